This design comes from an exercise in tuning for small area on the open sky130 flow, not from production work. At most, simulation tests tie the RTL to the original design; equivalence was not proved. The runs stand in the order in which they began. Some may have run side by side, so a run need not build on the results above it, and the first need not be the original design. Not every run is shown, and edits may drop behaviour that the tests do not exercise. Only the layout flow was run in run 1; the RTL was not checked for function there. Power and IR drop assume default switching activity.

## design/flow/design.v

```verilog
`timescale 1ns / 1ps
module rand_gen(
    input wire clk,
    input wire reset,
    input wire en,
    output reg [31:0] rnd
    );
    always @ (posedge clk) begin
        if (reset)
            rnd <= 1;
        else if (en)
            rnd <= (rnd * 32'h41C6_4E6D + 32'h0000_3039) & 32'hffff_ffff;
    end
endmodule
`timescale 1ns / 1ps
module mario(
    input wire clk,
    input wire reset,
    input wire en,
    input wire rst,
    input wire start,
    input wire over,
    input wire [4:0] keydown,
    output reg [9:0] x,
    output reg [8:0] y,
    output reg [2:0] state,
    output reg [3:0] animation_state
    );
    localparam MARIO_INITIAL  = 3'b000,
               MARIO_FLYING   = 3'b001,
               MARIO_JUMPING  = 3'b010,
               MARIO_WALKING  = 3'b011,
               MARIO_STANDING = 3'b100,
               MARIO_DYING    = 3'b101,
               MARIO_CLAMPING = 3'b110;
    localparam MARIO_STAND       = 4'b0000,
               MARIO_WALK_LEFT1  = 4'b0001,
               MARIO_WALK_LEFT2  = 4'b0010,
               MARIO_WALK_LEFT3  = 4'b0011,
               MARIO_WALK_RIGHT1 = 4'b0100,
               MARIO_WALK_RIGHT2 = 4'b0101,
               MARIO_WALK_RIGHT3 = 4'b1110,
               MARIO_FLY_LEFT    = 4'b0110,
               MARIO_FLY_RIGHT   = 4'b0111,
               MARIO_CLAMP1      = 4'b1000,
               MARIO_CLAMP2      = 4'b1001,
               MARIO_DIE1        = 4'b1010,
               MARIO_DIE2        = 4'b1011,
               MARIO_DIE3        = 4'b1100,
               MARIO_DIE4        = 4'b1101;
    localparam TOP_BOARD = 9'd5,
               BOTTOM_BOARD = 9'd461,
               LEFT_BOARD = 10'd5,
               RIGHT_BOARD = 10'd640;
    localparam land0lx = 10'd250,
               land0ly =  9'd53,
               land0rx = 10'd388,
               land0ry =  9'd70,
               land1lx = 10'd0,
               land1ly =  9'd115,
               land1rx = 10'd591,
               land1ry =  9'd131,
               land2lx = 10'd49,
               land2ly =  9'd197,
               land2rx = 10'd640,
               land2ry =  9'd213,
               land3lx = 10'd0,
               land3ly =  9'd286,
               land3rx = 10'd591,
               land3ry =  9'd302,
               land4lx = 10'd49,
               land4ly =  9'd376,
               land4rx = 10'd640,
               land4ry =  9'd393,
               land5lx = 10'd0,
               land5ly =  9'd461,
               land5rx = 10'd640,
               land5ry =  9'd479;
    localparam ladder0lx = 10'd339,
               ladder0ly =  9'd15,
               ladder0rx = 10'd353,
               ladder0ry =  9'd81,
               ladder1lx = 10'd541,
               ladder1ly =  9'd77,
               ladder1rx = 10'd555,
               ladder1ry =  9'd163,
               ladder2lx = 10'd48,
               ladder2ly =  9'd159,
               ladder2rx = 10'd62,
               ladder2ry =  9'd252,
               ladder3lx = 10'd546,
               ladder3ly =  9'd248,
               ladder3rx = 10'd560,
               ladder3ry =  9'd342,
               ladder4lx = 10'd53,
               ladder4ly =  9'd338,
               ladder4rx = 10'd67,
               ladder4ry =  9'd427;
    localparam MARIO_INITIAL_X = 10'd450,
               MARIO_INITIAL_Y = 9'd425;
    localparam MARIO_HEIGHT = 9'd36,
	           MARIO_WIDTH  = 10'd34;
    localparam MOVSPEED_X = 3'd4,
               MOVSPEED_Y = 6'd50,
               CLAMPSPEED = 3'd3,
               ACCELERATION_Y = 3'd3;
    wire COLLATION_LEFT, COLLATION_RIGHT, COLLATION_DOWN, COLLATION_UP;
    wire KEYUP, KEYDOWN, KEYLEFT, KEYRIGHT, KEYJUMP;
    wire EN_CLAMP_DOWN, EN_CLAMP_UP;
    assign COLLATION_RIGHT = (x + MARIO_WIDTH  >= RIGHT_BOARD) |
                             (y < land0ry & y + MARIO_HEIGHT > land0ly) & (x + MARIO_WIDTH >= land0lx & x + MARIO_WIDTH <= land0rx) |
                             (y < land1ry & y + MARIO_HEIGHT > land1ly) & (x + MARIO_WIDTH >= land1lx & x + MARIO_WIDTH <= land1rx) |
                             (y < land2ry & y + MARIO_HEIGHT > land2ly) & (x + MARIO_WIDTH >= land2lx & x + MARIO_WIDTH <= land2rx) |
                             (y < land3ry & y + MARIO_HEIGHT > land3ly) & (x + MARIO_WIDTH >= land3lx & x + MARIO_WIDTH <= land3rx) |
                             (y < land4ry & y + MARIO_HEIGHT > land4ly) & (x + MARIO_WIDTH >= land4lx & x + MARIO_WIDTH <= land4rx) |
                             (y < land5ry & y + MARIO_HEIGHT > land5ly) & (x + MARIO_WIDTH >= land5lx & x + MARIO_WIDTH <= land5rx);
    assign COLLATION_LEFT  = (x <= LEFT_BOARD) |
                             ((y < land0ry & y + MARIO_HEIGHT > land0ly) & (x >= land0lx & x <= land0rx)) |
                             ((y < land1ry & y + MARIO_HEIGHT > land1ly) & (x >= land1lx & x <= land1rx)) |
                             ((y < land2ry & y + MARIO_HEIGHT > land2ly) & (x >= land2lx & x <= land2rx)) |
                             ((y < land3ry & y + MARIO_HEIGHT > land3ly) & (x >= land3lx & x <= land3rx)) |
                             ((y < land4ry & y + MARIO_HEIGHT > land4ly) & (x >= land4lx & x <= land4rx)) |
                             ((y < land5ry & y + MARIO_HEIGHT > land5ly) & (x >= land5lx & x <= land5rx));
    assign COLLATION_DOWN  = (y + MARIO_HEIGHT >= BOTTOM_BOARD) | 
                             ((x < land0rx & x + MARIO_WIDTH > land0lx) & (y + MARIO_HEIGHT >= land0ly & y + MARIO_HEIGHT <= land0ry)) |
                             ((x < land1rx & x + MARIO_WIDTH > land1lx) & (y + MARIO_HEIGHT >= land1ly & y + MARIO_HEIGHT <= land1ry)) |
                             ((x < land2rx & x + MARIO_WIDTH > land2lx) & (y + MARIO_HEIGHT >= land2ly & y + MARIO_HEIGHT <= land2ry)) |
                             ((x < land3rx & x + MARIO_WIDTH > land3lx) & (y + MARIO_HEIGHT >= land3ly & y + MARIO_HEIGHT <= land3ry)) |
                             ((x < land4rx & x + MARIO_WIDTH > land4lx) & (y + MARIO_HEIGHT >= land4ly & y + MARIO_HEIGHT <= land4ry)) |
                             ((x < land5rx & x + MARIO_WIDTH > land5lx) & (y + MARIO_HEIGHT >= land5ly & y + MARIO_HEIGHT <= land5ry));
    assign COLLATION_UP    = (y <= TOP_BOARD) |
                             ((x < land0rx & x + MARIO_WIDTH > land0lx) & (y >= land0ly & y <= land0ry)) |
                             ((x < land1rx & x + MARIO_WIDTH > land1lx) & (y >= land1ly & y <= land1ry)) |
                             ((x < land2rx & x + MARIO_WIDTH > land2lx) & (y >= land2ly & y <= land2ry)) |
                             ((x < land3rx & x + MARIO_WIDTH > land3lx) & (y >= land3ly & y <= land3ry)) |
                             ((x < land4rx & x + MARIO_WIDTH > land4lx) & (y >= land4ly & y <= land4ry)) |
                             ((x < land5rx & x + MARIO_WIDTH > land5lx) & (y >= land5ly & y <= land5ry));
    assign KEYUP    = keydown[0];
    assign KEYLEFT  = keydown[1];
    assign KEYRIGHT = keydown[2];
    assign KEYDOWN  = keydown[3];
    assign KEYJUMP  = keydown[4];
    assign EN_CLAMP_UP   = (x > 300 && x < 400) | 
                           (x >= ladder0lx & x <= ladder0rx & y > ladder0ly & y < ladder0ry) |
                           (x >= ladder1lx & x <= ladder1rx & y > ladder1ly & y < ladder1ry) |
                           (x >= ladder2lx & x <= ladder2rx & y > ladder2ly & y < ladder2ry) |
                           (x >= ladder3lx & x <= ladder3rx & y > ladder3ly & y < ladder3ry) |
                           (x >= ladder4lx & x <= ladder4rx & y > ladder4ly & y < ladder4ry);
    assign EN_CLAMP_DOWN = (x > 300 && x < 400) |
                           (x >= ladder0lx & x <= ladder0rx & y > ladder0ly & y < ladder0ry) |
                           (x >= ladder1lx & x <= ladder1rx & y > ladder1ly & y < ladder1ry) |
                           (x >= ladder2lx & x <= ladder2rx & y > ladder2ly & y < ladder2ry) |
                           (x >= ladder3lx & x <= ladder3rx & y > ladder3ly & y < ladder3ry) |
                           (x >= ladder4lx & x <= ladder4rx & y > ladder4ly & y < ladder4ry);
    reg signed [9:0] SPEED_X;
    wire signed [12:0] SPEED_Y;
    reg signed [12:0] SPEED_Y10x;
    assign SPEED_Y = SPEED_Y10x / 10;
    reg [2:0] next_state;
    reg [4:0] animation_counter;
    reg last_direction;
    reg [3:0] animation_hold;
    always@ (posedge clk) begin
        if (reset) animation_hold <= MARIO_STAND;
        else animation_hold <= animation_state;
    end
    always@ (posedge clk) begin
      if (reset) begin
        x <= MARIO_INITIAL_X;
        y <= MARIO_INITIAL_Y;
        SPEED_X <= 0;
        SPEED_Y10x <= 0;
        state <= MARIO_INITIAL;
        animation_counter <= 0;
        last_direction <= 1'b1;
      end
      else if (en) begin
        state <= next_state;
        case (state)
            MARIO_INITIAL: begin
                x <= MARIO_INITIAL_X;
                y <= MARIO_INITIAL_Y;
            end
            MARIO_JUMPING: begin
                SPEED_Y10x <= -MOVSPEED_Y;
            end
            MARIO_FLYING: begin
                animation_counter <= animation_counter + 1'b1;
                if(y + SPEED_Y < TOP_BOARD) begin
                    y <= TOP_BOARD;
                    SPEED_Y10x <= 0;
                end
                else if((y + SPEED_Y > land0ly & y + SPEED_Y < land0ry) & (x + SPEED_X < land0rx & x + SPEED_X + MARIO_WIDTH > land0lx)) begin
                    y <= land0ry;
                    SPEED_Y10x <= 0;
                end
                else if((y + SPEED_Y > land1ly & y + SPEED_Y < land1ry) & (x + SPEED_X < land1rx & x + SPEED_X + MARIO_WIDTH > land1lx)) begin
                    y <= land1ry;
                    SPEED_Y10x <= 0;
                end
                else if((y + SPEED_Y > land2ly & y + SPEED_Y < land2ry) & (x + SPEED_X < land2rx & x + SPEED_X + MARIO_WIDTH > land2lx)) begin
                    y <= land2ry;
                    SPEED_Y10x <= 0;
                end
                else if((y + SPEED_Y > land3ly & y + SPEED_Y < land3ry) & (x + SPEED_X < land3rx & x + SPEED_X + MARIO_WIDTH > land3lx)) begin
                    y <= land3ry;
                    SPEED_Y10x <= 0;
                end
                else if((y + SPEED_Y > land4ly & y + SPEED_Y < land4ry) & (x + SPEED_X < land4rx & x + SPEED_X + MARIO_WIDTH > land4lx)) begin
                    y <= land4ry;
                    SPEED_Y10x <= 0;
                end
                else if((y + SPEED_Y > land5ly & y + SPEED_Y < land5ry) & (x + SPEED_X < land5rx & x + SPEED_X + MARIO_WIDTH > land5lx)) begin
                    y <= land5ry;
                    SPEED_Y10x <= 0;
                end
                else if(y + MARIO_HEIGHT + SPEED_Y > BOTTOM_BOARD) begin
                    y <= BOTTOM_BOARD - MARIO_HEIGHT;
                    SPEED_Y10x <= 0;
                end
                else if((y + MARIO_HEIGHT + SPEED_Y > land0ly & y + MARIO_HEIGHT + SPEED_Y < land0ry) & (x + SPEED_X < land0rx & x + SPEED_X + MARIO_WIDTH > land0lx)) begin
                    y <= land0ly - MARIO_HEIGHT;
                    SPEED_Y10x <= 0;
                end
                else if((y + MARIO_HEIGHT + SPEED_Y > land1ly & y + MARIO_HEIGHT + SPEED_Y < land1ry) & (x + SPEED_X < land1rx & x + SPEED_X + MARIO_WIDTH > land1lx)) begin
                    y <= land1ly - MARIO_HEIGHT;
                    SPEED_Y10x <= 0;
                end
                else if((y + MARIO_HEIGHT + SPEED_Y > land2ly & y + MARIO_HEIGHT + SPEED_Y < land2ry) & (x + SPEED_X < land2rx & x + SPEED_X + MARIO_WIDTH > land2lx)) begin
                    y <= land2ly - MARIO_HEIGHT;
                    SPEED_Y10x <= 0;
                end
                else if((y + MARIO_HEIGHT + SPEED_Y > land3ly & y + MARIO_HEIGHT + SPEED_Y < land3ry) & (x + SPEED_X < land3rx & x + SPEED_X + MARIO_WIDTH > land3lx)) begin
                    y <= land3ly - MARIO_HEIGHT;
                    SPEED_Y10x <= 0;
                end
                else if((y + MARIO_HEIGHT + SPEED_Y > land4ly & y + MARIO_HEIGHT + SPEED_Y < land4ry) & (x + SPEED_X < land4rx & x + SPEED_X + MARIO_WIDTH > land4lx)) begin
                    y <= land4ly - MARIO_HEIGHT;
                    SPEED_Y10x <= 0;
                end
                else if((y + MARIO_HEIGHT + SPEED_Y > land5ly & y + MARIO_HEIGHT + SPEED_Y < land5ry) & (x + SPEED_X < land5rx & x + SPEED_X + MARIO_WIDTH > land5lx)) begin
                    y <= land5ly - MARIO_HEIGHT;
                    SPEED_Y10x <= 0;
                end
                else y <= y + SPEED_Y;
                if(x + SPEED_X < LEFT_BOARD) begin
                    x <= LEFT_BOARD;
                    SPEED_X <= 0;
                end
                else if(x + MARIO_WIDTH + SPEED_X > RIGHT_BOARD) begin
                    x <= RIGHT_BOARD - MARIO_WIDTH;
                    SPEED_X <= 0;
                end
                else x <= x + SPEED_X;
                SPEED_Y10x <= SPEED_Y10x + ACCELERATION_Y;
            end
            MARIO_WALKING: begin
                animation_counter <= animation_counter + 1'b1;
                SPEED_Y10x <= 0;
                if(KEYLEFT) begin
                    SPEED_X <= -MOVSPEED_X;
                    last_direction <= 1;
                end
                else if(KEYRIGHT) begin
                    SPEED_X <= MOVSPEED_X;
                    last_direction <= 0;
                end
                else begin
                    SPEED_X <= MOVSPEED_X;
                end
                if(x + SPEED_X < LEFT_BOARD)
                    x <= LEFT_BOARD;
                else if(x + MARIO_WIDTH + SPEED_X > RIGHT_BOARD)
                    x <= RIGHT_BOARD - MARIO_WIDTH;
                else x <= x + SPEED_X;
            end
            MARIO_STANDING: begin
                SPEED_X <= 0;
                SPEED_Y10x <= 0;
            end
            MARIO_DYING: begin
                SPEED_X <= 0;
                SPEED_Y10x <= 0;
            end
            MARIO_CLAMPING: begin
                SPEED_X <= 0;
                SPEED_Y10x <= 0;
                if(KEYUP | KEYDOWN) begin
                    animation_counter <= animation_counter + 1'b1;
                    if(KEYUP) begin
                        if(y - CLAMPSPEED < TOP_BOARD)
                            y <= TOP_BOARD;
                        else y <= y - CLAMPSPEED;
                    end
                    else begin
                        if(y + MARIO_HEIGHT + CLAMPSPEED > BOTTOM_BOARD)
                            y <= BOTTOM_BOARD - MARIO_HEIGHT;
                        else y <= y + CLAMPSPEED;
                    end
                end
            end
        endcase
      end
    end
    always@ (*) begin
        case(state)
            MARIO_FLYING: begin
                if(last_direction) animation_state = MARIO_FLY_LEFT;
                else animation_state = MARIO_FLY_RIGHT;
            end
            MARIO_WALKING: begin
                if(SPEED_X > 0) begin
                    case (animation_counter[3:2])
                        2'b00: animation_state = MARIO_WALK_RIGHT1;
                        2'b01: animation_state = MARIO_WALK_RIGHT3;
                        2'b10: animation_state = MARIO_WALK_RIGHT2;
                        2'b11: animation_state = MARIO_WALK_RIGHT3;
                    endcase
                end
                else begin
                    case (animation_counter[3:2])
                        2'b00: animation_state = MARIO_WALK_LEFT1;
                        2'b01: animation_state = MARIO_WALK_LEFT3;
                        2'b10: animation_state = MARIO_WALK_LEFT2;
                        2'b11: animation_state = MARIO_WALK_LEFT3;
                    endcase
                end
            end
            MARIO_DYING: begin
                case (animation_counter[4:3])
                    2'b00: animation_state = MARIO_DIE1;
                    2'b01: animation_state = MARIO_DIE2;
                    2'b10: animation_state = MARIO_DIE3;
                    2'b11: animation_state = MARIO_DIE4;
                endcase
            end
            MARIO_CLAMPING: begin
                if(KEYDOWN | KEYUP) begin
                    case (animation_counter[2:1])
                        2'b00: animation_state = MARIO_CLAMP1;
                        2'b01: animation_state = MARIO_CLAMP1;
                        2'b10: animation_state = MARIO_CLAMP2;
                        2'b11: animation_state = MARIO_CLAMP2;
                    endcase
                end
                else animation_state = animation_hold;
            end
            default: animation_state = last_direction ? MARIO_WALK_LEFT3 : MARIO_WALK_RIGHT3;
        endcase
    end
    always@ (*) begin
        next_state = state;
        case(state)
            MARIO_INITIAL: begin
                if(start & (~rst)) next_state = MARIO_STANDING;
                else next_state = MARIO_INITIAL;
            end
            MARIO_JUMPING: begin
                if(rst) next_state = MARIO_INITIAL;
                else if(over) next_state = MARIO_DYING;
                else next_state = MARIO_FLYING;
            end
            MARIO_FLYING: begin
                if(rst) next_state = MARIO_INITIAL;
                else if(over) next_state = MARIO_DYING;
                else if(COLLATION_DOWN & (SPEED_Y10x >= 0)) next_state = MARIO_STANDING;
                else next_state = MARIO_FLYING;
            end
            MARIO_WALKING: begin
                if(rst) next_state = MARIO_INITIAL;
                else if(over) next_state = MARIO_DYING;
                else if(~COLLATION_DOWN) next_state = MARIO_FLYING;
                else if(KEYJUMP) next_state = MARIO_JUMPING;
                else if(KEYUP & EN_CLAMP_UP) next_state = MARIO_CLAMPING;
                else if(KEYDOWN & EN_CLAMP_DOWN) next_state = MARIO_CLAMPING;
                else if((~KEYLEFT) & (~KEYRIGHT)) next_state = MARIO_STANDING;
                else next_state = MARIO_WALKING;
            end
            MARIO_STANDING: begin
                if(rst) begin
                    next_state = MARIO_INITIAL;
                end
                else if(over) begin
                    next_state = MARIO_DYING;
                end
                else if(~COLLATION_DOWN) begin
                    next_state = MARIO_FLYING;
                end
                else if(KEYJUMP) begin
                    next_state = MARIO_JUMPING;
                end
                else if(KEYUP & EN_CLAMP_UP) begin
                    next_state = MARIO_CLAMPING;
                end
                else if(KEYDOWN & EN_CLAMP_DOWN) begin
                    next_state = MARIO_CLAMPING;
                end
                else if(KEYLEFT | KEYRIGHT) begin
                    next_state = MARIO_WALKING;
                end
                else next_state = MARIO_STANDING;
            end
            MARIO_DYING: begin
                if(rst) begin
                    next_state = MARIO_INITIAL;
                end
                else next_state = MARIO_DYING;
            end
            MARIO_CLAMPING: begin
                if(rst) begin
                    next_state = MARIO_INITIAL;
                end
                else if(over) begin
                    next_state = MARIO_DYING;
                end
                else if(COLLATION_DOWN & KEYJUMP) begin
                    next_state = MARIO_JUMPING;
                end
                else if(KEYLEFT & (~COLLATION_LEFT)) begin
                    next_state = MARIO_WALKING;
                end
                else if(KEYRIGHT & (~COLLATION_RIGHT)) begin
                    next_state = MARIO_WALKING;
                end
                else if(EN_CLAMP_UP | EN_CLAMP_DOWN) begin
                    next_state = MARIO_CLAMPING;
                end
                else begin
                    next_state = MARIO_STANDING;
                end
            end
        endcase
    end
endmodule
`timescale 1ns / 1ps
module barrel(
    input wire clk,
    input wire reset,
    input wire en,
    input wire rst,
    input wire start,
    input wire over,
    output reg [9:0] x,
    output reg [8:0] y,
    output reg [1:0] state,
    output reg [2:0] animation_state
    );
    localparam BARREL_INITIAL = 2'b00,
               BARREL_ROLLING = 2'b01,
               BARREL_FALLING = 2'b10;
    localparam BARREL_ROLL1 = 3'b000,
               BARREL_ROLL2 = 3'b001,
               BARREL_ROLL3 = 3'b010,
               BARREL_ROLL4 = 3'b011,
               BARREL_FALL1 = 3'b100,
               BARREL_FALL2 = 3'b101;
    localparam TOP_BOARD = 9'd5,
               BOTTOM_BOARD = 9'd461,
               LEFT_BOARD = 10'd5,
               RIGHT_BOARD = 10'd640;
    localparam land0lx = 10'd250,
               land0ly =  9'd53,
               land0rx = 10'd388,
               land0ry =  9'd70,
               land1lx = 10'd0,
               land1ly =  9'd115,
               land1rx = 10'd591,
               land1ry =  9'd131,
               land2lx = 10'd49,
               land2ly =  9'd197,
               land2rx = 10'd640,
               land2ry =  9'd213,
               land3lx = 10'd0,
               land3ly =  9'd286,
               land3rx = 10'd591,
               land3ry =  9'd302,
               land4lx = 10'd49,
               land4ly =  9'd376,
               land4rx = 10'd640,
               land4ry =  9'd393,
               land5lx = 10'd0,
               land5ly =  9'd461,
               land5rx = 10'd640,
               land5ry =  9'd479;
    localparam ladder0lx = 10'd137,
               ladder0ly =  9'd27,
               ladder0rx = 10'd147,
               ladder0ry =  9'd48,
               ladder1lx = 10'd539,
               ladder1ly =  9'd89,
               ladder1rx = 10'd549,
               ladder1ry =  9'd109,
               ladder2lx = 10'd46,
               ladder2ly =  9'd171,
               ladder2rx = 10'd56,
               ladder2ry =  9'd191,
               ladder3lx = 10'd544,
               ladder3ly =  9'd260,
               ladder3rx = 10'd554,
               ladder3ry =  9'd280,
               ladder4lx = 10'd51,
               ladder4ly =  9'd350,
               ladder4rx = 10'd61,
               ladder4ry =  9'd371;
    localparam BARREL_INITIAL_X = 10'd203,
               BARREL_INITIAL_Y =  9'd90;
    localparam BARREL_FALL_WIDTH  = 10'd42,
               BARREL_FALL_HEIGHT = 9'd24,
               BARREL_ROLL_WIDTH  = 10'd32,
               BARREL_ROLL_HEIGHT = 9'd24;
    localparam MOVESPEED_X = 3'd1,
               MOVESPEED_Y = 3'd1,
               accumulate_Y = 1'b0;
    wire COLLATION_DOWN;
    wire EN_FALL;
    wire [31:0] randnumber;
    wire RAND_MATCH;
    assign COLLATION_DOWN = (y + BARREL_FALL_HEIGHT >= BOTTOM_BOARD) | 
                            ((x < land0rx & x + BARREL_FALL_WIDTH > land0lx) & (y + BARREL_FALL_HEIGHT >= land0ly & y + BARREL_FALL_HEIGHT <= land0ry)) |
                            ((x < land1rx & x + BARREL_FALL_WIDTH > land1lx) & (y + BARREL_FALL_HEIGHT >= land1ly & y + BARREL_FALL_HEIGHT <= land1ry)) |
                            ((x < land2rx & x + BARREL_FALL_WIDTH > land2lx) & (y + BARREL_FALL_HEIGHT >= land2ly & y + BARREL_FALL_HEIGHT <= land2ry)) |
                            ((x < land3rx & x + BARREL_FALL_WIDTH > land3lx) & (y + BARREL_FALL_HEIGHT >= land3ly & y + BARREL_FALL_HEIGHT <= land3ry)) |
                            ((x < land4rx & x + BARREL_FALL_WIDTH > land4lx) & (y + BARREL_FALL_HEIGHT >= land4ly & y + BARREL_FALL_HEIGHT <= land4ry)) |
                            ((x < land5rx & x + BARREL_FALL_WIDTH > land5lx) & (y + BARREL_FALL_HEIGHT >= land5ly & y + BARREL_FALL_HEIGHT <= land5ry));
    assign EN_FALL = (x >= ladder0lx & x <= ladder0rx & y >= ladder0ly & y <= ladder0ry) |
                     (x >= ladder1lx & x <= ladder1rx & y >= ladder1ly & y <= ladder1ry) |
                     (x >= ladder2lx & x <= ladder2rx & y >= ladder2ly & y <= ladder2ry) |
                     (x >= ladder3lx & x <= ladder3rx & y >= ladder3ly & y <= ladder3ry) |
                     (x >= ladder4lx & x <= ladder4rx & y >= ladder4ly & y <= ladder4ry);
    rand_gen m20(.clk(clk), .reset(reset), .en(en), .rnd(randnumber));
    assign RAND_MATCH = randnumber[3:2] == 2'b10;
   reg signed [10:0] SPEED_X;
	reg signed [9:0] SPEED_Y;
    reg [1:0] next_state;
    reg [4:0] animation_counter;
    always@ (posedge clk) begin
      if (reset) begin
        x <= BARREL_INITIAL_X;
        y <= BARREL_INITIAL_Y;
        SPEED_X <= MOVESPEED_X;
        SPEED_Y <= 0;
        state <= BARREL_INITIAL;
        animation_counter <= 0;
      end
      else if (en) begin
        state <= next_state;
        if (state == BARREL_ROLLING || state == BARREL_FALLING)
            animation_counter <= animation_counter + 1'b1;
        case (state)
            BARREL_INITIAL: begin
                x <= BARREL_INITIAL_X;
                y <= BARREL_INITIAL_Y;
                SPEED_X <= MOVESPEED_X;
                SPEED_Y <= 0;
            end
            BARREL_ROLLING: begin
                if(x + BARREL_ROLL_WIDTH + SPEED_X > RIGHT_BOARD) begin
                    x <= RIGHT_BOARD - BARREL_ROLL_WIDTH;
                    SPEED_X <= -MOVESPEED_X;
                end
                else if(x + SPEED_X < LEFT_BOARD) begin
                    x <= LEFT_BOARD;
                    SPEED_X <= MOVESPEED_X;
                end
                else begin
                    x <= x + SPEED_X;
                end
                SPEED_Y <= 0;
            end
            BARREL_FALLING: begin
                if(y + BARREL_FALL_HEIGHT + SPEED_Y > BOTTOM_BOARD) begin
                    y <= BOTTOM_BOARD - BARREL_FALL_HEIGHT;
                    SPEED_Y <= 0;
                end
                else if((y + BARREL_FALL_HEIGHT + SPEED_Y > land0ly & y + BARREL_FALL_HEIGHT + SPEED_Y < land0ry) & (x + SPEED_X < land0rx & x + SPEED_X + BARREL_ROLL_WIDTH > land0lx) & (~EN_FALL)) begin
                    y <= land0ly - BARREL_FALL_HEIGHT;
                    SPEED_Y <= 0;
                end
                else if((y + BARREL_FALL_HEIGHT + SPEED_Y > land1ly & y + BARREL_FALL_HEIGHT + SPEED_Y < land1ry) & (x + SPEED_X < land1rx & x + SPEED_X + BARREL_ROLL_WIDTH > land1lx) & (~EN_FALL)) begin
                    y <= land1ly - BARREL_FALL_HEIGHT;
                    SPEED_Y <= 0;
                end
                else if((y + BARREL_FALL_HEIGHT + SPEED_Y > land2ly & y + BARREL_FALL_HEIGHT + SPEED_Y < land2ry) & (x + SPEED_X < land2rx & x + SPEED_X + BARREL_ROLL_WIDTH > land2lx) & (~EN_FALL)) begin
                    y <= land2ly - BARREL_FALL_HEIGHT;
                    SPEED_Y <= 0;
                end
                else if((y + BARREL_FALL_HEIGHT + SPEED_Y > land3ly & y + BARREL_FALL_HEIGHT + SPEED_Y < land3ry) & (x + SPEED_X < land3rx & x + SPEED_X + BARREL_ROLL_WIDTH > land3lx) & (~EN_FALL)) begin
                    y <= land3ly - BARREL_FALL_HEIGHT;
                    SPEED_Y <= 0;
                end
                else if((y + BARREL_FALL_HEIGHT + SPEED_Y > land4ly & y + BARREL_FALL_HEIGHT + SPEED_Y < land4ry) & (x + SPEED_X < land4rx & x + SPEED_X + BARREL_ROLL_WIDTH > land4lx) & (~EN_FALL)) begin
                    y <= land4ly - BARREL_FALL_HEIGHT;
                    SPEED_Y <= 0;
                end
                else if((y + BARREL_FALL_HEIGHT + SPEED_Y > land5ly & y + BARREL_FALL_HEIGHT + SPEED_Y < land5ry) & (x + SPEED_X < land5rx & x + SPEED_X + BARREL_ROLL_WIDTH > land5lx) & (~EN_FALL)) begin
                    y <= land5ly - BARREL_FALL_HEIGHT;
                    SPEED_Y <= 0;
                end
                else begin
                    y <= y + SPEED_Y;
                end
                SPEED_Y <= MOVESPEED_Y;
            end
        endcase
      end
    end
    always@ (*) begin
        case(state)
            BARREL_FALLING: begin
                case (animation_counter[4])
                    1'b1: animation_state = BARREL_FALL1;
                    1'b0: animation_state = BARREL_FALL2;
                endcase
            end
            BARREL_ROLLING: begin
                case (animation_counter[4:3])
                    2'b00: animation_state = BARREL_ROLL1;
                    2'b01: animation_state = BARREL_ROLL2;
                    2'b10: animation_state = BARREL_ROLL3;
                    2'b11: animation_state = BARREL_ROLL4;
                endcase
            end
            default: begin
                animation_state = BARREL_ROLL1;
            end
        endcase
    end
    always@ (*) begin
        case(state)
            BARREL_INITIAL: begin
                if(start & (~rst)) next_state <= BARREL_ROLLING;
                else next_state <= BARREL_INITIAL;
            end
            BARREL_ROLLING: begin
                if(rst) next_state <= BARREL_INITIAL;
                else if(over) next_state <= BARREL_INITIAL;
                else if(~COLLATION_DOWN) next_state <= BARREL_FALLING;
                else if(EN_FALL & RAND_MATCH) next_state <= BARREL_FALLING;
                else next_state <= BARREL_ROLLING;
            end
            BARREL_FALLING: begin
                if(rst) next_state <= BARREL_INITIAL;
                else if(over) next_state <= BARREL_INITIAL;
                else if(EN_FALL) next_state <= BARREL_FALLING;
                else if(COLLATION_DOWN) next_state <= BARREL_ROLLING;
                else next_state <= BARREL_FALLING;
            end
            default: begin
                next_state <= BARREL_INITIAL;
            end
        endcase
    end
endmodule
`timescale 1ns / 1ps
module kong(
    input wire clk,
    input wire reset,
    input wire en,
    input wire rst,
    input wire start,
    input wire over,
    output reg is_drop,
    output wire [9:0] x,
    output wire [8:0] y,
    output reg state,
    output reg [1:0] animation_state
    );
    localparam KONG_INITIAL = 1'b0,
               KONG_PLAYING = 1'b1;
    localparam KONG_NORMAL = 2'b00,
               KONG_GET    = 2'b01,
               KONG_HOLD   = 2'b10,
               KONG_DROP   = 2'b11;
    localparam KONG_INITIAL_X = 127,
               KONG_INITIAL_Y = 79;
    reg next_state;
    reg [7:0] animation_counter;
    assign x = KONG_INITIAL_X;
    assign y = KONG_INITIAL_Y;
    always@ (posedge clk) begin
        if (reset) state <= KONG_INITIAL;
        else if (en) state <= next_state;
    end
    always@ (posedge clk) begin
      if (reset) begin
        is_drop <= 0;
        animation_state <= KONG_NORMAL;
        animation_counter <= 0;
      end
      else if (en) begin
        case(state)
            KONG_INITIAL: begin
                animation_state <= KONG_NORMAL;
            end
            KONG_PLAYING: begin
                case (animation_counter[7:5])
                    3'b101: begin
                        is_drop <= 0;
                        animation_state <= KONG_GET;
                    end
                    3'b110: begin
                        is_drop <= 0;
                        animation_state <= KONG_HOLD;
                    end
                    3'b111: begin
                        is_drop <= 1;
                        animation_state <= KONG_DROP;
                    end
                    default: begin
                        is_drop <= 0;
                        animation_state <= KONG_NORMAL;
                    end
                endcase
                animation_counter <= animation_counter + 1'b1;
            end
        endcase
      end
    end
    always@ (*) begin
        next_state = state;
        case(state)
            KONG_INITIAL: begin
                if(start & (~rst)) next_state = KONG_PLAYING;
                else next_state = KONG_INITIAL;
            end
            KONG_PLAYING: begin
                if(rst | over) next_state = KONG_INITIAL;
                else next_state = KONG_PLAYING;
            end
        endcase
    end
endmodule
`timescale 1ns / 1ps
module queue(
    input wire clk,
    input wire reset,
    input wire en,
    input wire rst,
    input wire start,
    input wire over,
    output wire [9:0] x,
    output wire [8:0] y,
    output reg state,
    output reg animation_state
    );
    localparam QUEUE_INITIAL = 1'b0,
               QUEUE_PLAYING = 1'b1;
    localparam QUEUE_LEFT  = 1'b0,
               QUEUE_RIGHT = 1'b1;
    localparam QUEUE_INITIAL_X = 280,
               QUEUE_INITIAL_Y = 27;
    reg next_state;
    reg [4:0] animation_counter;
    assign x = QUEUE_INITIAL_X;
    assign y = QUEUE_INITIAL_Y;
    always@ (posedge clk) begin
        if (reset) state <= QUEUE_INITIAL;
        else if (en) state <= next_state;
    end
    always@ (posedge clk) begin
      if (reset) begin
        animation_state <= QUEUE_RIGHT;
        animation_counter <= 0;
      end
      else if (en) begin
        case(state)
            QUEUE_INITIAL: begin
                animation_state <= QUEUE_RIGHT;
            end
            QUEUE_PLAYING: begin
                case (animation_counter[4])
                    1'b0: animation_state <= QUEUE_RIGHT;
                    1'b1: animation_state <= QUEUE_LEFT;
                endcase
                animation_counter <= animation_counter + 1'b1;
            end
        endcase
      end
    end
    always@ (*) begin
        next_state = state;
        case(state)
            QUEUE_INITIAL: begin
                if(start & (~rst)) next_state = QUEUE_PLAYING;
                else next_state = QUEUE_INITIAL;
            end
            QUEUE_PLAYING: begin
                if(rst | over) next_state = QUEUE_INITIAL;
                else next_state = QUEUE_PLAYING;
            end
        endcase
    end
endmodule
module score(
    input wire clk,
    input wire reset,
    input wire rst,
    input wire[9:0] mario_posx, barrel_posx,
    input wire[8:0] mario_posy, barrel_posy,
    input wire barrel_fall,
    input wire mario_jumping,
    output reg[10:0] count
);
    localparam[2:0] same_floor_no_intersection = 3'b001, start = 3'b000,
        different_floor = 3'b010, same_floor_with_intersection = 3'b011, goal = 3'b100;
    localparam[9:0] mario_width = 34, barrel_fall_width = 42, barrel_roll_width = 32;
    localparam[8:0] mario_height = 36, barrel_height = 24, jump_height = 60;
    wire same_floor;
    wire intersection;
    wire[9:0] barrel_posx1,barrel_posx2,mario_posx1,mario_posx2;
    wire[8:0] barrel_bottom, mario_bottom;
    reg[10:0] count_next;
    reg[2:0] state, state_next;
    assign barrel_posx1 = barrel_posx;
    assign barrel_posx2 = barrel_posx + (barrel_fall ? barrel_fall_width : barrel_roll_width);
    assign mario_posx1 = mario_posx;
    assign mario_posx2 = mario_posx + mario_width;
    assign barrel_bottom = barrel_posy + barrel_height;
    assign mario_bottom = mario_posy + mario_height;
    assign same_floor = mario_bottom <= barrel_bottom + 4 & mario_bottom >= barrel_bottom - jump_height;
    assign intersection = (mario_posx2 > barrel_posx1 & barrel_posx2 > mario_posx1)
    | (mario_posx2 < barrel_posx1 & barrel_posx2 < mario_posx1);
    always @(posedge clk)
    begin
        if(reset | rst)
        begin
            count <= 0;
            state <= start;
        end
        else begin
            count <= count_next;
            state <= state_next;
        end
    end
    always @(*) begin
        case (state)
          start:
          begin
            count_next = 0;
            if(same_floor)
                state_next = intersection ? same_floor_with_intersection : same_floor_no_intersection;
            else
                state_next = different_floor;
          end
          different_floor:
          begin
            count_next = count;
            if(same_floor)
                state_next = intersection ? same_floor_with_intersection : same_floor_no_intersection;
            else
                state_next = different_floor;
          end
          same_floor_no_intersection:
          begin
            count_next = count;
            if(same_floor)
                state_next = intersection ? same_floor_with_intersection : same_floor_no_intersection;
            else
                state_next = different_floor;
          end
          same_floor_with_intersection:
          begin
            count_next = count;
            if(same_floor)
                state_next =  intersection ? same_floor_with_intersection :
                 (mario_jumping ? goal : same_floor_no_intersection);
            else
                state_next = different_floor;
          end
          goal:
            begin
                count_next = count + 1;
                state_next = same_floor_no_intersection;
            end
          default:
            begin
                count_next = count;
                state_next = start;
            end
        endcase
    end
endmodule
`timescale 1ns / 1ps
module state_fsm(
    input wire clk,
    input wire reset,
    input wire start,
    input wire restart,
    input wire over,
    input wire success,
    output reg [1:0] state
    );
    localparam GAME_INITIAL = 2'b00,
               GAME_RUNNING = 2'b01,
               GAME_OVER    = 2'b10,
               GAME_SUCCESS = 2'b11;
    reg [1:0] next_state;
    always @ (posedge clk) begin
        if (reset) state <= GAME_INITIAL;
        else state <= next_state;
    end
    always@ (*) begin
        next_state = state;
        case (state)
            GAME_INITIAL: begin
                if (start & ~restart)
                    next_state = GAME_RUNNING;
            end
            GAME_RUNNING: begin
                if (over) begin
                    next_state = GAME_OVER;
                end
                else if (restart) begin
                    next_state = GAME_INITIAL;
                end
                else if (success) begin
                    next_state = GAME_SUCCESS;
                end
            end
            GAME_OVER: begin
                if (restart) begin
                    next_state = GAME_INITIAL;
                end
            end
            GAME_SUCCESS: begin
                if(restart) begin
                    next_state = GAME_INITIAL;
                end
            end
        endcase
    end
endmodule
`timescale 1ns / 1ps
module game_core(
    input  wire         clk,
    input  wire         reset,
    input  wire         tick_slow,
    input  wire         tick_fast,
    input  wire [4:0]   keys,
    input  wire         start,
    input  wire         restart,
    input  wire         cheat,
    output wire [1:0]   game_state,
    output wire [9:0]   mario_x,
    output wire [8:0]   mario_y,
    output wire [2:0]   mario_state,
    output wire [3:0]   mario_anim,
    output wire [1:0]   kong_anim,
    output wire         queue_anim,
    output wire [159:0] barrel_x_flat,
    output wire [143:0] barrel_y_flat,
    output wire [31:0]  barrel_state_flat,
    output wire [47:0]  barrel_anim_flat,
    output wire [23:0]  score_bcd
    );
	localparam GAME_INITIAL = 2'b00,
               GAME_RUNNING = 2'b01,
               GAME_OVER    = 2'b10,
               GAME_SUCCESS = 2'b11;
	wire over, success;
	wire [1:0] cur_state;
	wire [31:0] total_count;
	assign success = cheat||(mario_y < 30 && (mario_x > 250 && mario_x < 350) && mario_state == 3'b100);
	state_fsm StateControl(.clk(clk), .reset(reset), .start(start), .restart(restart), .over(over), .success(success), .state(cur_state));
	assign game_state = cur_state;
	localparam queue_width  	  = 44,
           	   queue_height 	  = 50,
               kong_height  	  = 72,
	           kong_width   	  = 112,
               mario_height 	  = 36,
	           mario_width        = 34,
			      BARREL_FALL_WIDTH  = 42,
               BARREL_FALL_HEIGHT = 24,
               BARREL_ROLL_WIDTH  = 32,
               BARREL_ROLL_HEIGHT = 24;
	wire [3:0] mario_animation;
	mario myMario(.clk(clk), .reset(reset), .en(tick_slow),
				  .rst(cur_state == GAME_INITIAL),
				  .start(cur_state == GAME_RUNNING),
				  .over(cur_state == GAME_OVER),
				  .keydown(keys),
				  .x(mario_x), .y(mario_y),
				  .state(mario_state),
				  .animation_state(mario_animation));
	assign mario_anim = mario_animation;
	wire [9:0] kong_x;
	wire [8:0] kong_y;
	wire kong_state;
	wire [1:0] kong_animation;
	reg [3:0] drop_count;
	reg is_drop_d;
	wire is_drop;
	kong myKong(.clk(clk), .reset(reset), .en(tick_slow),
				.rst(cur_state == GAME_INITIAL),
				.start(cur_state == GAME_RUNNING),
				.over(cur_state == GAME_OVER),
				.is_drop(is_drop),
				.x(kong_x), .y(kong_y),
				.state(kong_state),
				.animation_state(kong_animation));
	assign kong_anim = kong_animation;
	always @(posedge clk) begin
		if (reset) begin
			is_drop_d <= 1'b0;
			drop_count <= 4'd0;
		end
		else begin
			is_drop_d <= is_drop;
			if (is_drop & ~is_drop_d)
				drop_count <= drop_count + 1'b1;
		end
	end
	wire [9:0] queue_x;
	wire [8:0] queue_y;
	wire queue_state;
	wire queue_animation;
	queue myQueue(.clk(clk), .reset(reset), .en(tick_slow),
				  .rst(cur_state == GAME_INITIAL),
				  .start(cur_state == GAME_RUNNING),
				  .over(cur_state == GAME_OVER),
				  .x(queue_x), .y(queue_y),
				  .state(queue_state),
				  .animation_state(queue_animation));
	assign queue_anim = queue_animation;
	localparam BARREL_NUM_MAX = 16;
	localparam BARREL_INITIAL = 2'b00,
               BARREL_ROLLING = 2'b01,
               BARREL_FALLING = 2'b10;
	wire [9:0] barrel_x [0:BARREL_NUM_MAX - 1];
	wire [8:0] barrel_y [0:BARREL_NUM_MAX - 1];
	wire [1:0] barrel_state [0:BARREL_NUM_MAX - 1];
	wire [2:0] barrel_animation [0:BARREL_NUM_MAX - 1];
	wire [9:0] barrel_curwidth [0:BARREL_NUM_MAX - 1];
	wire [8:0] barrel_curheight [0:BARREL_NUM_MAX - 1];
	wire [10:0] barrel_count [0:BARREL_NUM_MAX - 1];
	generate
		genvar target_index;
		for(target_index = 0; target_index < BARREL_NUM_MAX; target_index = target_index + 1) begin: barrel_generator
			barrel myBarrel(.clk(clk), .reset(reset), .en(tick_fast),
							.rst(cur_state == GAME_INITIAL),
							.start((cur_state == GAME_RUNNING) & (target_index == drop_count)),
							.over((cur_state == GAME_OVER) | (barrel_x[target_index] > 560 & barrel_y[target_index] > 410)),
							.x(barrel_x[target_index]), .y(barrel_y[target_index]),
							.state(barrel_state[target_index]),
							.animation_state(barrel_animation[target_index]));
			assign barrel_curwidth[target_index] = barrel_state[target_index] == BARREL_FALLING ? BARREL_FALL_WIDTH : (barrel_state[target_index] == BARREL_ROLLING ? BARREL_ROLL_WIDTH : 0);
			assign barrel_curheight[target_index] = barrel_state[target_index] == BARREL_FALLING ? BARREL_FALL_HEIGHT : (barrel_state[target_index] == BARREL_ROLLING ? BARREL_ROLL_HEIGHT : 0);
			score myScore(.clk(clk), .reset(reset),
						  .rst(cur_state == GAME_INITIAL),
						  .mario_posx(mario_x), .mario_posy(mario_y),
						  .barrel_posx(barrel_x[target_index]), .barrel_posy(barrel_y[target_index]),
						  .barrel_fall(barrel_animation[target_index][2] == 1'b1),
						  .mario_jumping(mario_state == 3'b001),
						  .count(barrel_count[target_index]));
			assign barrel_x_flat[target_index*10 +: 10] = barrel_x[target_index];
			assign barrel_y_flat[target_index*9 +: 9] = barrel_y[target_index];
			assign barrel_state_flat[target_index*2 +: 2] = barrel_state[target_index];
			assign barrel_anim_flat[target_index*3 +: 3] = barrel_animation[target_index];
		end
	endgenerate
	assign total_count = (barrel_count[0] + barrel_count[1] + barrel_count[2] + barrel_count[3] + barrel_count[4] + barrel_count[5] + barrel_count[6] + barrel_count[7] + barrel_count[8] + barrel_count[9] + barrel_count[10] + barrel_count[11] + barrel_count[12] + barrel_count[13] + barrel_count[14] + barrel_count[15]);
	assign
        score_bcd[ 3: 0] = total_count % 10,
        score_bcd[ 7: 4] = total_count/     10 % 10,
        score_bcd[11: 8] = total_count/    100 % 10,
        score_bcd[15:12] = total_count/   1000 % 10,
        score_bcd[19:16] = total_count/  10000 % 10,
        score_bcd[23:20] = total_count/ 100000 % 10;
	reg [BARREL_NUM_MAX - 1 : 0] mario_collision;
	wire collision;
	generate
		genvar coltarget_index;
		for(coltarget_index = 0; coltarget_index < BARREL_NUM_MAX; coltarget_index = coltarget_index + 1) begin: barrel_collision_check
			always@ (*) begin
				mario_collision[coltarget_index] = ((barrel_state[coltarget_index] == BARREL_ROLLING) ||
				(barrel_state[coltarget_index] == BARREL_FALLING)) &&
				((barrel_x[coltarget_index] > mario_x &&
				barrel_x[coltarget_index] < mario_x + mario_width-2 &&
				barrel_y[coltarget_index] > mario_y+2 &&
				barrel_y[coltarget_index] < mario_y + mario_height) ||
				(barrel_x[coltarget_index] + barrel_curwidth[coltarget_index] > mario_x &&
				barrel_x[coltarget_index] + barrel_curwidth[coltarget_index] < mario_x + mario_width-2 &&
				barrel_y[coltarget_index] > mario_y+2 &&
				barrel_y[coltarget_index] < mario_y + mario_height) ||
				(barrel_x[coltarget_index] > mario_x &&
				barrel_x[coltarget_index] < mario_x + mario_width-2 &&
				barrel_y[coltarget_index] + barrel_curheight[coltarget_index] > mario_y+2 &&
				barrel_y[coltarget_index] + barrel_curheight[coltarget_index] < mario_y + mario_height) ||
				(barrel_x[coltarget_index] + barrel_curwidth[coltarget_index] > mario_x &&
				barrel_x[coltarget_index] + barrel_curwidth[coltarget_index] < mario_x-2 + mario_width &&
				barrel_y[coltarget_index] + barrel_curheight[coltarget_index] > mario_y+2 &&
				barrel_y[coltarget_index] + barrel_curheight[coltarget_index] < mario_y + mario_height));
			end
		end
	endgenerate
	reg [127:0] collision_sampler;
	assign collision = |mario_collision;
	assign over = (~cheat) & ((&collision_sampler) | (mario_x < 183 && mario_y < 114));
	always @(posedge clk) begin
		if (reset)
			collision_sampler <= 128'b0;
		else if (tick_slow)
			collision_sampler <= {collision_sampler[126:0], collision};
	end
endmodule
```

## design/flow/run.sh

```bash
#!/bin/bash
# synth_recipe.tcl (not shown) runs the flow's synth.tcl, then flattens the netlist and writes it again
# the make line also repeats each setting of config.mk as NAME=value (left out here)
make -C /OpenROAD-flow-scripts/flow DESIGN_CONFIG=/design/flow/config.mk WORK_HOME=/design/flow/orfs CLKGATE_MAP_FILE= SYNTH_SCRIPT=/design/flow/synth_recipe.tcl finish
```

## design/flow/config.mk

```make
export PLATFORM = sky130hd
export DESIGN_NAME = game_core
export DESIGN_NICKNAME = game_core
export VERILOG_FILES = /design/flow/design.v
export SDC_FILE = /design/flow/constraint.sdc
export NUM_CORES = 4
export LEC_CHECK = 0
export CAP_MARGIN = 20
export CORE_MARGIN = 2
export CORE_UTILIZATION = 40
export SLEW_MARGIN = 20
```

## design/flow/constraint.sdc

```tcl
create_clock -name core_clock -period 30.0 [get_ports {clk}]
set_input_delay 6.0000 -clock core_clock [delete_from_list [all_inputs] [get_ports {clk}]]
set_output_delay 6.0000 -clock core_clock [all_outputs]
set_load 0.01 [all_outputs]
```

==> flow_summary.toml, run 1 <==
[drt]
wl_per_cell_um = 23.1
drt_iter0_drc = 14000
routed_via_density = 6.04
drc_errors = 0
antenna_left = 0
vias = 148000
routed_wl_um = 567000
drtPass1Iterations = 8

[critical_path]
critPathLaunchType = "flop"
end_kind = "output pin"
cp_max_fo = 13
reg2reg_slack_ps = 19160
timing.rr.end = "myMario.y[6]"
rr_startpoint = "myMario.SPEED_Y10x[4]"
critPathKind = "reg -> out"
cp.arrival_ps = 15640
required_ps = 24000
slowest_stage = "o32ai_2"
cp_top_family = "compound AO/OA/AOI/OAI gates"
crit_path_max_incr_delay_ps = 810
crit_top_cell = "fa_1"
critPathBufInv = 3
rr_worst_depth = 45

[pwr]
p_leak_nw = 69.0
power.density_mw_per_mm2 = 25.2
vdd_ir_drop_max_uv = 69.6

[final_layout]
drive_gt1_frac = 0.0464
final_common_cell = "ha_1"
area_growth_pct = 10.3
layout.nets = 22500
instances_no_fill = 24600
layout_common_cells = "ha_1, nor2_1, a21oi_1"

[cts]
cts_tree = "built"
cts_num_sinks = 937
cts_root_buffer = "clkbuf_16"
h-tree-depth = 3
clockBufferDepth = 3
clk_latency_ps = 850
numCtsBuffers = 114
post_cts_buffers = 0
cts-resized-gates = 0
clkTransAtPathRegs_ps = 60
ctsHoldBuffers = 0

[global_routing]
grt.overflow.total = 0
grt_pass1_wl_um = 854000
grt_max_degree = 93
antenna_found_initial = 29
grt_pass1_vias = 138000
grt_usage = 0.292

[placed_design]
dp_hpwl_um = 421000
placedCellCount = 24300
io_buffers = 445
gp_congestion = 0.969

[floorplan]
dieWidth_um = 609
initial_core_util = 0.401
die_h_um = 609
io_pins = 451
dieArea_mm2 = 0.371
core_area_mm2 = 0.365
rows = 222

[timing]
fin_skew_ps = 73.6
fin_setup_tns_ps = 0
fmax_ghz = 0.0462
maxSlewViolCount = 0
final.period_utilization = 0.721
finalHoldViolCount = 0
finalSetupViolCount = 0
rsz0062_at_grt = "false"
finalCriticalPeriod_ps = 21640
worst_pin_slew_ps = 1260
slew_headroom = 0.158

[synthesis]
async_flop_share = 0
ys_dominant_reg_cell = "dfxtp_1"
yosysSeqAreaShare = 0.128
yosysWarningCount = 8
synth_area_mm2 = 0.147
postSynthCellCount = 19500
synth_cell_type_count = 134
synth_edf_count = 0
synth_seq_cells = 937
synth_area_per_cell_um2 = 7.53

[min_path]
holdPathStages = 2
hold_path_startpoint = "myKong.animation_state[0]"
hold_end = "myKong.animation_state[0]"
hold_path_class = "reg -> reg"

[run_status]
outcome = "complete, no violations"

[flow_run]
max_cap_violations = 0
[area by class of cell]
class	count	area [µm²]
repair buffers	843	7450
diodes	17	42.5
fillers	37100	203000
flip-flops and latches	937	18800
clock buffers	156	3320
inverters	1013	3840
clock inverters	53	738
multi-input cells	16700	121000
well taps	4816	6030
[kinds of logic (layout without fill, tap and decap cells)]
| kind of cell | after synthesis | after routing | share of synthesized area |
|---|---|---|---|
| AND/OR/NAND/NOR | 6778 | 6778 | 0.226 |
| AO/OA/AOI/OAI | 5328 | 5328 | 0.230 |
| other | 1 | 22 | 0.0000256 |
| buffers and inverters | 1802 | 2065 | 0.0475 |
| XOR/XNOR | 1437 | 1437 | 0.0862 |
| flip-flops | 937 | 937 | 0.128 |
| multiplexers | 265 | 265 | 0.0183 |
| adder cells (fa/ha/maj) | 2907 | 2907 | 0.264 |
[per-stage QoR]
stage	hold WS [ps]	cell area, µm²	power, mW	utilization	setup WS, ps
6_report	474	162000	4.07	0.443	8360
2_1_floorplan	450	147000	2.18	-	12380
5_1_grt	489	162000	4.28	0.443	7410
3_3_place_gp	463	157000	2.52	0.431	9370
4_1_cts	478	161000	4.08	0.442	8280
3_5_place_dp	465	157000	2.53	0.431	9240
[power by group]
group          switching (mW)  leakage, nW  internal, mW  total, mW
Clock                   0.656         1.98         0.889       1.54
Combinational           0.764         59.5         0.453       1.22
Sequential             0.0404         7.59          1.27       1.31
[worst max-delay path by stage]
stage | startpoint | to | slack [ps] | cells after the start
floorplan | barrel_generator[6].myScore.count[6] | score_bcd[11] | 12380 | 44
global placement | barrel_generator[1].myScore.count[2] | score_bcd[7] | 9370 | 43
detailed placement | barrel_generator[1].myScore.count[2] | score_bcd[7] | 9240 | 43
CTS | barrel_generator[1].myScore.count[2] | score_bcd[7] | 8280 | 43
global route | barrel_generator[3].myScore.count[1] | score_bcd[7] | 7410 | 49
finish | barrel_generator[1].myScore.count[2] | score_bcd[7] | 8360 | 45
[flip-flops by register name, indices dropped and copies added (netlist names), 16 cells and up]
signal / cells
barrel_generator.myBarrel.SPEED_X: 16
barrel_generator.myBarrel.SPEED_Y: 16
barrel_generator.myBarrel.animation_counter: 80
barrel_generator.myBarrel.m20.rnd: 64
barrel_generator.myBarrel.state: 32
barrel_generator.myBarrel.x: 160
barrel_generator.myBarrel.y: 144
barrel_generator.myScore.count: 176
barrel_generator.myScore.state: 48
collision_sampler: 128
[worst register-to-register path, delay by kind of cell (launching register included)]
kind / cells / cell delay [ps]
AO/OA/AOI/OAI: 24 / 4960
AND/OR/NAND/NOR: 13 / 2880
XOR/XNOR: 3 / 1150
multiplexers: 2 / 690
adder cells (fa/ha/maj): 2 / 610
flip-flops: 1 / 390
buffers and inverters: 1 / 50
[cell usage after synthesis, drive strengths merged (434+ instances only)]
library cell / instances / area [µm²]
o21ai: 1221 / 6120
nand3: 599 / 3000
inv: 956 / 3590
nor2: 1861 / 6990
xor2: 514 / 4500
xnor2: 922 / 8100
nor3: 438 / 2200
nand4: 485 / 3030
dfxtp: 937 / 18800
nand2: 1585 / 5960
nand2b: 434 / 2720
ha: 2577 / 32200
nor2b: 475 / 2970
clkbuf: 616 / 2310
a21oi: 1718 / 8620
[metal layers]
| metal | wire length [µm] | vias up | GRT usage |
|---|---|---|---|
| li1 | - | 70900 | - |
| met1 | 241000 | 70200 | 0.381 |
| met2 | 244000 | 5975 | 0.455 |
| met3 | 48600 | 1176 | 0.0561 |
| met4 | 33300 | 4 | 0.152 |
| met5 | 31 | - | 0 |
==> run 2, diff against run 1 <==
--- a/design/flow/design.v
+++ b/design/flow/design.v
@@ -3,13 +3,13 @@
     input wire clk,
     input wire reset,
     input wire en,
-    output reg [31:0] rnd
+    output reg [3:0] rnd
     );
     always @ (posedge clk) begin
         if (reset)
-            rnd <= 1;
+            rnd <= 4'd1;
         else if (en)
-            rnd <= (rnd * 32'h41C6_4E6D + 32'h0000_3039) & 32'hffff_ffff;
+            rnd <= {rnd[1:0], 2'b00} + {rnd[2:0], 3'b000} + rnd + 4'd9;
     end
 endmodule
 `timescale 1ns / 1ps
@@ -439,217 +439,128 @@
     input wire en,
     input wire rst,
     input wire start,
-    input wire over,
+    input wire over_game,
+    input wire rnd_match,
+    input wire [6:0] nax,        
+    input wire [3:0] hx0,        
+    input wire [3:0] hx1,        
+    input wire [6:0] nay,        
+    input wire [3:0] hy0,
+    input wire [3:0] hy1,
+    input wire mario_jumping,
     output reg [9:0] x,
     output reg [8:0] y,
-    output reg [1:0] state,
-    output reg [2:0] animation_state
+    output wire [1:0] state,
+    output wire [2:0] animation_state,
+    output wire collision,
+    output reg goal,
+    output wire wrap
     );
-    localparam BARREL_INITIAL = 2'b00,
-               BARREL_ROLLING = 2'b01,
-               BARREL_FALLING = 2'b10;
-    localparam BARREL_ROLL1 = 3'b000,
-               BARREL_ROLL2 = 3'b001,
-               BARREL_ROLL3 = 3'b010,
-               BARREL_ROLL4 = 3'b011,
-               BARREL_FALL1 = 3'b100,
-               BARREL_FALL2 = 3'b101;
-    localparam TOP_BOARD = 9'd5,
-               BOTTOM_BOARD = 9'd461,
-               LEFT_BOARD = 10'd5,
-               RIGHT_BOARD = 10'd640;
-    localparam land0lx = 10'd250,
-               land0ly =  9'd53,
-               land0rx = 10'd388,
-               land0ry =  9'd70,
-               land1lx = 10'd0,
-               land1ly =  9'd115,
-               land1rx = 10'd591,
-               land1ry =  9'd131,
-               land2lx = 10'd49,
-               land2ly =  9'd197,
-               land2rx = 10'd640,
-               land2ry =  9'd213,
-               land3lx = 10'd0,
-               land3ly =  9'd286,
-               land3rx = 10'd591,
-               land3ry =  9'd302,
-               land4lx = 10'd49,
-               land4ly =  9'd376,
-               land4rx = 10'd640,
-               land4ry =  9'd393,
-               land5lx = 10'd0,
-               land5ly =  9'd461,
-               land5rx = 10'd640,
-               land5ry =  9'd479;
-    localparam ladder0lx = 10'd137,
-               ladder0ly =  9'd27,
-               ladder0rx = 10'd147,
-               ladder0ry =  9'd48,
-               ladder1lx = 10'd539,
-               ladder1ly =  9'd89,
-               ladder1rx = 10'd549,
-               ladder1ry =  9'd109,
-               ladder2lx = 10'd46,
-               ladder2ly =  9'd171,
-               ladder2rx = 10'd56,
-               ladder2ry =  9'd191,
-               ladder3lx = 10'd544,
-               ladder3ly =  9'd260,
-               ladder3rx = 10'd554,
-               ladder3ry =  9'd280,
-               ladder4lx = 10'd51,
-               ladder4ly =  9'd350,
-               ladder4rx = 10'd61,
-               ladder4ry =  9'd371;
-    localparam BARREL_INITIAL_X = 10'd203,
-               BARREL_INITIAL_Y =  9'd90;
-    localparam BARREL_FALL_WIDTH  = 10'd42,
-               BARREL_FALL_HEIGHT = 9'd24,
-               BARREL_ROLL_WIDTH  = 10'd32,
-               BARREL_ROLL_HEIGHT = 9'd24;
-    localparam MOVESPEED_X = 3'd1,
-               MOVESPEED_Y = 3'd1,
-               accumulate_Y = 1'b0;
-    wire COLLATION_DOWN;
-    wire EN_FALL;
-    wire [31:0] randnumber;
-    wire RAND_MATCH;
-    assign COLLATION_DOWN = (y + BARREL_FALL_HEIGHT >= BOTTOM_BOARD) | 
-                            ((x < land0rx & x + BARREL_FALL_WIDTH > land0lx) & (y + BARREL_FALL_HEIGHT >= land0ly & y + BARREL_FALL_HEIGHT <= land0ry)) |
-                            ((x < land1rx & x + BARREL_FALL_WIDTH > land1lx) & (y + BARREL_FALL_HEIGHT >= land1ly & y + BARREL_FALL_HEIGHT <= land1ry)) |
-                            ((x < land2rx & x + BARREL_FALL_WIDTH > land2lx) & (y + BARREL_FALL_HEIGHT >= land2ly & y + BARREL_FALL_HEIGHT <= land2ry)) |
-                            ((x < land3rx & x + BARREL_FALL_WIDTH > land3lx) & (y + BARREL_FALL_HEIGHT >= land3ly & y + BARREL_FALL_HEIGHT <= land3ry)) |
-                            ((x < land4rx & x + BARREL_FALL_WIDTH > land4lx) & (y + BARREL_FALL_HEIGHT >= land4ly & y + BARREL_FALL_HEIGHT <= land4ry)) |
-                            ((x < land5rx & x + BARREL_FALL_WIDTH > land5lx) & (y + BARREL_FALL_HEIGHT >= land5ly & y + BARREL_FALL_HEIGHT <= land5ry));
-    assign EN_FALL = (x >= ladder0lx & x <= ladder0rx & y >= ladder0ly & y <= ladder0ry) |
-                     (x >= ladder1lx & x <= ladder1rx & y >= ladder1ly & y <= ladder1ry) |
-                     (x >= ladder2lx & x <= ladder2rx & y >= ladder2ly & y <= ladder2ry) |
-                     (x >= ladder3lx & x <= ladder3rx & y >= ladder3ly & y <= ladder3ry) |
-                     (x >= ladder4lx & x <= ladder4rx & y >= ladder4ly & y <= ladder4ry);
-    rand_gen m20(.clk(clk), .reset(reset), .en(en), .rnd(randnumber));
-    assign RAND_MATCH = randnumber[3:2] == 2'b10;
-   reg signed [10:0] SPEED_X;
-	reg signed [9:0] SPEED_Y;
-    reg [1:0] next_state;
+    reg [1:0] st;
+    reg sx;
     reg [4:0] animation_counter;
-    always@ (posedge clk) begin
-      if (reset) begin
-        x <= BARREL_INITIAL_X;
-        y <= BARREL_INITIAL_Y;
-        SPEED_X <= MOVESPEED_X;
-        SPEED_Y <= 0;
-        state <= BARREL_INITIAL;
-        animation_counter <= 0;
-      end
-      else if (en) begin
-        state <= next_state;
-        if (state == BARREL_ROLLING || state == BARREL_FALLING)
-            animation_counter <= animation_counter + 1'b1;
-        case (state)
-            BARREL_INITIAL: begin
-                x <= BARREL_INITIAL_X;
-                y <= BARREL_INITIAL_Y;
-                SPEED_X <= MOVESPEED_X;
-                SPEED_Y <= 0;
-            end
-            BARREL_ROLLING: begin
-                if(x + BARREL_ROLL_WIDTH + SPEED_X > RIGHT_BOARD) begin
-                    x <= RIGHT_BOARD - BARREL_ROLL_WIDTH;
-                    SPEED_X <= -MOVESPEED_X;
-                end
-                else if(x + SPEED_X < LEFT_BOARD) begin
-                    x <= LEFT_BOARD;
-                    SPEED_X <= MOVESPEED_X;
-                end
-                else begin
-                    x <= x + SPEED_X;
-                end
-                SPEED_Y <= 0;
-            end
-            BARREL_FALLING: begin
-                if(y + BARREL_FALL_HEIGHT + SPEED_Y > BOTTOM_BOARD) begin
-                    y <= BOTTOM_BOARD - BARREL_FALL_HEIGHT;
-                    SPEED_Y <= 0;
-                end
-                else if((y + BARREL_FALL_HEIGHT + SPEED_Y > land0ly & y + BARREL_FALL_HEIGHT + SPEED_Y < land0ry) & (x + SPEED_X < land0rx & x + SPEED_X + BARREL_ROLL_WIDTH > land0lx) & (~EN_FALL)) begin
-                    y <= land0ly - BARREL_FALL_HEIGHT;
-                    SPEED_Y <= 0;
-                end
-                else if((y + BARREL_FALL_HEIGHT + SPEED_Y > land1ly & y + BARREL_FALL_HEIGHT + SPEED_Y < land1ry) & (x + SPEED_X < land1rx & x + SPEED_X + BARREL_ROLL_WIDTH > land1lx) & (~EN_FALL)) begin
-                    y <= land1ly - BARREL_FALL_HEIGHT;
-                    SPEED_Y <= 0;
-                end
-                else if((y + BARREL_FALL_HEIGHT + SPEED_Y > land2ly & y + BARREL_FALL_HEIGHT + SPEED_Y < land2ry) & (x + SPEED_X < land2rx & x + SPEED_X + BARREL_ROLL_WIDTH > land2lx) & (~EN_FALL)) begin
-                    y <= land2ly - BARREL_FALL_HEIGHT;
-                    SPEED_Y <= 0;
-                end
-                else if((y + BARREL_FALL_HEIGHT + SPEED_Y > land3ly & y + BARREL_FALL_HEIGHT + SPEED_Y < land3ry) & (x + SPEED_X < land3rx & x + SPEED_X + BARREL_ROLL_WIDTH > land3lx) & (~EN_FALL)) begin
-                    y <= land3ly - BARREL_FALL_HEIGHT;
-                    SPEED_Y <= 0;
-                end
-                else if((y + BARREL_FALL_HEIGHT + SPEED_Y > land4ly & y + BARREL_FALL_HEIGHT + SPEED_Y < land4ry) & (x + SPEED_X < land4rx & x + SPEED_X + BARREL_ROLL_WIDTH > land4lx) & (~EN_FALL)) begin
-                    y <= land4ly - BARREL_FALL_HEIGHT;
-                    SPEED_Y <= 0;
-                end
-                else if((y + BARREL_FALL_HEIGHT + SPEED_Y > land5ly & y + BARREL_FALL_HEIGHT + SPEED_Y < land5ry) & (x + SPEED_X < land5rx & x + SPEED_X + BARREL_ROLL_WIDTH > land5lx) & (~EN_FALL)) begin
-                    y <= land5ly - BARREL_FALL_HEIGHT;
-                    SPEED_Y <= 0;
-                end
-                else begin
-                    y <= y + SPEED_Y;
+    wire idle    = (st == 2'd0);
+    wire rolling = (st == 2'd1);
+    wire falling = st[1];
+    wire sy = st[1] & st[0];
+    assign state = {st[1], st[0] & ~st[1]};
+    assign animation_state = falling ? {2'b10, ~animation_counter[4]} :
+                             rolling ? {1'b0, animation_counter[4:3]} : 3'b000;
+    wire collation_down = (y >= 9'd437) |
+                          (x <= 10'd590 && y >= 9'd91  && y <= 9'd107) |
+                          (x >= 10'd8   && y >= 9'd173 && y <= 9'd189) |
+                          (x <= 10'd590 && y >= 9'd262 && y <= 9'd278) |
+                          (x >= 10'd8   && y >= 9'd352 && y <= 9'd369);
+    wire en_fall = (x >= 10'd539 && x <= 10'd549 && y <= 9'd109) |
+                   (x >= 10'd46  && x <= 10'd56  && y >= 9'd171 && y <= 9'd191) |
+                   (x >= 10'd544 && x <= 10'd554 && y >= 9'd260 && y <= 9'd280) |
+                   (x >= 10'd51  && x <= 10'd61  && y >= 9'd350 && y <= 9'd371);
+    wire over = over_game | (x > 10'd560 && y > 9'd410);
+    wire hit_right = sx & (x >= 10'd608);
+    wire hit_left  = ~sx & (x <= 10'd5);
+    wire ov1 = sx ? (x <= 10'd589) : (x <= 10'd591);
+    wire ov2 = sx ? (x >= 10'd17) : (x >= 10'd19);
+    wire [8:0] yp = y + sy;
+    wire land_bot = yp >= 9'd438;
+    wire land1 = yp >= 9'd92  && yp <= 9'd106 && ov1 && !en_fall;
+    wire land2 = yp >= 9'd174 && yp <= 9'd188 && ov2 && !en_fall;
+    wire land3 = yp >= 9'd263 && yp <= 9'd277 && ov1 && !en_fall;
+    wire land4 = yp >= 9'd353 && yp <= 9'd368 && ov2 && !en_fall;
+    always @(posedge clk) begin
+        if (reset) begin
+            x <= 10'd203;
+            y <= 9'd90;
+            sx <= 1'b1;
+            st <= 2'd0;
+            animation_counter <= 5'd0;
+        end
+        else if (en) begin
+            if (!idle)
+                animation_counter <= animation_counter + 1'b1;
+            case (st)
+                2'd0: begin
+                    x <= 10'd203;
+                    y <= 9'd90;
+                    sx <= 1'b1;
+                    if (start) st <= 2'd1;
+                end
+                2'd1: begin
+                    if (hit_right) begin
+                        x <= 10'd608;
+                        sx <= 1'b0;
+                    end
+                    else if (hit_left) begin
+                        x <= 10'd5;
+                        sx <= 1'b1;
+                    end
+                    else if (sx)
+                        x <= x + 1'b1;
+                    else
+                        x <= x - 1'b1;
+                    if (rst | over) st <= 2'd0;
+                    else if (~collation_down | (en_fall & rnd_match)) st <= 2'd2;
+                end
+                default: begin
+                    if (land_bot)   y <= 9'd437;
+                    else if (land1) y <= 9'd91;
+                    else if (land2) y <= 9'd173;
+                    else if (land3) y <= 9'd262;
+                    else if (land4) y <= 9'd352;
+                    else y <= yp;
+                    if (rst | over) st <= 2'd0;
+                    else if (~en_fall & collation_down) st <= 2'd1;
+                    else st <= 2'd3;
                 end
-                SPEED_Y <= MOVESPEED_Y;
-            end
-        endcase
-      end
-    end
-    always@ (*) begin
-        case(state)
-            BARREL_FALLING: begin
-                case (animation_counter[4])
-                    1'b1: animation_state = BARREL_FALL1;
-                    1'b0: animation_state = BARREL_FALL2;
-                endcase
-            end
-            BARREL_ROLLING: begin
-                case (animation_counter[4:3])
-                    2'b00: animation_state = BARREL_ROLL1;
-                    2'b01: animation_state = BARREL_ROLL2;
-                    2'b10: animation_state = BARREL_ROLL3;
-                    2'b11: animation_state = BARREL_ROLL4;
-                endcase
-            end
-            default: begin
-                animation_state = BARREL_ROLL1;
-            end
-        endcase
+            endcase
+        end
     end
-    always@ (*) begin
-        case(state)
-            BARREL_INITIAL: begin
-                if(start & (~rst)) next_state <= BARREL_ROLLING;
-                else next_state <= BARREL_INITIAL;
-            end
-            BARREL_ROLLING: begin
-                if(rst) next_state <= BARREL_INITIAL;
-                else if(over) next_state <= BARREL_INITIAL;
-                else if(~COLLATION_DOWN) next_state <= BARREL_FALLING;
-                else if(EN_FALL & RAND_MATCH) next_state <= BARREL_FALLING;
-                else next_state <= BARREL_ROLLING;
-            end
-            BARREL_FALLING: begin
-                if(rst) next_state <= BARREL_INITIAL;
-                else if(over) next_state <= BARREL_INITIAL;
-                else if(EN_FALL) next_state <= BARREL_FALLING;
-                else if(COLLATION_DOWN) next_state <= BARREL_ROLLING;
-                else next_state <= BARREL_FALLING;
-            end
-            default: begin
-                next_state <= BARREL_INITIAL;
-            end
-        endcase
+    wire [7:0] ux = {1'b0, x[6:0]} + {1'b0, nax};
+    wire okx = ux[7] ? ({1'b0, x[9:7]} == hx1) : ({1'b0, x[9:7]} == hx0);
+    wire [6:0] u = ux[6:0];
+    wire [7:0] uy = {1'b0, y[6:0]} + {1'b0, nay};
+    wire oky = uy[7] ? ({2'b0, y[8:7]} == hy1) : ({2'b0, y[8:7]} == hy0);
+    wire [6:0] v = uy[6:0];
+    wire near_y = oky && v >= 7'd11 && v <= 7'd67;         
+    wire same_floor = oky && v >= 7'd40 && v <= 7'd104;    
+    wire hit_x = okx && (falling ? ((u >= 7'd65 && u <= 7'd95) || (u >= 7'd23 && u <= 7'd53))
+                                 : (u >= 7'd33 && u <= 7'd95 && u != 7'd64));
+    assign collision = !idle && near_y && hit_x;
+    wire intersection = okx && u <= 7'd97 && (falling ? u >= 7'd23 : u >= 7'd33);
+    reg sfwi;
+    reg [10:0] count;
+    always @(posedge clk) begin
+        if (reset | rst) begin
+            sfwi <= 1'b0;
+            goal <= 1'b0;
+            count <= 11'd0;
+        end
+        else begin
+            sfwi <= ~goal & same_floor & intersection;
+            goal <= sfwi & same_floor & ~intersection & mario_jumping;
+            count <= count + goal;
+        end
     end
+    assign wrap = goal & (&count);
 endmodule
 `timescale 1ns / 1ps
 module kong(
@@ -791,94 +702,40 @@
         endcase
     end
 endmodule
+`timescale 1ns / 1ps
 module score(
     input wire clk,
     input wire reset,
     input wire rst,
-    input wire[9:0] mario_posx, barrel_posx,
-    input wire[8:0] mario_posy, barrel_posy,
-    input wire barrel_fall,
-    input wire mario_jumping,
-    output reg[10:0] count
-);
-    localparam[2:0] same_floor_no_intersection = 3'b001, start = 3'b000,
-        different_floor = 3'b010, same_floor_with_intersection = 3'b011, goal = 3'b100;
-    localparam[9:0] mario_width = 34, barrel_fall_width = 42, barrel_roll_width = 32;
-    localparam[8:0] mario_height = 36, barrel_height = 24, jump_height = 60;
-    wire same_floor;
-    wire intersection;
-    wire[9:0] barrel_posx1,barrel_posx2,mario_posx1,mario_posx2;
-    wire[8:0] barrel_bottom, mario_bottom;
-    reg[10:0] count_next;
-    reg[2:0] state, state_next;
-    assign barrel_posx1 = barrel_posx;
-    assign barrel_posx2 = barrel_posx + (barrel_fall ? barrel_fall_width : barrel_roll_width);
-    assign mario_posx1 = mario_posx;
-    assign mario_posx2 = mario_posx + mario_width;
-    assign barrel_bottom = barrel_posy + barrel_height;
-    assign mario_bottom = mario_posy + mario_height;
-    assign same_floor = mario_bottom <= barrel_bottom + 4 & mario_bottom >= barrel_bottom - jump_height;
-    assign intersection = (mario_posx2 > barrel_posx1 & barrel_posx2 > mario_posx1)
-    | (mario_posx2 < barrel_posx1 & barrel_posx2 < mario_posx1);
-    always @(posedge clk)
-    begin
-        if(reset | rst)
-        begin
-            count <= 0;
-            state <= start;
-        end
-        else begin
-            count <= count_next;
-            state <= state_next;
-        end
+    input wire [15:0] goal,
+    input wire [15:0] wrap,
+    output wire [23:0] bcd
+    );
+    reg [14:0] total;
+    wire [4:0] n_goal = goal[0] + goal[1] + goal[2] + goal[3] + goal[4] + goal[5] + goal[6] + goal[7] +
+                        goal[8] + goal[9] + goal[10] + goal[11] + goal[12] + goal[13] + goal[14] + goal[15];
+    wire [4:0] n_wrap = wrap[0] + wrap[1] + wrap[2] + wrap[3] + wrap[4] + wrap[5] + wrap[6] + wrap[7] +
+                        wrap[8] + wrap[9] + wrap[10] + wrap[11] + wrap[12] + wrap[13] + wrap[14] + wrap[15];
+    always @(posedge clk) begin
+        if (reset | rst)
+            total <= 15'd0;
+        else
+            total <= total + n_goal - {n_wrap[3:0], 11'd0};
     end
+    integer i;
+    reg [34:0] sh;
     always @(*) begin
-        case (state)
-          start:
-          begin
-            count_next = 0;
-            if(same_floor)
-                state_next = intersection ? same_floor_with_intersection : same_floor_no_intersection;
-            else
-                state_next = different_floor;
-          end
-          different_floor:
-          begin
-            count_next = count;
-            if(same_floor)
-                state_next = intersection ? same_floor_with_intersection : same_floor_no_intersection;
-            else
-                state_next = different_floor;
-          end
-          same_floor_no_intersection:
-          begin
-            count_next = count;
-            if(same_floor)
-                state_next = intersection ? same_floor_with_intersection : same_floor_no_intersection;
-            else
-                state_next = different_floor;
-          end
-          same_floor_with_intersection:
-          begin
-            count_next = count;
-            if(same_floor)
-                state_next =  intersection ? same_floor_with_intersection :
-                 (mario_jumping ? goal : same_floor_no_intersection);
-            else
-                state_next = different_floor;
-          end
-          goal:
-            begin
-                count_next = count + 1;
-                state_next = same_floor_no_intersection;
-            end
-          default:
-            begin
-                count_next = count;
-                state_next = start;
-            end
-        endcase
+        sh = {20'd0, total};
+        for (i = 0; i < 15; i = i + 1) begin
+            if (sh[18:15] >= 5) sh[18:15] = sh[18:15] + 3;
+            if (sh[22:19] >= 5) sh[22:19] = sh[22:19] + 3;
+            if (sh[26:23] >= 5) sh[26:23] = sh[26:23] + 3;
+            if (sh[30:27] >= 5) sh[30:27] = sh[30:27] + 3;
+            if (sh[34:31] >= 5) sh[34:31] = sh[34:31] + 3;
+            sh = sh << 1;
+        end
     end
+    assign bcd = {4'd0, sh[34:15]};
 endmodule
 `timescale 1ns / 1ps
 module state_fsm(
@@ -959,46 +816,30 @@
                GAME_SUCCESS = 2'b11;
 	wire over, success;
 	wire [1:0] cur_state;
-	wire [31:0] total_count;
 	assign success = cheat||(mario_y < 30 && (mario_x > 250 && mario_x < 350) && mario_state == 3'b100);
 	state_fsm StateControl(.clk(clk), .reset(reset), .start(start), .restart(restart), .over(over), .success(success), .state(cur_state));
 	assign game_state = cur_state;
-	localparam queue_width  	  = 44,
-           	   queue_height 	  = 50,
-               kong_height  	  = 72,
-	           kong_width   	  = 112,
-               mario_height 	  = 36,
-	           mario_width        = 34,
-			      BARREL_FALL_WIDTH  = 42,
-               BARREL_FALL_HEIGHT = 24,
-               BARREL_ROLL_WIDTH  = 32,
-               BARREL_ROLL_HEIGHT = 24;
-	wire [3:0] mario_animation;
+	wire g_init = (cur_state == GAME_INITIAL);
+	wire g_run  = (cur_state == GAME_RUNNING);
+	wire g_over = (cur_state == GAME_OVER);
 	mario myMario(.clk(clk), .reset(reset), .en(tick_slow),
-				  .rst(cur_state == GAME_INITIAL),
-				  .start(cur_state == GAME_RUNNING),
-				  .over(cur_state == GAME_OVER),
+				  .rst(g_init), .start(g_run), .over(g_over),
 				  .keydown(keys),
 				  .x(mario_x), .y(mario_y),
 				  .state(mario_state),
-				  .animation_state(mario_animation));
-	assign mario_anim = mario_animation;
+				  .animation_state(mario_anim));
 	wire [9:0] kong_x;
 	wire [8:0] kong_y;
 	wire kong_state;
-	wire [1:0] kong_animation;
 	reg [3:0] drop_count;
 	reg is_drop_d;
 	wire is_drop;
 	kong myKong(.clk(clk), .reset(reset), .en(tick_slow),
-				.rst(cur_state == GAME_INITIAL),
-				.start(cur_state == GAME_RUNNING),
-				.over(cur_state == GAME_OVER),
+				.rst(g_init), .start(g_run), .over(g_over),
 				.is_drop(is_drop),
 				.x(kong_x), .y(kong_y),
 				.state(kong_state),
-				.animation_state(kong_animation));
-	assign kong_anim = kong_animation;
+				.animation_state(kong_anim));
 	always @(posedge clk) begin
 		if (reset) begin
 			is_drop_d <= 1'b0;
@@ -1013,93 +854,51 @@
 	wire [9:0] queue_x;
 	wire [8:0] queue_y;
 	wire queue_state;
-	wire queue_animation;
 	queue myQueue(.clk(clk), .reset(reset), .en(tick_slow),
-				  .rst(cur_state == GAME_INITIAL),
-				  .start(cur_state == GAME_RUNNING),
-				  .over(cur_state == GAME_OVER),
+				  .rst(g_init), .start(g_run), .over(g_over),
 				  .x(queue_x), .y(queue_y),
 				  .state(queue_state),
-				  .animation_state(queue_animation));
-	assign queue_anim = queue_animation;
-	localparam BARREL_NUM_MAX = 16;
-	localparam BARREL_INITIAL = 2'b00,
-               BARREL_ROLLING = 2'b01,
-               BARREL_FALLING = 2'b10;
-	wire [9:0] barrel_x [0:BARREL_NUM_MAX - 1];
-	wire [8:0] barrel_y [0:BARREL_NUM_MAX - 1];
-	wire [1:0] barrel_state [0:BARREL_NUM_MAX - 1];
-	wire [2:0] barrel_animation [0:BARREL_NUM_MAX - 1];
-	wire [9:0] barrel_curwidth [0:BARREL_NUM_MAX - 1];
-	wire [8:0] barrel_curheight [0:BARREL_NUM_MAX - 1];
-	wire [10:0] barrel_count [0:BARREL_NUM_MAX - 1];
+				  .animation_state(queue_anim));
+	wire [3:0] rnd;
+	rand_gen rng(.clk(clk), .reset(reset), .en(tick_fast), .rnd(rnd));
+	wire rnd_match = (rnd[3:2] == 2'b10);
+	wire mario_jumping = (mario_state == 3'b001);
+	wire [10:0] nax = 11'd64 - {1'b0, mario_x};
+	wire [10:0] nay = 11'd32 - {2'b0, mario_y};
+	wire [3:0] hx0 = 4'd0 - nax[10:7];
+	wire [3:0] hx1 = ~nax[10:7];
+	wire [3:0] hy0 = 4'd0 - nay[10:7];
+	wire [3:0] hy1 = ~nay[10:7];
+	wire [15:0] collide, goal, wrap;
+	genvar i;
 	generate
-		genvar target_index;
-		for(target_index = 0; target_index < BARREL_NUM_MAX; target_index = target_index + 1) begin: barrel_generator
+		for (i = 0; i < 16; i = i + 1) begin: barrel_generator
 			barrel myBarrel(.clk(clk), .reset(reset), .en(tick_fast),
-							.rst(cur_state == GAME_INITIAL),
-							.start((cur_state == GAME_RUNNING) & (target_index == drop_count)),
-							.over((cur_state == GAME_OVER) | (barrel_x[target_index] > 560 & barrel_y[target_index] > 410)),
-							.x(barrel_x[target_index]), .y(barrel_y[target_index]),
-							.state(barrel_state[target_index]),
-							.animation_state(barrel_animation[target_index]));
-			assign barrel_curwidth[target_index] = barrel_state[target_index] == BARREL_FALLING ? BARREL_FALL_WIDTH : (barrel_state[target_index] == BARREL_ROLLING ? BARREL_ROLL_WIDTH : 0);
-			assign barrel_curheight[target_index] = barrel_state[target_index] == BARREL_FALLING ? BARREL_FALL_HEIGHT : (barrel_state[target_index] == BARREL_ROLLING ? BARREL_ROLL_HEIGHT : 0);
-			score myScore(.clk(clk), .reset(reset),
-						  .rst(cur_state == GAME_INITIAL),
-						  .mario_posx(mario_x), .mario_posy(mario_y),
-						  .barrel_posx(barrel_x[target_index]), .barrel_posy(barrel_y[target_index]),
-						  .barrel_fall(barrel_animation[target_index][2] == 1'b1),
-						  .mario_jumping(mario_state == 3'b001),
-						  .count(barrel_count[target_index]));
-			assign barrel_x_flat[target_index*10 +: 10] = barrel_x[target_index];
-			assign barrel_y_flat[target_index*9 +: 9] = barrel_y[target_index];
-			assign barrel_state_flat[target_index*2 +: 2] = barrel_state[target_index];
-			assign barrel_anim_flat[target_index*3 +: 3] = barrel_animation[target_index];
+							.rst(g_init),
+							.start(g_run & (drop_count == i)),
+							.over_game(g_over),
+							.rnd_match(rnd_match),
+							.nax(nax[6:0]), .hx0(hx0), .hx1(hx1),
+							.nay(nay[6:0]), .hy0(hy0), .hy1(hy1),
+							.mario_jumping(mario_jumping),
+							.x(barrel_x_flat[i*10 +: 10]), .y(barrel_y_flat[i*9 +: 9]),
+							.state(barrel_state_flat[i*2 +: 2]),
+							.animation_state(barrel_anim_flat[i*3 +: 3]),
+							.collision(collide[i]), .goal(goal[i]), .wrap(wrap[i]));
 		end
 	endgenerate
-	assign total_count = (barrel_count[0] + barrel_count[1] + barrel_count[2] + barrel_count[3] + barrel_count[4] + barrel_count[5] + barrel_count[6] + barrel_count[7] + barrel_count[8] + barrel_count[9] + barrel_count[10] + barrel_count[11] + barrel_count[12] + barrel_count[13] + barrel_count[14] + barrel_count[15]);
-	assign
-        score_bcd[ 3: 0] = total_count % 10,
-        score_bcd[ 7: 4] = total_count/     10 % 10,
-        score_bcd[11: 8] = total_count/    100 % 10,
-        score_bcd[15:12] = total_count/   1000 % 10,
-        score_bcd[19:16] = total_count/  10000 % 10,
-        score_bcd[23:20] = total_count/ 100000 % 10;
-	reg [BARREL_NUM_MAX - 1 : 0] mario_collision;
-	wire collision;
-	generate
-		genvar coltarget_index;
-		for(coltarget_index = 0; coltarget_index < BARREL_NUM_MAX; coltarget_index = coltarget_index + 1) begin: barrel_collision_check
-			always@ (*) begin
-				mario_collision[coltarget_index] = ((barrel_state[coltarget_index] == BARREL_ROLLING) ||
-				(barrel_state[coltarget_index] == BARREL_FALLING)) &&
-				((barrel_x[coltarget_index] > mario_x &&
-				barrel_x[coltarget_index] < mario_x + mario_width-2 &&
-				barrel_y[coltarget_index] > mario_y+2 &&
-				barrel_y[coltarget_index] < mario_y + mario_height) ||
-				(barrel_x[coltarget_index] + barrel_curwidth[coltarget_index] > mario_x &&
-				barrel_x[coltarget_index] + barrel_curwidth[coltarget_index] < mario_x + mario_width-2 &&
-				barrel_y[coltarget_index] > mario_y+2 &&
-				barrel_y[coltarget_index] < mario_y + mario_height) ||
-				(barrel_x[coltarget_index] > mario_x &&
-				barrel_x[coltarget_index] < mario_x + mario_width-2 &&
-				barrel_y[coltarget_index] + barrel_curheight[coltarget_index] > mario_y+2 &&
-				barrel_y[coltarget_index] + barrel_curheight[coltarget_index] < mario_y + mario_height) ||
-				(barrel_x[coltarget_index] + barrel_curwidth[coltarget_index] > mario_x &&
-				barrel_x[coltarget_index] + barrel_curwidth[coltarget_index] < mario_x-2 + mario_width &&
-				barrel_y[coltarget_index] + barrel_curheight[coltarget_index] > mario_y+2 &&
-				barrel_y[coltarget_index] + barrel_curheight[coltarget_index] < mario_y + mario_height));
-			end
-		end
-	endgenerate
-	reg [127:0] collision_sampler;
-	assign collision = |mario_collision;
-	assign over = (~cheat) & ((&collision_sampler) | (mario_x < 183 && mario_y < 114));
+	score myScore(.clk(clk), .reset(reset), .rst(g_init), .goal(goal), .wrap(wrap), .bcd(score_bcd));
+	reg [7:0] collision_run;
+	wire collision = |collide;
+	assign over = (~cheat) & (collision_run[7] | (mario_x < 183 && mario_y < 114));
 	always @(posedge clk) begin
 		if (reset)
-			collision_sampler <= 128'b0;
-		else if (tick_slow)
-			collision_sampler <= {collision_sampler[126:0], collision};
+			collision_run <= 8'd0;
+		else if (tick_slow) begin
+			if (!collision)
+				collision_run <= 8'd0;
+			else if (!collision_run[7])
+				collision_run <= collision_run + 1'b1;
+		end
 	end
 endmodule
==> flow_summary.toml, run 2 <==
[pwr]
vdd_ir_drop_max_uv = 46.9
power.density_mw_per_mm2 = 35.4
p_leak_nw = 32.9

[global_routing]
antenna_found_initial = 9
grt_usage = 0.276
grt_max_degree = 96
grt_pass1_vias = 72600
grt_pass1_wl_um = 422000
grt.overflow.total = 0

[synthesis]
synth_area_leaders = "dfxtp_1, ha_1, a21oi_1"
yosysWarningCount = 8
synth_top_family_by_area = "compound AO/OA/AOI/OAI gates"
ys_dominant_reg_cell = "dfxtp_1"
synthTopCellsByCount = "nor2_1, a21oi_1, nand2_1"
yosysMostFrequentCell = "nor2_1"
yosysSeqAreaShare = 0.199
synth_top_area_share = 0.199
synth_xor_xnor_area_share = 0.105
synth_area_mm2 = 0.0746
synthAdderAreaFrac = 0.119
synth_edf_count = 0
synth_compound_area_frac = 0.259
synth_cell_type_count = 119
synth_mux_area_frac = 0.0175
async_flop_share = 0
postSynthCellCount = 10300
synth-simple-area-share = 0.243
synth_seq_cells = 740
synth_area_per_cell_um2 = 7.27
yosysTopAreaCell = "dfxtp_1"

[critical_path]
critPathBufInv = 12
cp_max_fo = 6
crit_top_cell = "ha_1"
slowest_stage = "clkdlybuf4s50_1"
crit_path_max_incr_delay_ps = 620
cp_top_family = "compound AO/OA/AOI/OAI gates"
cp.arrival_ps = 16540
end_kind = "output pin"
required_ps = 24000
rr_worst_depth = 35
critPathLaunchType = "flop"
critPathKind = "reg -> out"
critical_path_depth = 74

[timing]
finalSetupViolCount = 0
fin_skew_ps = 28.1
final.period_utilization = 0.751
fmax_ghz = 0.0444
worst_pin_slew_ps = 1210
finalCriticalPeriod_ps = 22540
setup_ws_ps = 7460
slew_headroom = 0.187
rsz0062_at_grt = "false"
maxSlewViolCount = 0
fin_setup_tns_ps = 0
finalHoldViolCount = 0

[final_layout]
final_common_cell = "nor2_1"
drive_gt1_frac = 0.0403
layout.nets = 11000
layout_common_cells = "nor2_1, a21oi_1, nand2_1"
largest_register = "barrel_generator.myBarrel.count"
largest_reg_flops = 176
area_growth_pct = 13.0
final_area_mm2 = 0.0843
top_regs = "barrel_generator.myBarrel.count (176), barrel_generator.myBarrel.x (160), barrel_generator.myBarrel.y (144)"

[cts]
cts-resized-gates = 0
numCtsBuffers = 94
cts_num_sinks = 740
clockBufferDepth = 3
ctsHoldBuffers = 0
cts_tree = "built"
h-tree-depth = 3
post_cts_buffers = 0
clk_latency_ps = 750
cts_root_buffer = "clkbuf_16"
clkTransAtPathRegs_ps = 60

[min_path]
hold_path_class = "reg -> reg"
holdPathStages = 2

[drt]
drtPass1Iterations = 6
met1_length_um = 115000
vias = 77200
antenna_left = 0
routed_wl_um = 275000
wl_per_cell_um = 21.3
wl_met3_um = 18800
drt_iter0_drc = 6519
drc_errors = 0
wl_met2_um = 124000
routed_via_density = 5.98
routed.top_layer = "met5"

[placed_design]
gp_congestion = 0.932
io_buffers = 445
dp_hpwl_um = 197000
dp_slack_ps = 8310
placed_area_mm2 = 0.0809

[flow_run]
max_cap_violations = 0

[run_status]
outcome = "complete, no violations"

[floorplan]
dieArea_mm2 = 0.190
core_area_mm2 = 0.185
die_h_um = 436
dieWidth_um = 436
initial_core_util = 0.402
io_pins = 451
rows = 158
## run 2: path summary, 6_finish.rpt
check | slack, ps | to | from
hold / removal | 420 | barrel_generator[13].myBarrel.goal | barrel_generator[13].myBarrel.sfwi
setup reg to reg | 19900 | myMario.y[0] | myMario.SPEED_Y10x[2]
setup / recovery | 7460 | score_bcd[10] | myScore.total[12]
hold reg to reg | 420 | barrel_generator[13].myBarrel.goal | barrel_generator[13].myBarrel.sfwi
## run 2: where the power goes
part / switching (mW) / internal, mW
clock network: 0.515 / 0.758
registers: 0.0311 / 0.992
logic: 0.440 / 0.250
total: 0.987 / 2.00
## run 2: layer usage
layer  vias to the layer above  GRT usage
li1                      37100          -
met1                     36800      0.346
met2                      2710      0.450
met3                       586     0.0432
met4                         4      0.158
met5                         -          0
## run 2: final cells by class
class                           instances  area, µm²
Antenna cell                            3       7.51
Fill cell                           18800     101000
Multi-Input combinational cell       8442      55800
Tap cell                             2480       3100
Timing Repair Buffer                  546       5220
Clock inverter                         40        676
Sequential cell                       740      14800
Inverter                              529       1990
Clock buffer                          133       2760
## run 2: tightest hold or removal path, cell delays in order (launching register included)
cell and delay (ps):
dfxtp_1 290, nand2_1 50, nor3_1 40
## run 2: per-stage QoR
stage / hold WS, ps / power, mW / instances / utilization
after floorplan: 400 / 1.53 / 10300 / -
after global placement: 409 / 1.71 / 12700 / 0.436
after detailed placement: 411 / 1.72 / 12700 / 0.436
after CTS: 416 / 3.00 / 12900 / 0.455
after global routing: 431 / 3.12 / 12900 / 0.455
final: 421 / 2.99 / 12900 / 0.455
## run 2: cells by family after synthesis
family,after synthesis
xor+xnor,892
simple gates,3753
mux,126
buf+inv,1088
flops,740
compound gates,2998
fa+ha+maj,668
other cells,1
==> run 3, diff against run 2 <==
==> design/flow/design.v (replaced) <==
`timescale 1ns / 1ps
module rand_gen(
    input wire clk,
    input wire reset,
    input wire en,
    output reg [3:0] rnd
    );
    always @ (posedge clk) begin
        if (reset)
            rnd <= 4'd1;
        else if (en)
            rnd <= {rnd[1:0], 2'b00} + {rnd[2:0], 3'b000} + rnd + 4'd9;
    end
endmodule
`timescale 1ns / 1ps
module mario(
    input wire clk,
    input wire reset,
    input wire en,
    input wire rst,
    input wire start,
    input wire over,
    input wire [4:0] keydown,
    output reg [9:0] x,
    output reg [8:0] y,
    output reg [2:0] state,
    output reg [3:0] animation_state
    );
    localparam MARIO_INITIAL  = 3'b000,
               MARIO_FLYING   = 3'b001,
               MARIO_JUMPING  = 3'b010,
               MARIO_WALKING  = 3'b011,
               MARIO_STANDING = 3'b100,
               MARIO_DYING    = 3'b101,
               MARIO_CLAMPING = 3'b110;
    wire KEYUP    = keydown[0];
    wire KEYLEFT  = keydown[1];
    wire KEYRIGHT = keydown[2];
    wire KEYDOWN  = keydown[3];
    wire KEYJUMP  = keydown[4];
    reg sx_nz, sx_neg;             
    reg signed [5:0] sq;           
    reg [3:0] sr;                  
    reg [4:0] animation_counter;
    reg last_direction;
    reg [3:0] animation_hold;
    wire band0 = (y >= 9'd18  && y <= 9'd69);
    wire band1 = (y >= 9'd80  && y <= 9'd130);
    wire band2 = (y >= 9'd162 && y <= 9'd212);
    wire band3 = (y >= 9'd251 && y <= 9'd301);
    wire band4 = (y >= 9'd341 && y <= 9'd392);
    wire COLLATION_RIGHT = (x >= 10'd606) |
                           (band0 & x >= 10'd216 & x <= 10'd354) |
                           ((band1 | band3) & x <= 10'd557) |
                           ((band2 | band4) & x >= 10'd15);
    wire COLLATION_LEFT  = (x <= 10'd5) |
                           (band0 & x >= 10'd250 & x <= 10'd388) |
                           ((band1 | band3) & x <= 10'd591) |
                           ((band2 | band4) & x >= 10'd49);
    wire COLLATION_DOWN  = (y >= 9'd425) |
                           (x >= 10'd217 & x <= 10'd387 & y >= 9'd17  & y <= 9'd34) |
                           (x <= 10'd590 & y >= 9'd79  & y <= 9'd95) |
                           (x >= 10'd16  & y >= 9'd161 & y <= 9'd177) |
                           (x <= 10'd590 & y >= 9'd250 & y <= 9'd266) |
                           (x >= 10'd16  & y >= 9'd340 & y <= 9'd357);
    wire EN_CLAMP = (x > 10'd300 && x < 10'd400) |
                    (x >= 10'd541 & x <= 10'd555 & y >= 9'd78  & y <= 9'd162) |
                    (x >= 10'd48  & x <= 10'd62  & y >= 9'd160 & y <= 9'd251) |
                    (x >= 10'd546 & x <= 10'd560 & y >= 9'd249 & y <= 9'd341) |
                    (x >= 10'd53  & x <= 10'd67  & y >= 9'd339 & y <= 9'd426);
    wire [9:0] xs = x + {{7{sx_nz & sx_neg}}, sx_nz, 2'b00};
    wire xs_left  = xs <= 10'd4;
    wire xs_right = xs >= 10'd607;
    wire [5:0] sy = sq + {5'd0, sq[5] & (sr != 4'd0)};
    wire [9:0] yq = {1'b0, y} + {{4{sy[5]}}, sy};
    wire ov0 = xs >= 10'd217 && xs <= 10'd387;
    wire ov1 = xs <= 10'd590;
    wire ov2 = xs >= 10'd16;
    wire fly_top  = yq <= 10'd4;
    wire head0 = yq >= 10'd54  && yq <= 10'd69  && ov0;
    wire head1 = yq >= 10'd116 && yq <= 10'd130 && ov1;
    wire head2 = yq >= 10'd198 && yq <= 10'd212 && ov2;
    wire head3 = yq >= 10'd287 && yq <= 10'd301 && ov1;
    wire head4 = yq >= 10'd377 && yq <= 10'd392 && ov2;
    wire fly_bot  = yq >= 10'd426;
    wire feet0 = yq >= 10'd18  && yq <= 10'd33  && ov0;
    wire feet1 = yq >= 10'd80  && yq <= 10'd94  && ov1;
    wire feet2 = yq >= 10'd162 && yq <= 10'd176 && ov2;
    wire feet3 = yq >= 10'd251 && yq <= 10'd265 && ov1;
    wire feet4 = yq >= 10'd341 && yq <= 10'd356 && ov2;
    always @(posedge clk) begin
        if (reset) animation_hold <= 4'b0000;
        else animation_hold <= animation_state;
    end
    reg [2:0] next_state;
    always @(posedge clk) begin
      if (reset) begin
        x <= 10'd450;
        y <= 9'd425;
        sx_nz <= 1'b0;
        sx_neg <= 1'b0;
        sq <= 6'sd0;
        sr <= 4'd0;
        state <= MARIO_INITIAL;
        animation_counter <= 5'd0;
        last_direction <= 1'b1;
      end
      else if (en) begin
        state <= next_state;
        case (state)
            MARIO_INITIAL: begin
                x <= 10'd450;
                y <= 9'd425;
            end
            MARIO_JUMPING: begin
                sq <= -6'sd5;
                sr <= 4'd0;
            end
            MARIO_FLYING: begin
                animation_counter <= animation_counter + 1'b1;
                if (fly_top)      y <= 9'd5;
                else if (head0)   y <= 9'd70;
                else if (head1)   y <= 9'd131;
                else if (head2)   y <= 9'd213;
                else if (head3)   y <= 9'd302;
                else if (head4)   y <= 9'd393;
                else if (fly_bot) y <= 9'd425;
                else if (feet0)   y <= 9'd17;
                else if (feet1)   y <= 9'd79;
                else if (feet2)   y <= 9'd161;
                else if (feet3)   y <= 9'd250;
                else if (feet4)   y <= 9'd340;
                else y <= yq[8:0];
                if (xs_left) begin
                    x <= 10'd5;
                    sx_nz <= 1'b0;
                end
                else if (xs_right) begin
                    x <= 10'd606;
                    sx_nz <= 1'b0;
                end
                else x <= xs;
                if (sr >= 4'd7) begin
                    sr <= sr - 4'd7;
                    sq <= sq + 6'sd1;
                end
                else sr <= sr + 4'd3;
            end
            MARIO_WALKING: begin
                animation_counter <= animation_counter + 1'b1;
                sq <= 6'sd0;
                sr <= 4'd0;
                sx_nz <= 1'b1;
                if (KEYLEFT) begin
                    sx_neg <= 1'b1;
                    last_direction <= 1'b1;
                end
                else if (KEYRIGHT) begin
                    sx_neg <= 1'b0;
                    last_direction <= 1'b0;
                end
                else sx_neg <= 1'b0;
                if (xs_left) x <= 10'd5;
                else if (xs_right) x <= 10'd606;
                else x <= xs;
            end
            MARIO_STANDING, MARIO_DYING: begin
                sx_nz <= 1'b0;
                sq <= 6'sd0;
                sr <= 4'd0;
            end
            MARIO_CLAMPING: begin
                sx_nz <= 1'b0;
                sq <= 6'sd0;
                sr <= 4'd0;
                if (KEYUP | KEYDOWN) begin
                    animation_counter <= animation_counter + 1'b1;
                    if (KEYUP) begin
                        if (y <= 9'd7) y <= 9'd5;
                        else y <= y - 9'd3;
                    end
                    else begin
                        if (y >= 9'd423) y <= 9'd425;
                        else y <= y + 9'd3;
                    end
                end
            end
            default: ;
        endcase
      end
    end
    always @(*) begin
        case (state)
            MARIO_FLYING:
                animation_state = last_direction ? 4'b0110 : 4'b0111;
            MARIO_WALKING:
                if (sx_nz & ~sx_neg)
                    animation_state = animation_counter[2] ? 4'b1110 :
                                      (animation_counter[3] ? 4'b0101 : 4'b0100);
                else
                    animation_state = animation_counter[2] ? 4'b0011 :
                                      (animation_counter[3] ? 4'b0010 : 4'b0001);
            MARIO_DYING:
                animation_state = {2'b10, animation_counter[4:3]} + 4'd2;
            MARIO_CLAMPING:
                if (KEYDOWN | KEYUP)
                    animation_state = animation_counter[2] ? 4'b1001 : 4'b1000;
                else
                    animation_state = animation_hold;
            default:
                animation_state = last_direction ? 4'b0011 : 4'b1110;
        endcase
    end
    always @(*) begin
        next_state = state;
        case (state)
            MARIO_INITIAL:
                next_state = (start & ~rst) ? MARIO_STANDING : MARIO_INITIAL;
            MARIO_JUMPING:
                next_state = rst ? MARIO_INITIAL : over ? MARIO_DYING : MARIO_FLYING;
            MARIO_FLYING:
                if (rst) next_state = MARIO_INITIAL;
                else if (over) next_state = MARIO_DYING;
                else if (COLLATION_DOWN & ~sq[5]) next_state = MARIO_STANDING;
                else next_state = MARIO_FLYING;
            MARIO_WALKING:
                if (rst) next_state = MARIO_INITIAL;
                else if (over) next_state = MARIO_DYING;
                else if (~COLLATION_DOWN) next_state = MARIO_FLYING;
                else if (KEYJUMP) next_state = MARIO_JUMPING;
                else if ((KEYUP | KEYDOWN) & EN_CLAMP) next_state = MARIO_CLAMPING;
                else if ((~KEYLEFT) & (~KEYRIGHT)) next_state = MARIO_STANDING;
                else next_state = MARIO_WALKING;
            MARIO_STANDING:
                if (rst) next_state = MARIO_INITIAL;
                else if (over) next_state = MARIO_DYING;
                else if (~COLLATION_DOWN) next_state = MARIO_FLYING;
                else if (KEYJUMP) next_state = MARIO_JUMPING;
                else if ((KEYUP | KEYDOWN) & EN_CLAMP) next_state = MARIO_CLAMPING;
                else if (KEYLEFT | KEYRIGHT) next_state = MARIO_WALKING;
                else next_state = MARIO_STANDING;
            MARIO_DYING:
                next_state = rst ? MARIO_INITIAL : MARIO_DYING;
            MARIO_CLAMPING:
                if (rst) next_state = MARIO_INITIAL;
                else if (over) next_state = MARIO_DYING;
                else if (COLLATION_DOWN & KEYJUMP) next_state = MARIO_JUMPING;
                else if (KEYLEFT & (~COLLATION_LEFT)) next_state = MARIO_WALKING;
                else if (KEYRIGHT & (~COLLATION_RIGHT)) next_state = MARIO_WALKING;
                else if (EN_CLAMP) next_state = MARIO_CLAMPING;
                else next_state = MARIO_STANDING;
            default: ;
        endcase
    end
endmodule
`timescale 1ns / 1ps
module barrel(
    input wire clk,
    input wire reset,
    input wire en,
    input wire rst,
    input wire start,
    input wire over_game,
    input wire rnd_match,
    input wire [6:0] nax,        
    input wire [3:0] hx0,        
    input wire [3:0] hx1,        
    input wire [6:0] nay,        
    input wire [3:0] hy0,
    input wire [3:0] hy1,
    input wire mario_jumping,
    output reg [9:0] x,
    output reg [8:0] y,
    output wire [1:0] state,
    output wire [2:0] animation_state,
    output wire collision,
    output reg goal,
    output wire wrap
    );
    function ge;                       
        input [9:0] a;
        input [9:0] k;
        integer i;
        reg r;
        begin
            r = 1'b1;
            for (i = 0; i < 10; i = i + 1)
                r = k[i] ? (a[i] & r) : (a[i] | r);
            ge = r;
        end
    endfunction
    function [9:0] incdec10;           
        input [9:0] a;
        input up;
        input en;
        integer i;
        reg c;
        begin
            c = en;
            for (i = 0; i < 10; i = i + 1) begin
                incdec10[i] = a[i] ^ c;
                c = c & (a[i] ~^ up);
            end
        end
    endfunction
    function [9:0] inc9;               
        input [8:0] a;
        input ci;
        integer i;
        reg c;
        begin
            c = ci;
            for (i = 0; i < 9; i = i + 1) begin
                inc9[i] = a[i] ^ c;
                c = c & a[i];
            end
            inc9[9] = c;
        end
    endfunction
    function [7:0] add7;               
        input [6:0] a;
        input [6:0] b;
        integer i;
        reg c;
        begin
            c = 1'b0;
            for (i = 0; i < 7; i = i + 1) begin
                add7[i] = a[i] ^ b[i] ^ c;
                c = (a[i] & b[i]) | (a[i] & c) | (b[i] & c);
            end
            add7[7] = c;
        end
    endfunction
    function [10:0] inc11;
        input [10:0] a;
        input ci;
        integer i;
        reg c;
        begin
            c = ci;
            for (i = 0; i < 11; i = i + 1) begin
                inc11[i] = a[i] ^ c;
                c = c & a[i];
            end
        end
    endfunction
    function [4:0] inc5;
        input [4:0] a;
        input ci;
        integer i;
        reg c;
        begin
            c = ci;
            for (i = 0; i < 5; i = i + 1) begin
                inc5[i] = a[i] ^ c;
                c = c & a[i];
            end
        end
    endfunction
    reg [1:0] st;
    reg sx;
    reg [4:0] animation_counter;
    wire idle    = (st == 2'd0);
    wire rolling = (st == 2'd1);
    wire falling = st[1];
    wire sy = st[1] & st[0];
    assign state = {st[1], st[0] & ~st[1]};
    assign animation_state = falling ? {2'b10, ~animation_counter[4]} :
                             rolling ? {1'b0, animation_counter[4:3]} : 3'b000;
    wire collation_down = (y >= 9'd437) |
                          (x <= 10'd590 && y >= 9'd91  && y <= 9'd107) |
                          (x >= 10'd8   && y >= 9'd173 && y <= 9'd189) |
                          (x <= 10'd590 && y >= 9'd262 && y <= 9'd278) |
                          (x >= 10'd8   && y >= 9'd352 && y <= 9'd369);
    wire en_fall = (x >= 10'd539 && x <= 10'd549 && y <= 9'd109) |
                   (x >= 10'd46  && x <= 10'd56  && y >= 9'd171 && y <= 9'd191) |
                   (x >= 10'd544 && x <= 10'd554 && y >= 9'd260 && y <= 9'd280) |
                   (x >= 10'd51  && x <= 10'd61  && y >= 9'd350 && y <= 9'd371);
    wire over = over_game | (x >= 10'd561 && y >= 9'd411);
    wire hit_right = sx & (x >= 10'd608);
    wire hit_left  = ~sx & (x <= 10'd5);
    wire ov1 = sx ? (x <= 10'd589) : (x <= 10'd591);
    wire ov2 = sx ? (x >= 10'd17) : (x >= 10'd19);
    wire [8:0] yp = inc9(y, sy);
    wire land_bot = yp >= 9'd438;
    wire land1 = yp >= 9'd92  && yp <= 9'd106 && ov1 && !en_fall;
    wire land2 = yp >= 9'd174 && yp <= 9'd188 && ov2 && !en_fall;
    wire land3 = yp >= 9'd263 && yp <= 9'd277 && ov1 && !en_fall;
    wire land4 = yp >= 9'd353 && yp <= 9'd368 && ov2 && !en_fall;
    always @(posedge clk) begin
        if (reset) begin
            x <= 10'd203;
            y <= 9'd90;
            sx <= 1'b1;
            st <= 2'd0;
            animation_counter <= 5'd0;
        end
        else if (en) begin
            if (!idle)
                animation_counter <= inc5(animation_counter, 1'b1);
            case (st)
                2'd0: begin
                    x <= 10'd203;
                    y <= 9'd90;
                    sx <= 1'b1;
                    if (start) st <= 2'd1;
                end
                2'd1: begin
                    if (hit_right) begin
                        x <= 10'd608;
                        sx <= 1'b0;
                    end
                    else if (hit_left) begin
                        x <= 10'd5;
                        sx <= 1'b1;
                    end
                    else
                        x <= incdec10(x, sx, 1'b1);
                    if (rst | over) st <= 2'd0;
                    else if (~collation_down | (en_fall & rnd_match)) st <= 2'd2;
                end
                default: begin
                    if (land_bot)   y <= 9'd437;
                    else if (land1) y <= 9'd91;
                    else if (land2) y <= 9'd173;
                    else if (land3) y <= 9'd262;
                    else if (land4) y <= 9'd352;
                    else y <= yp;
                    if (rst | over) st <= 2'd0;
                    else if (~en_fall & collation_down) st <= 2'd1;
                    else st <= 2'd3;
                end
            endcase
        end
    end
    wire [7:0] ux = add7(x[6:0], nax);
    wire okx = ux[7] ? ({1'b0, x[9:7]} == hx1) : ({1'b0, x[9:7]} == hx0);
    wire [6:0] u = ux[6:0];
    wire [7:0] uy = add7(y[6:0], nay);
    wire oky = uy[7] ? ({2'b0, y[8:7]} == hy1) : ({2'b0, y[8:7]} == hy0);
    wire [6:0] v = uy[6:0];
    wire near_y = oky && v >= 7'd34 && v <= 7'd90;         
    wire same_floor = oky && v >= 7'd63;                   
    wire hit_x = okx && (falling ? (u[6] || (u >= 7'd22 && u <= 7'd52))
                                 : ((u[6] | u[5]) && u != 7'd63)) && u <= 7'd94;
    assign collision = !idle && near_y && hit_x;
    wire intersection = okx && u <= 7'd96 && (falling ? u >= 7'd22 : (u[6] | u[5]));
    reg sfwi;
    reg [10:0] count;
    always @(posedge clk) begin
        if (reset | rst) begin
            sfwi <= 1'b0;
            goal <= 1'b0;
            count <= 11'd0;
        end
        else begin
            sfwi <= ~goal & same_floor & intersection;
            goal <= sfwi & same_floor & ~intersection & mario_jumping;
            count <= inc11(count, goal);
        end
    end
    assign wrap = goal & (&count);
endmodule
`timescale 1ns / 1ps
module kong(
    input wire clk,
    input wire reset,
    input wire en,
    input wire rst,
    input wire start,
    input wire over,
    output reg is_drop,
    output wire [9:0] x,
    output wire [8:0] y,
    output reg state,
    output reg [1:0] animation_state
    );
    localparam KONG_INITIAL = 1'b0,
               KONG_PLAYING = 1'b1;
    localparam KONG_NORMAL = 2'b00,
               KONG_GET    = 2'b01,
               KONG_HOLD   = 2'b10,
               KONG_DROP   = 2'b11;
    localparam KONG_INITIAL_X = 127,
               KONG_INITIAL_Y = 79;
    reg next_state;
    reg [7:0] animation_counter;
    assign x = KONG_INITIAL_X;
    assign y = KONG_INITIAL_Y;
    always@ (posedge clk) begin
        if (reset) state <= KONG_INITIAL;
        else if (en) state <= next_state;
    end
    always@ (posedge clk) begin
      if (reset) begin
        is_drop <= 0;
        animation_state <= KONG_NORMAL;
        animation_counter <= 0;
      end
      else if (en) begin
        case(state)
            KONG_INITIAL: begin
                animation_state <= KONG_NORMAL;
            end
            KONG_PLAYING: begin
                case (animation_counter[7:5])
                    3'b101: begin
                        is_drop <= 0;
                        animation_state <= KONG_GET;
                    end
                    3'b110: begin
                        is_drop <= 0;
                        animation_state <= KONG_HOLD;
                    end
                    3'b111: begin
                        is_drop <= 1;
                        animation_state <= KONG_DROP;
                    end
                    default: begin
                        is_drop <= 0;
                        animation_state <= KONG_NORMAL;
                    end
                endcase
                animation_counter <= animation_counter + 1'b1;
            end
        endcase
      end
    end
    always@ (*) begin
        next_state = state;
        case(state)
            KONG_INITIAL: begin
                if(start & (~rst)) next_state = KONG_PLAYING;
                else next_state = KONG_INITIAL;
            end
            KONG_PLAYING: begin
                if(rst | over) next_state = KONG_INITIAL;
                else next_state = KONG_PLAYING;
            end
        endcase
    end
endmodule
`timescale 1ns / 1ps
module queue(
    input wire clk,
    input wire reset,
    input wire en,
    input wire rst,
    input wire start,
    input wire over,
    output wire [9:0] x,
    output wire [8:0] y,
    output reg state,
    output reg animation_state
    );
    localparam QUEUE_INITIAL = 1'b0,
               QUEUE_PLAYING = 1'b1;
    localparam QUEUE_LEFT  = 1'b0,
               QUEUE_RIGHT = 1'b1;
    localparam QUEUE_INITIAL_X = 280,
               QUEUE_INITIAL_Y = 27;
    reg next_state;
    reg [4:0] animation_counter;
    assign x = QUEUE_INITIAL_X;
    assign y = QUEUE_INITIAL_Y;
    always@ (posedge clk) begin
        if (reset) state <= QUEUE_INITIAL;
        else if (en) state <= next_state;
    end
    always@ (posedge clk) begin
      if (reset) begin
        animation_state <= QUEUE_RIGHT;
        animation_counter <= 0;
      end
      else if (en) begin
        case(state)
            QUEUE_INITIAL: begin
                animation_state <= QUEUE_RIGHT;
            end
            QUEUE_PLAYING: begin
                case (animation_counter[4])
                    1'b0: animation_state <= QUEUE_RIGHT;
                    1'b1: animation_state <= QUEUE_LEFT;
                endcase
                animation_counter <= animation_counter + 1'b1;
            end
        endcase
      end
    end
    always@ (*) begin
        next_state = state;
        case(state)
            QUEUE_INITIAL: begin
                if(start & (~rst)) next_state = QUEUE_PLAYING;
                else next_state = QUEUE_INITIAL;
            end
            QUEUE_PLAYING: begin
                if(rst | over) next_state = QUEUE_INITIAL;
                else next_state = QUEUE_PLAYING;
            end
        endcase
    end
endmodule
`timescale 1ns / 1ps
module score(
    input wire clk,
    input wire reset,
    input wire rst,
    input wire [15:0] goal,
    input wire [15:0] wrap,
    output wire [23:0] bcd
    );
    reg [3:0] d0, d1, d2, d3;
    reg [1:0] d4;
    function [4:0] popcount16;
        input [15:0] g;
        reg s0, c0, s1, c1, s2, c2, s3, c3, s4, c4;
        reg t0, e0, t1, e1, b0, f0;
        reg u0, h0, u1, h1, u2, h2, v0, k0;
        reg q0, r0;
        begin
            s0 = g[0] ^ g[1] ^ g[2];    c0 = (g[0] & g[1]) | (g[0] & g[2]) | (g[1] & g[2]);
            s1 = g[3] ^ g[4] ^ g[5];    c1 = (g[3] & g[4]) | (g[3] & g[5]) | (g[4] & g[5]);
            s2 = g[6] ^ g[7] ^ g[8];    c2 = (g[6] & g[7]) | (g[6] & g[8]) | (g[7] & g[8]);
            s3 = g[9] ^ g[10] ^ g[11];  c3 = (g[9] & g[10]) | (g[9] & g[11]) | (g[10] & g[11]);
            s4 = g[12] ^ g[13] ^ g[14]; c4 = (g[12] & g[13]) | (g[12] & g[14]) | (g[13] & g[14]);
            t0 = s0 ^ s1 ^ s2;          e0 = (s0 & s1) | (s0 & s2) | (s1 & s2);
            t1 = s3 ^ s4 ^ g[15];       e1 = (s3 & s4) | (s3 & g[15]) | (s4 & g[15]);
            b0 = t0 ^ t1;               f0 = t0 & t1;
            u0 = c0 ^ c1 ^ c2;          h0 = (c0 & c1) | (c0 & c2) | (c1 & c2);
            u1 = c3 ^ c4 ^ e0;          h1 = (c3 & c4) | (c3 & e0) | (c4 & e0);
            u2 = e1 ^ f0;               h2 = e1 & f0;
            v0 = u0 ^ u1 ^ u2;          k0 = (u0 & u1) | (u0 & u2) | (u1 & u2);
            q0 = h0 ^ h1 ^ h2;          r0 = (h0 & h1) | (h0 & h2) | (h1 & h2);
            popcount16 = {r0 & q0 & k0, r0 ^ (q0 & k0), q0 ^ k0, v0, b0};
        end
    endfunction
    function [4:0] dadd;
        input [3:0] a;
        input [3:0] b;
        input ci;
        integer i;
        reg c;
        reg [3:0] s;
        reg over9;
        begin
            c = ci;
            for (i = 0; i < 4; i = i + 1) begin
                s[i] = a[i] ^ b[i] ^ c;
                c = (a[i] & b[i]) | (a[i] & c) | (b[i] & c);
            end
            over9 = c | (s[3] & (s[2] | s[1]));
            dadd = {over9, over9 ? s + 4'd6 : s};
        end
    endfunction
    function [4:0] dinc;
        input [3:0] a;
        input ci;
        begin
            dinc = (ci & (a == 4'd9)) ? 5'b10000 : {1'b0, a + {3'b0, ci}};
        end
    endfunction
    wire [4:0] n_goal = popcount16(goal);
    wire [4:0] n_wrap = popcount16(wrap);
    wire g_hi = n_goal[4] | (n_goal[3] & (n_goal[2] | n_goal[1]));
    wire [3:0] g_lo = g_hi ? n_goal[3:0] + 4'd6 : n_goal[3:0];
    wire [4:0] a0 = dadd(d0, g_lo, 1'b0);
    wire [4:0] a1 = dadd(d1, {3'b0, g_hi}, a0[4]);
    wire [4:0] a2 = dinc(d2, a1[4]);
    wire [4:0] a3 = dinc(d3, a2[4]);
    wire [1:0] a4 = d4 + a3[4];
    reg [19:0] k;
    always @(*) begin
        case (n_wrap)
            5'd0:  k = 20'h00000;
            5'd1:  k = 20'h97952;
            5'd2:  k = 20'h95904;
            5'd3:  k = 20'h93856;
            5'd4:  k = 20'h91808;
            5'd5:  k = 20'h89760;
            5'd6:  k = 20'h87712;
            5'd7:  k = 20'h85664;
            5'd8:  k = 20'h83616;
            5'd9:  k = 20'h81568;
            5'd10: k = 20'h79520;
            5'd11: k = 20'h77472;
            5'd12: k = 20'h75424;
            5'd13: k = 20'h73376;
            5'd14: k = 20'h71328;
            5'd15: k = 20'h69280;
            default: k = 20'h67232;
        endcase
    end
    wire [4:0] b0 = dadd(a0[3:0], k[3:0],   1'b0);
    wire [4:0] b1 = dadd(a1[3:0], k[7:4],   b0[4]);
    wire [4:0] b2 = dadd(a2[3:0], k[11:8],  b1[4]);
    wire [4:0] b3 = dadd(a3[3:0], k[15:12], b2[4]);
    wire [4:0] b4 = dadd({2'b0, a4}, k[19:16], b3[4]);
    always @(posedge clk) begin
        if (reset | rst) begin
            d0 <= 4'd0; d1 <= 4'd0; d2 <= 4'd0; d3 <= 4'd0; d4 <= 2'd0;
        end
        else begin
            d0 <= b0[3:0]; d1 <= b1[3:0]; d2 <= b2[3:0]; d3 <= b3[3:0]; d4 <= b4[1:0];
        end
    end
    assign bcd = {6'd0, d4, d3, d2, d1, d0};
endmodule
`timescale 1ns / 1ps
module state_fsm(
    input wire clk,
    input wire reset,
    input wire start,
    input wire restart,
    input wire over,
    input wire success,
    output reg [1:0] state
    );
    localparam GAME_INITIAL = 2'b00,
               GAME_RUNNING = 2'b01,
               GAME_OVER    = 2'b10,
               GAME_SUCCESS = 2'b11;
    reg [1:0] next_state;
    always @ (posedge clk) begin
        if (reset) state <= GAME_INITIAL;
        else state <= next_state;
    end
    always@ (*) begin
        next_state = state;
        case (state)
            GAME_INITIAL: begin
                if (start & ~restart)
                    next_state = GAME_RUNNING;
            end
            GAME_RUNNING: begin
                if (over) begin
                    next_state = GAME_OVER;
                end
                else if (restart) begin
                    next_state = GAME_INITIAL;
                end
                else if (success) begin
                    next_state = GAME_SUCCESS;
                end
            end
            GAME_OVER: begin
                if (restart) begin
                    next_state = GAME_INITIAL;
                end
            end
            GAME_SUCCESS: begin
                if(restart) begin
                    next_state = GAME_INITIAL;
                end
            end
        endcase
    end
endmodule
`timescale 1ns / 1ps
module game_core(
    input  wire         clk,
    input  wire         reset,
    input  wire         tick_slow,
    input  wire         tick_fast,
    input  wire [4:0]   keys,
    input  wire         start,
    input  wire         restart,
    input  wire         cheat,
    output wire [1:0]   game_state,
    output wire [9:0]   mario_x,
    output wire [8:0]   mario_y,
    output wire [2:0]   mario_state,
    output wire [3:0]   mario_anim,
    output wire [1:0]   kong_anim,
    output wire         queue_anim,
    output wire [159:0] barrel_x_flat,
    output wire [143:0] barrel_y_flat,
    output wire [31:0]  barrel_state_flat,
    output wire [47:0]  barrel_anim_flat,
    output wire [23:0]  score_bcd
    );
	localparam GAME_INITIAL = 2'b00,
               GAME_RUNNING = 2'b01,
               GAME_OVER    = 2'b10,
               GAME_SUCCESS = 2'b11;
	wire over, success;
	wire [1:0] cur_state;
	assign success = cheat||(mario_y < 30 && (mario_x > 250 && mario_x < 350) && mario_state == 3'b100);
	state_fsm StateControl(.clk(clk), .reset(reset), .start(start), .restart(restart), .over(over), .success(success), .state(cur_state));
	assign game_state = cur_state;
	wire g_init = (cur_state == GAME_INITIAL);
	wire g_run  = (cur_state == GAME_RUNNING);
	wire g_over = (cur_state == GAME_OVER);
	mario myMario(.clk(clk), .reset(reset), .en(tick_slow),
				  .rst(g_init), .start(g_run), .over(g_over),
				  .keydown(keys),
				  .x(mario_x), .y(mario_y),
				  .state(mario_state),
				  .animation_state(mario_anim));
	wire [9:0] kong_x;
	wire [8:0] kong_y;
	wire kong_state;
	reg [3:0] drop_count;
	reg is_drop_d;
	wire is_drop;
	kong myKong(.clk(clk), .reset(reset), .en(tick_slow),
				.rst(g_init), .start(g_run), .over(g_over),
				.is_drop(is_drop),
				.x(kong_x), .y(kong_y),
				.state(kong_state),
				.animation_state(kong_anim));
	always @(posedge clk) begin
		if (reset) begin
			is_drop_d <= 1'b0;
			drop_count <= 4'd0;
		end
		else begin
			is_drop_d <= is_drop;
			if (is_drop & ~is_drop_d)
				drop_count <= drop_count + 1'b1;
		end
	end
	wire [9:0] queue_x;
	wire [8:0] queue_y;
	wire queue_state;
	queue myQueue(.clk(clk), .reset(reset), .en(tick_slow),
				  .rst(g_init), .start(g_run), .over(g_over),
				  .x(queue_x), .y(queue_y),
				  .state(queue_state),
				  .animation_state(queue_anim));
	wire [3:0] rnd;
	rand_gen rng(.clk(clk), .reset(reset), .en(tick_fast), .rnd(rnd));
	wire rnd_match = (rnd[3:2] == 2'b10);
	wire mario_jumping = (mario_state == 3'b001);
	wire [10:0] nax = 11'd63 - {1'b0, mario_x};
	wire [10:0] nay = 11'd55 - {2'b0, mario_y};
	wire [3:0] hx0 = 4'd0 - nax[10:7];
	wire [3:0] hx1 = ~nax[10:7];
	wire [3:0] hy0 = 4'd0 - nay[10:7];
	wire [3:0] hy1 = ~nay[10:7];
	wire [15:0] collide, goal, wrap;
	genvar i;
	generate
		for (i = 0; i < 16; i = i + 1) begin: barrel_generator
			barrel myBarrel(.clk(clk), .reset(reset), .en(tick_fast),
							.rst(g_init),
							.start(g_run & (drop_count == i)),
							.over_game(g_over),
							.rnd_match(rnd_match),
							.nax(nax[6:0]), .hx0(hx0), .hx1(hx1),
							.nay(nay[6:0]), .hy0(hy0), .hy1(hy1),
							.mario_jumping(mario_jumping),
							.x(barrel_x_flat[i*10 +: 10]), .y(barrel_y_flat[i*9 +: 9]),
							.state(barrel_state_flat[i*2 +: 2]),
							.animation_state(barrel_anim_flat[i*3 +: 3]),
							.collision(collide[i]), .goal(goal[i]), .wrap(wrap[i]));
		end
	endgenerate
	score myScore(.clk(clk), .reset(reset), .rst(g_init), .goal(goal), .wrap(wrap), .bcd(score_bcd));
	reg [7:0] collision_run;
	wire collision = |collide;
	assign over = (~cheat) & (collision_run[7] | (mario_x < 183 && mario_y < 114));
	always @(posedge clk) begin
		if (reset)
			collision_run <= 8'd0;
		else if (tick_slow) begin
			if (!collision)
				collision_run <= 8'd0;
			else if (!collision_run[7])
				collision_run <= collision_run + 1'b1;
		end
	end
endmodule
==> flow_summary.toml, run 3 <==
[floorplan]
io_pins = 451
die_h_um = 407
core_area_mm2 = 0.161
rows = 147
dieWidth_um = 407
initial_core_util = 0.404
dieArea_mm2 = 0.166

[global_routing]
grt_usage = 0.279
antenna_found_initial = 5
grt_max_degree = 119
grt.overflow.total = 0
grt_pass1_wl_um = 370000
grt_pass1_vias = 61600

[final_layout]
top_regs = "barrel_generator.myBarrel.count (176), barrel_generator.myBarrel.x (160), barrel_generator.myBarrel.y (144)"
largest_reg_flops = 176
diodes = 0
drive_gt1_frac = 0.0464
final_common_cell = "nand2_1"
largest_register = "barrel_generator.myBarrel.count"
finish.utilization = 0.460
instances_no_fill = 10800
area_growth_pct = 13.9
layout.nets = 9253
layout_common_cells = "nand2_1, dfxtp_1, nor2_1"

[cts]
cts-resized-gates = 0
h-tree-depth = 3
cts_num_sinks = 740
cts_tree = "built"
cts_root_buffer = "clkbuf_16"
ctsHoldBuffers = 0
numCtsBuffers = 95
clockBufferDepth = 3
post_cts_buffers = 0
clk_latency_ps = 750
clkTransAtPathRegs_ps = 60

[timing]
final.period_utilization = 0.499
slew_headroom = 0.207
rsz0062_at_grt = "false"
worst_pin_slew_ps = 1180
finalCriticalPeriod_ps = 14980
finalHoldViolCount = 0
fin_skew_ps = 48.4
maxSlewViolCount = 0
finalSetupViolCount = 0
setup_ws_ps = 15020
fin_setup_tns_ps = 0
fmax_ghz = 0.0667

[critical_path]
critPathLaunchType = "flop"
cp_max_fo = 5
cp.arrival_ps = 15590
crit_path_max_incr_delay_ps = 530
slowest_stage = "fa_1"
reg2reg_slack_ps = 15020
crit_top_cell = "fa_1"
critPathKind = "reg -> reg"
required_ps = 30610
end_kind = "flop"

[drt]
routed_via_density = 6.10
drtPass1Iterations = 8
vias = 65800
routed_wl_um = 241000
wl_per_cell_um = 22.3
drt_iter0_drc = 6892
antenna_left = 0
drc_errors = 0

[synthesis]
yosysWarningCount = 8
yosysMostFrequentCell = "nand2_1"
synthTopCellsByCount = "nand2_1, dfxtp_1, nor2_1"
ys_dominant_reg_cell = "dfxtp_1"
postSynthCellCount = 8515
synth_area_per_cell_um2 = 7.63
synth_edf_count = 0
yosysTopAreaCell = "dfxtp_1"
synth_top_area_share = 0.228
synth_area_mm2 = 0.0650
synth_seq_cells = 740
synth_area_leaders = "dfxtp_1, ha_1, fa_1"
async_flop_share = 0
synth_cell_type_count = 104
yosysSeqAreaShare = 0.228

[pwr]
vdd_ir_drop_max_uv = 41.9
p_leak_nw = 29.1
report.power.total_mw = 2.50
power.density_mw_per_mm2 = 33.8

[run_status]
outcome = "complete, no violations"

[placed_design]
dp_hpwl_um = 172000
dp_slack_ps = 15050
gp_congestion = 0.929
io_buffers = 444
placedCellCount = 10600

[min_path]
hold_path_class = "reg -> reg"

[flow_run]
max_cap_violations = 0
[run 3: cell types whose count changed in the layout (fill, tap and decap cells not counted), moves of 166 or more]
cell      delta
a21oi_1    -458
fa_1       +166
nor2_1     -377
o21bai_1   -182
xnor2_1    -271
xor2_1     -255
[run 3: final cells by class]
class                      instances  area [µm²]
tap                             2160        2700
multi-input combinational       6727       46200
sequential                       740       14800
timing repair buffer             564        5350
clock buffer                     122        2660
clock inverter                    50         758
fill                           15900       86900
inverter                         422        1590
[run 3: worst paths after layout]
path | startpoint | to | cells after the start
min reg2reg | barrel_generator[12].myBarrel.sfwi | barrel_generator[12].myBarrel.goal | 2
max | barrel_generator[3].myBarrel.goal | myScore.d4[1] | 58
max reg2reg | barrel_generator[3].myBarrel.goal | myScore.d4[1] | 58
min | barrel_generator[12].myBarrel.sfwi | barrel_generator[12].myBarrel.goal | 2
[run 3: where the power goes]
part / leakage [nW] / total [mW] / internal [mW] / switching [mW]
clock network: 1.66 / 1.25 / 0.737 / 0.515
registers: 5.98 / 1.01 / 0.989 / 0.0169
logic: 21.4 / 0.243 / 0.0801 / 0.163
total: 29.1 / 2.50 / 1.81 / 0.695
[run 3: worst max-delay path: cells and delay by family (launching register included)]
family                   cells  cell delay [ps]
AND/OR/NAND/NOR              2              430
flip-flops                   1              380
adder cells (fa/ha/maj)     31            10190
XOR/XNOR                     2              340
buffers and inverters       16             1250
AO/OA/AOI/OAI                7             2240
[run 3: routing by layer]
metal	GRT usage	vias up	part of all wire
met5	0	-	0.000042
met1	0.376	31700	0.43
met3	0.0532	479	0.084
met2	0.437	2764	0.44
li1	-	30800	-
met4	0.109	2	0.039
[run 3: cell families (layout without fill, tap and decap cells)]
kind of cell,count (synthesis),after routing,share of synthesized area
AND/OR/NAND/NOR,3276,3276,0.253
AO/OA/AOI/OAI,2287,2287,0.230
other,1,6,0.0000577
multiplexers,103,103,0.0161
adder cells (fa/ha/maj),699,699,0.162
buffers and inverters,1053,1158,0.0635
XOR/XNOR,356,356,0.0483
flip-flops,740,740,0.228
[run 3: through the flow]
step | hold slack (ps) | instance area (µm²)
2_1_floorplan | 400 | 65000
3_3_place_gp | 410 | 70600
3_5_place_dp | 413 | 70600
4_1_cts | 422 | 74000
5_1_grt | 437 | 74000
6_report | 422 | 74000

==> static timing again, ports no longer ideal <==
In the flow no input, the clock included, has a driving cell. The finished layouts below were timed again as built, in two steps.
Step 1 sets driving cells, clkbuf_16 on the clock port and buf_2 on the other inputs (assumed; they add their load-dependent delay and slew).
Step 2 times the ports against the registers' clock, not the clock port: input delays grow and output delays shrink by t, the midpoint of the rising clock arrivals with the driver on.
a / b / c = ideal / step 1 / step 2; a / b = the first two.
| run | shift t [ns] | slack for setup (ns) | worst data-port slew with drivers (ns) |
|---|---|---|---|
| run 1 | 0.917 | 8.355 / 8.253 / 9.170 | 0.06 |
| run 2 | 0.824 | 7.456 / 7.369 / 8.192 | 0.05 |
| run 3 | 0.814 | 15.016 / 15.016 / 15.016 | 0.06 |
After both steps every run listed still meets setup and hold.
